This is an optimization exercise on Yosys and OpenROAD, whose aim is small area, not a production implementation.
Only simulation tests tie the RTL to the original design; equivalence was not proved.
The runs stand in the order in which they began. Some may have run side by side, so a run need not build on the results above it, and the first need not be the original design.
The series may have gaps, and a smaller design here may also do less where the tests do not look.
Power and IR drop assume default switching activity.

==> run.sh <==
#!/bin/bash
# synth_recipe.tcl (not shown) runs the flow's synth.tcl, then flattens the netlist and writes it again
# the make line also repeats each setting of config.mk as NAME=value (left out here)
make -C /OpenROAD-flow-scripts/flow DESIGN_CONFIG=/design/flow/config.mk WORK_HOME=/design/flow/orfs CLKGATE_MAP_FILE= SYNTH_SCRIPT=/design/flow/synth_recipe.tcl finish
==> config.mk <==
export PLATFORM = sky130hd
export DESIGN_NAME = top_RISCV
export DESIGN_NICKNAME = top_RISCV
export VERILOG_FILES = /design/flow/design.v
export SDC_FILE = /design/flow/constraint.sdc
export NUM_CORES = 8
export LEC_CHECK = 0
export ABC_AREA = 1
export CAP_MARGIN = 20
export CORE_MARGIN = 2
export CORE_UTILIZATION = 40
export SLEW_MARGIN = 20
==> constraint.sdc <==
create_clock -name core_clock -period 20.0 [get_ports {clk}]
set_input_delay 4.0000 -clock core_clock [delete_from_list [all_inputs] [get_ports {clk}]]
set_output_delay 4.0000 -clock core_clock [all_outputs]
set_load 0.01 [all_outputs]
==> design.v <==
module adder (
    input wire [31:0] in1,
    input wire [31:0] in2,
    output wire [31:0] out
);
assign out = in1 + in2;
endmodule
module mux2x1 #(parameter n = 32)(
    input wire sel,
    input wire [n-1:0] in0, in1,
    output reg [n-1:0] out
);
always @* begin
    out = (sel) ? in1 : in0;
end
endmodule
module mux3x1 #(parameter n = 32)(
    input wire [1:0] sel,
    input wire [n-1:0] in0, in1, in2,
    output reg [n-1:0] out
);
always @* begin
    case (sel)
        2'b10: out = in2;
        2'b01: out = in1;
        default: out = in0;
    endcase
end
endmodule
module flip_flop #(parameter n = 32) (
    input wire clk,
    input wire rst,
    input wire [n-1:0] d,
    output reg [n-1:0] q
);
always @(posedge clk or posedge rst) begin
    if (rst) begin
        q <= 'b0;
    end
    else begin
        q <= d; 
    end
end
endmodule
module Sign_ext (
    input wire [31:7] in,
    input wire [1:0] opcode,
    output reg [31:0] out
);
always @* begin
    case(opcode)
        2'b00: out = {{20{in[31]}}, in[31:20]};  
        2'b01: out = {{20{in[31]}}, in[31:25], in[11:7]};  
        2'b10: out = {{20{in[31]}}, in[7], in[30:25], in[11:8], 1'b0};  
        2'b11: out = {{12{in[31]}}, in[19:12], in[20], in[30:21], 1'b0};  
        default: out = 32'h00000000;  
    endcase
end
endmodule
module Reg_file (
    input wire clk,
    input wire rst,
    input wire [4:0] Addr1,
    input wire [4:0] Addr2,
    input wire [4:0] Addr3,
    input wire [31:0] wd3,
    input wire we3,
    output reg [31:0] rd1,
    output reg [31:0] rd2
);
reg [31:0] temp [0:31];
integer i;
always @(posedge clk or posedge rst) begin
    if (rst) begin
        for (i = 0; i < 32; i = i + 1) begin
            temp[i] <= 32'h0;
        end
    end
    else begin
        if (we3) begin
            temp[Addr3] <= wd3;
        end
    end
end
always @* begin
    rd1 = (Addr1 == 5'b0) ? 32'h0 : temp[Addr1];
    rd2 = (Addr2 == 5'b0) ? 32'h0 : temp[Addr2];
end
endmodule
module Alu (
    input wire [1:0] ALUctrl,
    input wire [31:0] A, B,
    output reg [31:0] ALUout,
    output wire zero
);
assign zero = (ALUout == 32'b0) ? 1'b1 : 1'b0;
always @(*)
begin
    case(ALUctrl)
        2'b00: ALUout = A + B;
        2'b01: ALUout = A - B;
        2'b10: ALUout = A & B;
        2'b11: ALUout = A | B;
        default: ALUout = 32'b0;
    endcase
end
endmodule
module Alu_decoder (
    input wire [1:0] ALUop,
    input wire [2:0] funct3,
    input wire        funct7_5,
    input wire        op_5,
    output reg [1:0] ALUctrl
);
always @(*)
begin
    case(ALUop)
        2'b00:  
            ALUctrl = 2'b00;
        2'b01:  
            ALUctrl = 2'b01;
        2'b10:  
            case(funct3)
                3'b000: 
                    if ({op_5, funct7_5} == 3'b11)
                        ALUctrl = 2'b01;  
                    else
                        ALUctrl = 2'b00;  
                3'b111: 
                    ALUctrl = 2'b10;  
                3'b110: 
                    ALUctrl = 2'b11;  
                default: 
                    ALUctrl = 2'b00;
            endcase
        default: 
            ALUctrl = 2'b00; 
    endcase
end
endmodule
module main_decoder (
    input wire [6:0] op,
    output reg jump,
    output reg jalr,
    output reg branch,
    output reg [1:0] immsrc,
    output reg ALUsrc,
    output reg [1:0] ALUop,
    output reg [1:0] resultsrc,
    output reg regwr,
    output reg memwr
);
reg [2:0] instr_type;
always @* begin
    instr_type[2] = (op[6] == 1'b1 && op[5:3] == 3'b000) ? 1 : 0;  
    instr_type[1] = (op == 7'b1100011) ? 1 : 0;  
    instr_type[0] = (op == 7'b1101111) ? 1 : 0;  
end
always@(*)
begin
  case(op)
    7'b0000011 :  
    begin
      regwr     = 1'b1  ;
      immsrc    = 2'b00 ;
      ALUsrc    = 1'b1  ;
      memwr     = 1'b0  ;
      resultsrc = 2'b01 ;
      branch    = 1'b0  ; 
      ALUop     = 2'b00 ;
      jump      = 1'b0  ;
      jalr      = 1'b0  ;
    end
    7'b0100011 :  
    begin
      regwr     = 1'b0  ;
      immsrc    = 2'b01 ;
      ALUsrc    = 1'b1  ;
      memwr     = 1'b1  ;
      resultsrc = 2'b00 ;
      branch    = 1'b0  ; 
      ALUop     = 2'b00 ;
      jump      = 1'b0  ;
      jalr      = 1'b0  ;
    end
    7'b0110011 :  
    begin
      regwr     = 1'b1  ;
      immsrc    = 2'b00 ;
      ALUsrc    = 1'b0  ;
      memwr     = 1'b0  ;
      resultsrc = 2'b00 ;
      branch    = 1'b0  ; 
      ALUop     = 2'b10 ;
      jump      = 1'b0  ;
      jalr      = 1'b0  ;
    end
    7'b1100011 :  
    begin
      regwr     = 1'b0  ;
      immsrc    = 2'b10 ;
      ALUsrc    = 1'b0  ;
      memwr     = 1'b0  ;
      resultsrc = 2'b00 ;
      branch    = 1'b1  ; 
      ALUop     = 2'b01 ;
      jump      = 1'b0  ;
      jalr      = 1'b0  ;
    end
    7'b0010011 :  
    begin
      regwr     = 1'b1  ;
      immsrc    = 2'b00 ;
      ALUsrc    = 1'b1  ;
      memwr     = 1'b0  ;
      resultsrc = 2'b00 ;
      branch    = 1'b0  ; 
      ALUop     = 2'b10 ;
      jump      = 1'b0  ;
      jalr      = 1'b0  ;
    end
    7'b1101111 :  
    begin
      regwr     = 1'b1  ;
      immsrc    = 2'b11 ;
      ALUsrc    = 1'b0  ;
      memwr     = 1'b0  ;
      resultsrc = 2'b10 ;
      branch    = 1'b0  ; 
      ALUop     = 2'b00 ;
      jump      = 1'b1  ;
      jalr      = 1'b0  ;
    end
    7'b1100111 :  
    begin
      regwr     = 1'b1  ;
      immsrc    = 2'b00 ;
      ALUsrc    = 1'b1  ;
      memwr     = 1'b0  ;
      resultsrc = 2'b10 ;
      branch    = 1'b0  ; 
      ALUop     = 2'b00 ;
      jump      = 1'b0  ;
      jalr      = 1'b1  ;
    end
    default : 
    begin
      regwr     = 1'b0  ;
      immsrc    = 2'b00 ;
      ALUsrc    = 1'b0  ;
      memwr     = 1'b0  ;
      resultsrc = 2'b00 ;
      branch    = 1'b0  ; 
      ALUop     = 2'b00 ;
      jump      = 1'b0  ;
      jalr      = 1'b0  ;
    end
  endcase
end
endmodule
module control_unit(
    input wire [6:0] op,
    input wire [2:0] funct3,
    input wire funct7_5,
    input wire zero,
    output wire [1:0] PCsrc,
    output wire [1:0] immsrc,
    output wire ALUsrc,
    output wire [1:0] ALUctrl,
    output wire [1:0] resultsrc,
    output wire regwr,
    output wire memwr
);
wire [1:0] ALUop;
wire jump;
wire jalr;
wire branch;
wire zero_new;
assign zero_new = (funct3[0] && op == 7'b1100011) ? !zero : zero;
assign PCsrc = {jalr, ((zero_new & branch) | jump)};
main_decoder u_md (
    .op(op),
    .jump(jump),
    .jalr(jalr),
    .branch(branch),
    .immsrc(immsrc),
    .ALUsrc(ALUsrc),
    .ALUop(ALUop), 
    .resultsrc(resultsrc),
    .regwr(regwr),
    .memwr(memwr)
);
Alu_decoder u_ad (
    .ALUop(ALUop),
    .funct3(funct3),
    .funct7_5(funct7_5),
    .op_5(op[5]),
    .ALUctrl(ALUctrl)
);
endmodule
module datapath (
    input wire clk,
    input wire rst,
    input wire [31:0] instr,
    input wire [31:0] read_data,
    input wire [1:0] PCsrc,
    input wire [1:0] immsrc,
    input wire ALUsrc,
    input wire [1:0] ALUctrl,
    input wire [1:0] resultsrc,
    input wire regwr,
    output wire [31:0] PC,
    output wire zero,
    output wire [31:0] ALUout,
    output wire [31:0] write_data
);
wire [31:0] PCnext, PCplus4, PCtarget;
wire [31:0] result;
wire [31:0] SrcA, SrcB;
wire [31:0] immext;
flip_flop #(32) u_ff(
    .clk(clk),
    .rst(rst),
    .d(PCnext), 
    .q(PC)
);
mux3x1 #(32) u_pcmux (
    .sel(PCsrc),
    .in0(PCplus4),
    .in1(PCtarget),
    .in2({ALUout[31:1], 1'b0}),
    .out(PCnext)
);
Reg_file u_regf (
    .clk(clk),
    .rst(rst),
    .Addr1(instr[19:15]),
    .Addr2(instr[24:20]),
    .Addr3(instr[11:7]),
    .wd3(result), 
    .we3(regwr),
    .rd1(SrcA), 
    .rd2(write_data)
);
Sign_ext u_signext(
    .in(instr[31:7]),
    .opcode(immsrc),
    .out(immext)
);
mux2x1 #(32) u_alumux (
    .sel(ALUsrc),
    .in0(write_data),
    .in1(immext),
    .out(SrcB)
);
adder u_adderplus4 (
    .in1(PC), 
    .in2(32'd4),
    .out(PCplus4)
);
adder u_addertarget (
    .in1(PC), 
    .in2(immext),
    .out(PCtarget)
);
Alu u_ALU (
    .ALUctrl(ALUctrl),
    .A(SrcA),
    .B(SrcB),
    .ALUout(ALUout),
    .zero(zero)
);
mux3x1 #(32) u_resultmux (
    .sel(resultsrc),
    .in0(ALUout),
    .in1(read_data),
    .in2(PCplus4),
    .out(result)
);
endmodule
module top_RISCV #(
    parameter n = 10,
    parameter m = 32
)(
    input wire clk,
    input wire rst,
    output wire [n-1:0] addr,
    output wire [m-1:0] write_data,
    output wire memwr,
    input wire [31:0] read_data,
    output wire [31:0] PC,
    input wire [31:0] instr
);
wire [1:0] PCsrc;
wire [1:0] immsrc;
wire ALUsrc;
wire [1:0] ALUctrl;
wire [1:0] resultsrc;
wire regwr;
wire zero;
wire [31:0] ALUout;
datapath u_dp (
    .clk(clk),
    .rst(rst),
    .instr(instr),
    .read_data(read_data),
    .PC(PC),
    .PCsrc(PCsrc),
    .immsrc(immsrc),
    .ALUsrc(ALUsrc),
    .ALUctrl(ALUctrl),
    .resultsrc(resultsrc),
    .regwr(regwr),
    .zero(zero),
    .ALUout(ALUout),
    .write_data(write_data)
);
control_unit u_cu (
    .op(instr[6:0]),
    .funct3(instr[14:12]),
    .funct7_5(instr[30]),
    .zero(zero),
    .PCsrc(PCsrc),
    .immsrc(immsrc),
    .ALUsrc(ALUsrc),
    .ALUctrl(ALUctrl),
    .resultsrc(resultsrc),
    .regwr(regwr),
    .memwr(memwr)
);
assign addr = ALUout[9:0];
endmodule
==> results of run 1 <==
==> sequential cells by signal, summed over array words and instances, names as in the netlist <==
signal            flops
u_dp.u_ff.q          32
u_dp.u_regf.temp    992
==> logic make-up (layout without fill, tap and decap cells) <==
family          Yosys count  in the layout
buf+inv                1097           1076
xor+xnor                 58             58
fa+ha+maj                74             74
other cells               0             32
flops                  1024           1024
compound gates         1833           1833
simple gates           4530           4530
==> final timing paths <==
path,from,end,slack (ns)
max,instr[21],addr[9],4.60
min,u_dp.u_regf.temp[20][21],u_dp.u_regf.temp[20][21],0.49
max reg2reg,u_dp.u_regf.temp[28][5],u_dp.u_ff.q[22],10.86
min reg2reg,u_dp.u_regf.temp[20][21],u_dp.u_regf.temp[20][21],0.49
max in group asynchronous,rst,u_dp.u_regf.temp[10][15],12.24
min in group asynchronous,rst,u_dp.u_regf.temp[18][2],3.75
==> routing by layer <==
layer  wire length [µm]  vias up
li1                   -    28208
met1             133000    32047
met2             133000     5987
met3              52900     1509
met4              29800       27
met5                194        -
==> layout make-up <==
class	instances	area (µm²)	area share
sequential	1024	25600	0.377
antenna	32	80.1	0.00118
tap	2016	2520	0.0371
timing repair buffer	331	2950	0.0434
clock inverter	51	698	0.0103
inverter	529	2000	0.0294
clock buffer	165	3400	0.0500
multi-input combinational	6495	30700	0.451
==> placed cells by master, fill, tap and decap left out, types with 35 or more instances in the layout <==
master / n
nand4_1: 256
ha_1: 72
a22o_1: 35
inv_2: 60
xor2_1: 41
a22oi_1: 43
a21oi_1: 244
nand3_1: 464
o21ai_0: 1162
nor2_1: 669
inv_1: 456
nor3_1: 55
buf_4: 182
o21ai_1: 102
dfrtp_1: 1024
clkbuf_16: 118
nand2_1: 2950
clkdlybuf4s50_1: 138
==> power by group <==
part | switching (mW) | internal, mW | leakage [nW] | total, mW
clock network | 0.995 | 1.35 | 2.00 | 2.35
registers | 0.133 | 2.18 | 14.0 | 2.31
logic | 0.887 | 0.302 | 16.0 | 1.19
total | 2.02 | 3.83 | 32.0 | 5.85
==> worst max-delay path, delay by kind of cell <==
| family | cells | cell delay (ns) |
|---|---|---|
| AND/OR/NAND/NOR | 13 | 2.88 |
| XOR/XNOR | 1 | 0.14 |
| buffers and inverters | 5 | 2.10 |
| AO/OA/AOI/OAI | 6 | 1.58 |
| adder cells (fa/ha/maj) | 2 | 0.62 |
==> summary.md, run 1 <==
| Metric | Value |
|---|---|
| Status | `complete, no violations` |
| Finished Layout Cells | `10643` |
| Clock transition at the registers of the reported paths | `around 0.060 ns` |
| GRT Total Usage | `0.445` |
| GR Overflow Total | `0` |
| Synth Area per Inst | `6.99 µm²` |
| Synth area leaders | `dfrtp_1 (43%), nand2_1 (18%), o21ai_0 (9.9%)` |
| Sink Count | `1024` |
| Die area | `154000 µm²` |
| Final Cell Area | `67900 µm²` |
| Most used DFF post-synth | `dfrtp_1` |
| Max stage delay cell, worst path | `nand3_1` |
| Fillcell total | `15420` |
| NumNets Final | `8638` |
| Worst hold margin | `0.486 ns` |
| RSZ-0062 raised after global routing | `false` |
| Synth Area in Compound Gates | `0.167` |
| Clk_skew | `0.0476 ns` |
| Vias in the first global route | `61084` |
| Clock Tree Buf Depth | `3` |
| Seq/Total Area, Yosys | `0.425` |
| Total nets after synthesis | `between 8000 and 9000` |
| Dominant cell by count in the synthesized netlist | `nand2_1` |
| Worst-margin pin slew | `1.27 ns` |
| Detailed Place HPWL | `~220 mm` |
| Die height | `392 µm` |
| Post-route ant nets | `0` |
| Vias per inst | `about 6.4` |
| Slew Viols, Final | `0` |
| Hold Path Class | `reg2reg` |
| Xor and xnor area share after synthesis | `0.00843` |
| Final setup violating endpoints | `0` |
| Final Wtd Congestion | `1.07` |
| Simple-gate share of the synthesized area | `0.311` |
| Core area | `150000 µm²` |
| FP Rows | `about 140` |
| Minimum clock period | `between 15 and 20 ns` |
| Pwr/cell area | `86.1 nW/µm²` |
| Routed wire length | `349 mm` |
| Post-synth EDFFs | `0` |
| Startpoint Class | `input pin` |
| Initial Util | `0.402` |
| CTS tree | `done` |
| Adder-cell area share of the yosys netlist | `0.0156` |
| Fmax | `approximately 0.065 GHz` |
| Cell area after synthesis | `60300 µm²` |
| Mux cell area share after synthesis | `0` |
| IO Pins | `141` |
| R2r worst-path depth | `44` |
| Capturing element type of the critical path | `primary output` |
| Cell variety after synth | `57` |
| DRC viols | `0` |
| Met2 GRT Util | `0.587` |
| H-Tree Level Count | `3` |
| Cell count after placement | `slightly above 10000` |
| First-pass GRT wire length | `480 mm` |
| WL/cell | `about 33 µm` |
| Yosys reg bits | `1024` |
| Max Cap Viol | `0` |
| PortBufs | `140` |
| CP arrival | `11.40 ns` |
| GRT met1 Usage | `0.592` |
| Mapped Cells | `8616` |
| CTS Root Cell | `clkbuf_16` |
| CTS Buf Count | `approximately 120` |
| Clk latency of the worst-skew pair | `0.80 ns` |
| Synth warn | `9` |
| Area Growth Syn to Fin | `12.7%` |
| Most frequent CP cell | `nand2_1` |
| Util after Layout | `0.454` |
| CP Max Fanout | `30` |
| FFs w/ async S/R, synth | `1.00` |
| Pwr Total | `about 5.8 mW` |
| Vias | `between 60000 and 70000` |
| Worst Setup Path Type | `in2out` |
| CTS resizes | `0` |
| Largest net degree at the start of global routing | `175` |
| Worst VDD drop | `0.0807 mV` |
| Max-slew headroom | `0.151` |
| Initial antenna violation count | `34` |
| Post-CTS Hold Fix Bufs | `0` |
| Crit-path max cell delay | `0.81 ns` |
| Tcrit/Tclk final | `0.770` |
| Die width | `about 390 µm` |
| Initial drt markers | `approximately 12000` |
| Post-CTS setup buffers | `0` |
| Hold depth | `2` |
| Fraction of layout cells with a size suffix above 1 | `0.0688` |
| Most common library cells after synthesis | `nand2_1 (2951), o21ai_0 (1188), dfrtp_1 (1024)` |
| Critical path required time | `16.00 ns` |
| Leak | `roughly 32 nW` |
| DP Worst Slack | `between 5 and 6 ns` |
| Dpl cell area | `63700 µm²` |
| Synth top area share | `0.425` |
| Final worst slack | `approximately 4.6 ns` |
| Hold Fails Final Rpt | `0` |
| First drt pass iteration count | `13` |
| Combinational family with the most area after synthesis | `simple AND/OR/NAND/NOR gates` |
| Total negative slack | `0 ns` |
| Cell type with the largest total area after synthesis | `dfrtp_1` |
| Met3 usage | `0.171` |
| Global route hottest layer | `met1` |
==> run 2, diff against run 1 <==
==> design.v (replaced) <==
module top_RISCV #(
    parameter n = 10,
    parameter m = 32
)(
    input wire clk,
    input wire rst,
    output wire [n-1:0] addr,
    output wire [m-1:0] write_data,
    output wire memwr,
    input wire [31:0] read_data,
    output wire [31:0] PC,
    input wire [31:0] instr
);
reg  [2:0]  ph;          
reg         clr;         
reg  [31:1] pc_q;        
reg  [27:0] sr;          
reg  [11:0] lk;          
reg  [9:0]  addr_q;      
reg  [4:0]  rd_w;        
reg         we_w, ld_w, jl_w;
reg         cy, lc, neq;
assign PC = {pc_q, 1'b0};
assign addr = addr_q;
wire [6:0] op = instr[6:0];
wire is_b    = op[6] & ~op[2];
wire is_jalr = op[6] & op[2] & ~op[3];
wire is_jal  = op[6] & op[3];
wire is_r    = ~op[6] & op[5] & op[4];
wire is_i    = ~op[6] & ~op[5] & op[4];
wire is_ld   = ~op[6] & ~op[5] & ~op[4];
wire is_st   = ~op[6] & op[5] & ~op[4];
wire is_jl   = is_jal | is_jalr;
wire wr_rd   = is_r | is_i | is_ld | is_jl;
reg [31:0] imm;
always @* begin
    if (is_st)      imm = {{20{instr[31]}}, instr[31:25], instr[11:7]};
    else if (is_b)  imm = {{20{instr[31]}}, instr[7], instr[30:25], instr[11:8], 1'b0};
    else if (is_jal) imm = {{12{instr[31]}}, instr[19:12], instr[20], instr[30:21], 1'b0};
    else            imm = {{20{instr[31]}}, instr[31:20]};
end
wire [31:0] pc_full = {pc_q, 1'b0};
wire [3:0] immn = imm[ph*4 +: 4];
wire [3:0] pcn  = pc_full[ph*4 +: 4];
wire [2:0] rph  = ph + 3'd5;
wire [3:0] rdn  = read_data[rph*4 +: 4];
wire [3:0] tap [0:31];
assign tap[0] = 4'b0;
wire [3:0] wd;
genvar r;
generate
    for (r = 1; r < 32; r = r + 1) begin : g_reg
        reg [31:0] q;
        wire we = clr | (we_w & (rd_w == r));
        always @(posedge clk)
            q <= {q[3:0], q[31:24], we ? wd : q[23:20], q[19:4]};
        assign tap[r] = q[3:0];
    end
endgenerate
wire [3:0] rs1n = tap[instr[19:15]];
wire [3:0] rs2n = tap[instr[24:20]];
wire sub   = is_r & instr[30];
wire logic_op = ~op[6] & op[4] & instr[14];
wire [3:0] A = (is_b | is_jal) ? pcn : rs1n;
wire [3:0] B = is_r ? rs2n : immn;
wire cin = (ph == 3'd0) ? sub : cy;
wire [4:0] sum = A + (B ^ {4{sub}}) + cin;
wire [3:0] res = logic_op ? (instr[12] ? (A & B) : (A | B)) : sum[3:0];
wire [4:0] lsum = pcn + ((ph == 3'd0) ? 4'd4 : {3'b0, lc});
wire ne_now = |(rs1n ^ rs2n);
wire taken = is_b & ~((neq | ne_now) ^ instr[12]);
wire jump = is_jl | taken;
assign wd = clr ? 4'b0 : ld_w ? rdn : jl_w ? lk[11:8] : sr[19:16];
assign write_data = {rs2n, sr};
assign memwr = is_st & (ph == 3'd7) & ~clr;
always @(posedge clk) begin
    cy  <= sum[4];
    lc  <= lsum[4];
    neq <= (ph != 3'd0 & neq) | ne_now;
    sr  <= {is_st ? rs2n : res, sr[27:4]};
    lk  <= {lk[7:0], is_jl ? lsum[3:0] : res};
    if (ph == 3'd2) begin
        addr_q <= {res[1:0], lk[3:0], lk[7:4]};
        rd_w <= instr[11:7];
        we_w <= wr_rd & ~clr;
        ld_w <= is_ld;
        jl_w <= is_jl;
    end
end
always @(posedge clk or posedge rst) begin
    if (rst) begin
        ph <= 3'd0;
        clr <= 1'b1;
        pc_q <= 31'b0;
    end else begin
        ph <= ph + 3'd1;
        if (ph == 3'd7) begin
            clr <= 1'b0;
            if (!clr)
                pc_q <= jump ? {res, sr[27:1]} : {pc_q[31:2] + 30'd1, pc_q[1]};
        end
    end
end
endmodule
==> summary.md, run 2 <==
| Metric | Value |
|---|---|
| Worst hold margin | `0.303 ns (was 0.486 ns)` |
| Hold depth | `0 (was 2)` |
| Reg2reg end | `pc_q[29] (was u_dp.u_ff.q[22])` |
| Detailed Place HPWL | `53.9 mm (was 224 mm)` |
| Yosys reg bits | `1088 (was 1024)` |
| Final Wtd Congestion | `0.918 (was 1.07)` |
| Total nets after synthesis | `2835 (was 8756)` |
| Launching point of the worst reg2reg path | `ph[0] (was u_dp.u_regf.temp[28][5])` |
| IO Pins | `141 (unchanged)` |
| CTS resizes | `0 (unchanged)` |
| Clock Tree Buf Depth | `3 (unchanged)` |
| Combinational family with the most area after synthesis | `simple AND/OR/NAND/NOR gates (unchanged)` |
| Number of flip-flops in the largest register | `992 (unchanged)` |
| Hold EP | `g_reg[11].q[22] (was u_dp.u_regf.temp[20][21])` |
| Synth Area per Inst | `10.8 µm² (was 6.99 µm²)` |
| Pwr/cell area | `133 nW/µm² (was 86.1 nW/µm²)` |
| Worst VDD drop | `0.0891 mV (was 0.0807 mV)` |
| Critical path required time | `16.00 ns (about the same)` |
| Worst Setup Path Type | `in2out (unchanged)` |
| Worst setup path startpoint | `instr[21] (unchanged)` |
| Minimum clock period | `11.25 ns (was 15.40 ns)` |
| CTS Buf Count | `100 (was 117)` |
| NumNets Final | `3021 (was 8638)` |
| Capturing element type of the critical path | `primary output (unchanged)` |
| Max-slew headroom | `0.260 (was 0.151)` |
| Hold_sp | `g_reg[11].q[26] (was u_dp.u_regf.temp[20][21])` |
| FP Rows | `99 (was 142)` |
| Hold Fails Final Rpt | `0 (unchanged)` |
| Clk_skew | `0.0334 ns (was 0.0476 ns)` |
| Die height | `276 µm (was 392 µm)` |
| Mapped Cells | `2756 (was 8616)` |
| Die area | `76300 µm² (was 154000 µm²)` |
| Synth top area share | `0.699 (was 0.425)` |
| Largest regs | `g.q x992, pc_q x31, sr x28 (was u_dp.u_regf.temp x992, u_dp.u_ff.q x32)` |
| Leak | `15.2 nW (was 32.0 nW)` |
| Worst-margin pin slew | `1.11 ns (was 1.27 ns)` |
| Diode count | `0 (was 32)` |
| Slew Viols, Final | `0 (unchanged)` |
| Die width | `276 µm (was 392 µm)` |
| Vias in the first global route | `19096 (was 61084)` |
| WL/cell | `19.4 µm (was 32.8 µm)` |
| Core area | `73200 µm² (was 150000 µm²)` |
| CTS tree | `done (unchanged)` |
| Fmax | `0.0889 GHz (was 0.0650 GHz)` |
| R2r worst-path depth | `15 (was 44)` |
| Synth area leaders | `dfxtp_1 (70%), nand2_1 (7.9%), o21ai_0 (3.1%) (was dfrtp_1 (43%), nand2_1 (18%), o21ai_0 (9.9%))` |
| Cell variety after synth | `45 (was 57)` |
| Fraction of layout cells with a size suffix above 1 | `0.0690 (was 0.0688)` |
| Status | `complete, no violations (unchanged)` |
| R2r setup slk | `15.45 ns (was 10.86 ns)` |
| Most frequent cells in the layout | `dfxtp_1 (1035), nand2_1 (624), nor2_1 (215) (was nand2_1 (2950), o21ai_0 (1162), dfrtp_1 (1024))` |
| Max Cap Viol | `0 (unchanged)` |
| PortBufs | `137 (was 140)` |
| H-Tree Level Count | `3 (unchanged)` |
| Final setup violating endpoints | `0 (unchanged)` |
| Cell area after synthesis | `29600 µm² (was 60300 µm²)` |
| Hold Path Class | `reg2reg (unchanged)` |
| Vias per inst | `4.79 (was 6.37)` |
| Initial antenna violation count | `4 (was 34)` |
| Seq/Total Area, Yosys | `0.747 (was 0.425)` |
| Area Growth Syn to Fin | `20.3% (was 12.7%)` |
| Mux cell area share after synthesis | `0.00135 (was 0)` |
| Sink Count | `1088 (was 1024)` |
| Post-CTS setup buffers | `0 (unchanged)` |
| FFs w/ async S/R, synth | `0.0322 (was 1.00)` |
| RSZ-0062 raised after global routing | `false (unchanged)` |
| DRC viols | `0 (unchanged)` |
| Most common library cells after synthesis | `dfxtp_1 (1035), nand2_1 (624), nor2_1 (216) (was nand2_1 (2951), o21ai_0 (1188), dfrtp_1 (1024))` |
| Clock transition at the registers of the reported paths | `0.06 ns (about the same)` |
| Post-CTS Hold Fix Bufs | `0 (unchanged)` |
| CP arrival | `7.25 ns (was 11.40 ns)` |
| Simple-gate share of the synthesized area | `0.160 (was 0.311)` |
| Initial Util | `0.405 (was 0.402)` |
| Pwr Total | `4.73 mW (was 5.85 mW)` |
| Initial drt markers | `1684 (was 12235)` |
| Clk latency of the worst-skew pair | `0.67 ns (was 0.80 ns)` |
| Startpoint Class | `input pin (unchanged)` |
| Largest net degree at the start of global routing | `62 (was 175)` |
| Dominant cell by count in the synthesized netlist | `dfxtp_1 (was nand2_1)` |
| Most common cell after layout, fill and taps aside | `dfxtp_1 (was nand2_1)` |
| Post-route ant nets | `0 (unchanged)` |
| First-pass GRT wire length | `116 mm (was 480 mm)` |
| Synth Area in Compound Gates | `0.0454 (was 0.167)` |
| Largest Register | `g.q (was u_dp.u_regf.temp)` |
| CTS Root Cell | `clkbuf_16 (unchanged)` |
| Cell type with the largest total area after synthesis | `dfxtp_1 (was dfrtp_1)` |
| Adder-cell area share of the yosys netlist | `0.00599 (was 0.0156)` |
| Synth warn | `1 (was 9)` |
| Post-synth EDFFs | `18 (was 0)` |
| Most used DFF post-synth | `dfxtp_1 (was dfrtp_1)` |
| Total negative slack | `0 ns (unchanged)` |
| First drt pass iteration count | `5 (was 13)` |
| CP Max Fanout | `9 (was 30)` |
| Routed wire length | `77.2 mm (was 349 mm)` |
| GRT Total Usage | `0.201 (was 0.445)` |
| GR Overflow Total | `0 (unchanged)` |
| Vias | `19110 (was 67778)` |
| Tcrit/Tclk final | `0.563 (was 0.770)` |
| Xor and xnor area share after synthesis | `0.00945 (was 0.00843)` |
run 2: kinds of logic after synthesis:
group	after synthesis
XOR/XNOR	32
flip-flops	1088
adder cells (fa/ha/maj)	13
buffers and inverters	237
multiplexers	4
AO/OA/AOI/OAI	249
other	1
AND/OR/NAND/NOR	1132
run 2: worst max-delay path, cell delays in order:
cell and delay [ns]:
clkdlybuf4s50_1 0.83, nand2_2 0.33, nor2_1 0.59, nand2_1 0.15, inv_1 0.12, nand2_1 0.06
nand2_1 0.06, nor2_1 0.04, nand2_1 0.08, nor2_1 0.10, nand3_1 0.25, clkdlybuf4s50_1 0.61
run 2: report_power, final:
part | internal [mW] | switching [mW]
logic | 0.158 | 0.188
clock network | 1.20 | 0.808
registers | 2.27 | 0.104
total | 3.63 | 1.10
run 2: metal layers:
metal,GRT usage,wire length [µm],part of all wire,vias to the layer above
li1,-,-,-,9235
met1,0.266,34900,0.45,8968
met2,0.327,35200,0.46,732
met3,0.0391,4510,0.058,169
met4,0.0758,2580,0.033,6
met5,0,41,0.00053,-
run 2: area by class of cell:
cell class | count | area [µm²]
fillers | 6545 | 37500
flip-flops and latches | 1088 | 22100
multi-input cells | 1431 | 6580
clock buffers | 135 | 2880
repair buffers | 154 | 1490
well taps | 959 | 1200
clock inverters | 52 | 743
inverters | 167 | 627
run 2: worst max-delay path by stage:
stage / endpoint / slack [ns]
floorplan: write_data[30] / 10.94
global placement: write_data[30] / 8.70
detailed placement: write_data[30] / 8.70
CTS: write_data[30] / 8.69
global route: write_data[29] / 8.72
finish: write_data[29] / 8.75
run 2: through the flow:
stage | utilization | setup WS (ns) | instance area [µm²] | instances
final | 0.487 | 8.75 | 35700 | 3986
after global routing | 0.487 | 8.72 | 35700 | 3986
after CTS | 0.487 | 8.69 | 35700 | 3985
after detailed placement | 0.438 | 8.70 | 32000 | 3798
after global placement | 0.438 | 8.70 | 32000 | 3798
after floorplan | - | 10.94 | 29600 | 2756
==> run 3, diff against run 2 <==
--- a/design.v
+++ b/design.v
@@ -18,7 +18,7 @@
 reg  [11:0] lk;          
 reg  [9:0]  addr_q;      
 reg  [4:0]  rd_w;        
-reg         we_w, ld_w, jl_w;
+reg         we_w, ld_w;
 reg         cy, lc, neq;
 assign PC = {pc_q, 1'b0};
 assign addr = addr_q;
@@ -70,7 +70,7 @@
 wire ne_now = |(rs1n ^ rs2n);
 wire taken = is_b & ~((neq | ne_now) ^ instr[12]);
 wire jump = is_jl | taken;
-assign wd = clr ? 4'b0 : ld_w ? rdn : jl_w ? lk[11:8] : sr[19:16];
+assign wd = clr ? 4'b0 : ld_w ? rdn : lk[11:8];
 assign write_data = {rs2n, sr};
 assign memwr = is_st & (ph == 3'd7) & ~clr;
 always @(posedge clk) begin
@@ -84,7 +84,6 @@
         rd_w <= instr[11:7];
         we_w <= wr_rd & ~clr;
         ld_w <= is_ld;
-        jl_w <= is_jl;
     end
 end
 always @(posedge clk or posedge rst) begin
--- a/config.mk
+++ b/config.mk
@@ -9,4 +9,7 @@
 export CAP_MARGIN = 20
 export CORE_MARGIN = 2
 export CORE_UTILIZATION = 40
+export CTS_BUF_LIST = sky130_fd_sc_hd__clkbuf_8
+export CTS_CLUSTER_DIAMETER = 80
+export CTS_CLUSTER_SIZE = 16
 export SLEW_MARGIN = 20
==> summary.md, run 3 <==
| Metric | Value |
|---|---|
| Critical path required time | `16.00 ns (about the same)` |
| CTS tree | `done (unchanged)` |
| Seq/Total Area, Yosys | `0.750 (was 0.747)` |
| Worst-path cell chain | `clkdlybuf4s50_1, buf_4, inv_1, nand2_1, nor2_1, nand2_1, nand2_1, nor2_1, nand2_1, nor2_1, nand2_1, clkdlybuf4s50_1 (was clkdlybuf4s50_1, nand2_2, nor2_1, nand2_1, inv_1, nand2_1, nand2_1, nor2_1, nand2_1, nor2_1, nand3_1, clkdlybuf4s50_1)` |
| First-pass GRT wire length | `111 mm (was 116 mm)` |
| Largest net degree at the start of global routing | `61 (was 62)` |
| Synth area leaders | `dfxtp_1 (70%), nand2_1 (7.9%), o21ai_0 (3.2%) (was dfxtp_1 (70%), nand2_1 (7.9%), o21ai_0 (3.1%))` |
| Final worst slack | `8.63 ns (was 8.75 ns)` |
| Number of flip-flops in the largest register | `992 (unchanged)` |
| Fraction of layout cells with a size suffix above 1 | `0.0487 (was 0.0690)` |
| Die width | `275 µm (was 276 µm)` |
| Post-route ant nets | `0 (unchanged)` |
| DP Worst Slack | `8.58 ns (was 8.70 ns)` |
| Minimum clock period | `11.37 ns (was 11.25 ns)` |
| GR Overflow Total | `0 (unchanged)` |
| Synth Area per Inst | `11.0 µm² (was 10.8 µm²)` |
| Post-CTS Hold Fix Bufs | `0 (unchanged)` |
| Max-slew headroom | `0.327 (was 0.260)` |
| Fmax | `0.0880 GHz (was 0.0889 GHz)` |
| IO Pins | `141 (unchanged)` |
| CP Max Fanout | `22 (was 9)` |
| Crit-path max cell delay | `0.54 ns (was 0.83 ns)` |
| Most frequent cells in the layout | `dfxtp_1 (1035), nand2_1 (618), nor2_1 (199) (was dfxtp_1 (1035), nand2_1 (624), nor2_1 (215))` |
| Die height | `275 µm (was 276 µm)` |
| Clock transition at the registers of the reported paths | `0.09 ns (was 0.06 ns)` |
| WL/cell | `19.7 µm (was 19.4 µm)` |
| Max Cap Viol | `0 (unchanged)` |
| CTS Root Cell | `clkbuf_8 (was clkbuf_16)` |
| DRC viols | `0 (unchanged)` |
| Max stage delay cell, worst path | `clkdlybuf4s50_1 (unchanged)` |
| Dominant cell by count in the synthesized netlist | `dfxtp_1 (unchanged)` |
| Vias | `18479 (was 19110)` |
| Cell type with the largest total area after synthesis | `dfxtp_1 (unchanged)` |
| Tcrit/Tclk final | `0.568 (was 0.563)` |
| Cell variety after synth | `48 (was 45)` |
| Synth top area share | `0.703 (was 0.699)` |
| Total nets after synthesis | `2769 (was 2835)` |
| Initial Util | `0.404 (was 0.405)` |
| Routed wire length | `75.5 mm (was 77.2 mm)` |
| Cell area after synthesis | `29500 µm² (was 29600 µm²)` |
| Finished Layout Cells | `3835 (was 3986)` |
| Post-CTS setup buffers | `0 (unchanged)` |
| CTS Buf Count | `79 (was 100)` |
| Largest Register | `g.q (unchanged)` |
| Hold Path Class | `reg2reg (unchanged)` |
| CP arrival | `7.37 ns (was 7.25 ns)` |
| Pwr Total | `3.75 mW (was 4.73 mW)` |
| Capturing element type of the critical path | `primary output (unchanged)` |
| Slew Viols, Final | `0 (unchanged)` |
| Dpl cell area | `31900 µm² (was 32000 µm²)` |
| Clk latency of the worst-skew pair | `0.72 ns (was 0.67 ns)` |
| PortBufs | `137 (unchanged)` |
| Worst-margin pin slew | `1.01 ns (was 1.11 ns)` |
| CTS resizes | `0 (unchanged)` |
| Worst VDD drop | `0.0947 mV (was 0.0891 mV)` |
| Mapped Cells | `2690 (was 2756)` |
| Post-synth EDFFs | `17 (was 18)` |
| Pwr/cell area | `113 nW/µm² (was 133 nW/µm²)` |
| R2r worst-path depth | `13 (was 15)` |
| Most common library cells after synthesis | `dfxtp_1 (1035), nand2_1 (618), nor2_1 (202) (was dfxtp_1 (1035), nand2_1 (624), nor2_1 (216))` |
| Yosys reg bits | `1087 (was 1088)` |
| FFs w/ async S/R, synth | `0.0322 (about the same)` |
| Status | `complete, no violations (unchanged)` |
| GRT Total Usage | `0.198 (was 0.201)` |
| CP top delay family | `buffers and inverters (was simple AND/OR/NAND/NOR gates)` |
| Area Growth Syn to Fin | `12.4% (was 20.3%)` |
| Most frequent CP cell | `nand2_1 (unchanged)` |
| Initial antenna violation count | `8 (was 4)` |
| Most common cell after layout, fill and taps aside | `dfxtp_1 (unchanged)` |
| Cell count after placement | `3734 (was 3798)` |
| Worst hold margin | `0.300 ns (was 0.303 ns)` |
| Worst Setup Path Type | `in2out (unchanged)` |
| Detailed Place HPWL | `53.2 mm (was 53.9 mm)` |
| Hold Fails Final Rpt | `0 (unchanged)` |
| Die area | `75800 µm² (was 76300 µm²)` |
| Startpoint Class | `input pin (unchanged)` |
| Synth warn | `1 (unchanged)` |
| Final Wtd Congestion | `0.959 (was 0.918)` |
| NumNets Final | `2935 (was 3021)` |
| Vias per inst | `4.82 (was 4.79)` |
| Initial drt markers | `1638 (was 1684)` |
| Util after Layout | `0.454 (was 0.487)` |
| Cell count along the critical path | `12 (unchanged)` |
| Most used DFF post-synth | `dfxtp_1 (unchanged)` |
| Final Cell Area | `33100 µm² (was 35700 µm²)` |
| Hold depth | `0 (unchanged)` |
| Clk_skew | `0.0456 ns (was 0.0334 ns)` |
| H-Tree Level Count | `3 (unchanged)` |
| Final setup violating endpoints | `0 (unchanged)` |
| Buf/Inv on CP | `4 (was 3)` |
| Vias in the first global route | `17785 (was 19096)` |
| Leak | `14.0 nW (was 15.2 nW)` |
| First drt pass iteration count | `6 (was 5)` |
| Total negative slack | `0 ns (unchanged)` |
| Sink Count | `1087 (was 1088)` |
| Core area | `73000 µm² (was 73200 µm²)` |
| FP Rows | `99 (unchanged)` |
| Largest regs | `g.q x992, pc_q x31, sr x28 (unchanged)` |
| RSZ-0062 raised after global routing | `false (unchanged)` |
| Clock Tree Buf Depth | `3 (unchanged)` |
run 3: cell count changes in the layout (fill, tap and decap cells not counted), sizes merged, moves of 7 or more:
cell and delta:
clkbuf -56, inv -32, nand3 -21, clkinv -19
nor3 -15, bufinv -13, o21ai +10, clkinvlp -8
nor2 -7
run 3: logic make-up (layout without fill, tap and decap cells):
kind of cell             Yosys count  in the layout  synth area share
AND/OR/NAND/NOR                 1097           1097             0.159
flip-flops                      1087           1087             0.750
AO/OA/AOI/OAI                    256            256            0.0469
buffers and inverters            199            381            0.0268
XOR/XNOR                          33             33           0.00981
adder cells (fa/ha/maj)           13             13           0.00603
multiplexers                       4              4           0.00136
other                              1              5          0.000127
run 3: layout make-up:
| class | count | area, µm² |
|---|---|---|
| inverter | 129 | 484 |
| timing repair buffer | 155 | 1500 |
| clock inverter | 18 | 150 |
| fill | 6715 | 39800 |
| clock buffer | 79 | 1090 |
| multi-input combinational | 1404 | 6570 |
| tap | 959 | 1200 |
| antenna | 4 | 10.0 |
| sequential | 1087 | 22100 |
run 3: routing by layer:
metal  GRT usage  part of all wire
met1       0.283              0.47
met3      0.0321             0.058
met5           0                 0
met4      0.0586             0.025
met2       0.309              0.45
run 3: worst paths after layout:
check,start,end,slack (ns)
max in group asynchronous,rst,clr,15.93
max,instr[24],write_data[31],8.63
min in group asynchronous,rst,pc_q[11],3.69
max reg2reg,ph[1],lk[1],15.33
min,g_reg[7].q[10],g_reg[7].q[6],0.30
min reg2reg,g_reg[7].q[10],g_reg[7].q[6],0.30
run 3: worst reg2reg max path: cells and delay by family, from the launching register on:
kind / cells / cell delay [ns]
buffers and inverters: 2 / 0.56
AND/OR/NAND/NOR: 2 / 0.57
adder cells (fa/ha/maj): 2 / 0.86
AO/OA/AOI/OAI: 7 / 1.83
flip-flops: 1 / 0.75
run 3: power by group:
| group | internal, mW | switching (mW) | total, mW |
|---|---|---|---|
| clock | 0.381 | 0.641 | 1.02 |
| combinational | 0.162 | 0.196 | 0.358 |
| sequential | 2.27 | 0.0981 | 2.37 |
==> run 4, diff against run 3 <==
--- a/design.v
+++ b/design.v
@@ -44,21 +44,43 @@
 wire [3:0] pcn  = pc_full[ph*4 +: 4];
 wire [2:0] rph  = ph + 3'd5;
 wire [3:0] rdn  = read_data[rph*4 +: 4];
-wire [3:0] tap [0:31];
-assign tap[0] = 4'b0;
+wire [127:0] taps;    
+assign taps[3:0] = 4'b0;
 wire [3:0] wd;
 genvar r;
 generate
     for (r = 1; r < 32; r = r + 1) begin : g_reg
         reg [31:0] q;
-        wire we = clr | (we_w & (rd_w == r));
+        wire we  = we_w & (rd_w == r);
+        wire web = ~(we | clr);
         always @(posedge clk)
-            q <= {q[3:0], q[31:24], we ? wd : q[23:20], q[19:4]};
-        assign tap[r] = q[3:0];
+            q <= {q[3:0], q[31:24], ({4{we}} & wd) | ({4{web}} & q[23:20]), q[19:4]};
+        assign taps[4*r +: 4] = q[3:0];
     end
 endgenerate
-wire [3:0] rs1n = tap[instr[19:15]];
-wire [3:0] rs2n = tap[instr[24:20]];
+function [3:0] rd_port(input [4:0] a, input [127:0] t);
+    reg [7:0] s;
+    reg [3:0] g0, g1, g2, g3;
+    integer i;
+    begin
+        s = 8'b1 << a[2:0];
+        g0 = 4'b0; g1 = 4'b0; g2 = 4'b0; g3 = 4'b0;
+        for (i = 0; i < 8; i = i + 1) begin
+            g0 = g0 | ({4{s[i]}} & t[4*i +: 4]);
+            g1 = g1 | ({4{s[i]}} & t[32 + 4*i +: 4]);
+            g2 = g2 | ({4{s[i]}} & t[64 + 4*i +: 4]);
+            g3 = g3 | ({4{s[i]}} & t[96 + 4*i +: 4]);
+        end
+        case (a[4:3])
+            2'd0: rd_port = g0;
+            2'd1: rd_port = g1;
+            2'd2: rd_port = g2;
+            default: rd_port = g3;
+        endcase
+    end
+endfunction
+wire [3:0] rs1n = rd_port(instr[19:15], taps);
+wire [3:0] rs2n = rd_port(instr[24:20], taps);
 wire sub   = is_r & instr[30];
 wire logic_op = ~op[6] & op[4] & instr[14];
 wire [3:0] A = (is_b | is_jal) ? pcn : rs1n;
@@ -70,7 +92,7 @@
 wire ne_now = |(rs1n ^ rs2n);
 wire taken = is_b & ~((neq | ne_now) ^ instr[12]);
 wire jump = is_jl | taken;
-assign wd = clr ? 4'b0 : ld_w ? rdn : lk[11:8];
+assign wd = ld_w ? rdn : lk[11:8];
 assign write_data = {rs2n, sr};
 assign memwr = is_st & (ph == 3'd7) & ~clr;
 always @(posedge clk) begin
@@ -82,7 +104,6 @@
     if (ph == 3'd2) begin
         addr_q <= {res[1:0], lk[3:0], lk[7:4]};
         rd_w <= instr[11:7];
-        we_w <= wr_rd & ~clr;
         ld_w <= is_ld;
     end
 end
@@ -91,8 +112,11 @@
         ph <= 3'd0;
         clr <= 1'b1;
         pc_q <= 31'b0;
+        we_w <= 1'b0;
     end else begin
         ph <= ph + 3'd1;
+        if (ph == 3'd2)
+            we_w <= wr_rd & ~clr;
         if (ph == 3'd7) begin
             clr <= 1'b0;
             if (!clr)
==> flow/run.sh (new file) <==
#!/bin/bash
# Layout flow: ORFS's own steps, with three changes that only affect how the
# layout is built: a different ABC mapping script in synthesis (registers are
# mapped before ABC, exactly as in the standard synthesis), the smallest buffer
# for the port buffers, and clock tree settings (leaf clustering, no dummy loads).
# Each tool's output goes to a log file in the work folder (orfs/logs/... for
# the ORFS steps).
set -euo pipefail
W=$(pwd)
F=$W/flow
{
  printf 'proc abc {args} {\n  set i [lsearch $args -script]\n  if {$i >= 0} { lset args [expr {$i + 1}] %s }\n  yosys abc {*}$args\n}\n' "$F/abc.script"
  cat "$W/synth_recipe.tcl"
} > "$W/own_synth.tcl"
. "$F/settings.sh"
make -C "$FLOW_HOME" DESIGN_CONFIG="$W/config.mk" WORK_HOME="$W/orfs" CLKGATE_MAP_FILE= \
  SYNTH_SCRIPT="$W/own_synth.tcl" \
  "BUFFER_PORTS_ARGS=$BUFFER_PORTS_ARGS" \
  "CTS_ARGS=$CTS_ARGS" \
  finish > "$W/make.log" 2>&1
R=$W/orfs/results/$FLOW_PLATFORM/top_RISCV/base
: # left out here: write the final layout as DEF
==> flow/abc.script (new file) <==
strash
&get -n
&dch -f
&nf -R 1000
&put
topo
==> flow/settings.sh (new file) <==
BUFFER_PORTS_ARGS="-buffer_cell sky130_fd_sc_hd__buf_1"
CTS_ARGS="-sink_clustering_enable -repair_clock_nets -dont_use_dummy_load -buf_list sky130_fd_sc_hd__clkbuf_8 -sink_clustering_size 16 -sink_clustering_max_diameter 80"
==> standard.sh (new file) <==
#!/bin/bash
# synth_recipe.tcl (not shown) runs the flow's synth.tcl, then flattens the netlist and writes it again
# the make line also repeats each setting of config.mk as NAME=value (left out here)
make -C /OpenROAD-flow-scripts/flow DESIGN_CONFIG=/design/flow/config.mk WORK_HOME=/design/flow/orfs CLKGATE_MAP_FILE= SYNTH_SCRIPT=/design/flow/synth_recipe.tcl "${@:-finish}"
--- a/config.mk
+++ b/config.mk
@@ -9,7 +9,4 @@
 export CAP_MARGIN = 20
 export CORE_MARGIN = 2
 export CORE_UTILIZATION = 40
-export CTS_BUF_LIST = sky130_fd_sc_hd__clkbuf_8
-export CTS_CLUSTER_DIAMETER = 80
-export CTS_CLUSTER_SIZE = 16
 export SLEW_MARGIN = 20
removed: run.sh
==> summary.md, run 4 <==
| Metric | Value |
|---|---|
| Post-route ant nets | `0 (unchanged)` |
| Buf/Inv on CP | `2 (was 4)` |
| Most common library cells after synthesis | `dfxtp_1 (1035), a22o_1 (135), nor2_1 (110) (was dfxtp_1 (1035), nand2_1 (618), nor2_1 (202))` |
| Synth area leaders | `dfxtp_1 (75%), a22o_1 (4.3%), dfrtp_1 (3.2%) (was dfxtp_1 (70%), nand2_1 (7.9%), o21ai_0 (3.2%))` |
| First-pass GRT wire length | `91.6 mm (was 111 mm)` |
| Leak | `11.8 nW (was 14.0 nW)` |
| CP top delay family | `compound AO/OA/AOI/OAI gates (was buffers and inverters)` |
| Crit-path max cell delay | `0.79 ns (was 0.54 ns)` |
| GRT Total Usage | `0.173 (was 0.198)` |
| Largest regs | `g.q x992, pc_q x31, sr x28 (unchanged)` |
| Post-synth EDFFs | `16 (was 17)` |
| Total nets after synthesis | `1948 (was 2769)` |
| Sw Share | `0.245 (was 0.250)` |
| Initial Util | `0.402 (was 0.404)` |
| Minimum clock period | `10.99 ns (was 11.37 ns)` |
| Sink Count | `1087 (unchanged)` |
| Slew Viols, Final | `0 (unchanged)` |
| Cell area after synthesis | `27500 µm² (was 29500 µm²)` |
| FFs w/ async S/R, synth | `0.0331 (was 0.0322)` |
| CTS resizes | `0 (unchanged)` |
| Max Cap Viol | `0 (unchanged)` |
| Largest net degree at the start of global routing | `44 (was 61)` |
| Fmax | `0.0910 GHz (was 0.0880 GHz)` |
| Util after Layout | `0.445 (was 0.454)` |
| Final setup violating endpoints | `0 (unchanged)` |
| Critical path required time | `16.00 ns (about the same)` |
| Startpoint Class | `input pin (unchanged)` |
| Synth top area share | `0.753 (was 0.703)` |
| Dominant cell by count in the synthesized netlist | `dfxtp_1 (unchanged)` |
| Pwr Total | `3.65 mW (was 3.75 mW)` |
| Most frequent CP cell | `buf_1 (was nand2_1)` |
| RSZ-0062 raised after global routing | `false (unchanged)` |
| Clock power share | `0.263 (was 0.273)` |
| CP arrival | `6.99 ns (was 7.37 ns)` |
| Core area | `68300 µm² (was 73000 µm²)` |
| Worst-path cell chain | `buf_1, and3b_1, a22o_1, a221oi_1, a31oi_1, a211oi_1, a21oi_1, buf_1 (was clkdlybuf4s50_1, buf_4, inv_1, nand2_1, nor2_1, nand2_1, nand2_1, nor2_1, nand2_1, nor2_1, nand2_1, clkdlybuf4s50_1)` |
| NumNets Final | `2183 (was 2935)` |
| Die width | `266 µm (was 275 µm)` |
| Largest Register | `g.q (unchanged)` |
| Hold Path Class | `reg2reg (unchanged)` |
| FP Rows | `96 (was 99)` |
| Number of flip-flops in the largest register | `992 (unchanged)` |
| Clk_skew | `0.0859 ns (was 0.0456 ns)` |
| Clock transition at the registers of the reported paths | `0.09 ns (about the same)` |
| Mapped Cells | `1869 (was 2690)` |
| Clock Tree Buf Depth | `3 (unchanged)` |
| Synth warn | `1 (unchanged)` |
| Max-slew headroom | `0.348 (was 0.327)` |
| Pint | `2.76 mW (was 2.81 mW)` |
| Max stage delay cell, worst path | `and3b_1 (was clkdlybuf4s50_1)` |
| First drt pass iteration count | `7 (was 6)` |
| Die height | `266 µm (was 275 µm)` |
| Finished Layout Cells | `2987 (was 3835)` |
| Post-CTS Hold Fix Bufs | `0 (unchanged)` |
| Most common cell after layout, fill and taps aside | `dfxtp_1 (unchanged)` |
| Yosys reg bits | `1087 (unchanged)` |
| R2r setup slk | `15.82 ns (was 15.33 ns)` |
| Worst Setup Path Type | `in2out (unchanged)` |
| Initial antenna violation count | `4 (was 8)` |
| Cell variety after synth | `46 (was 48)` |
| Clk latency of the worst-skew pair | `0.69 ns (was 0.72 ns)` |
| Worst VDD drop | `0.0822 mV (was 0.0947 mV)` |
| WL/cell | `20.7 µm (was 19.7 µm)` |
| Synth Area per Inst | `14.7 µm² (was 11.0 µm²)` |
| Most used DFF post-synth | `dfxtp_1 (unchanged)` |
| CTS Buf Count | `78 (was 79)` |
| Detailed Place HPWL | `41.3 mm (was 53.2 mm)` |
| CTS tree | `done (unchanged)` |
| Routed wire length | `61.8 mm (was 75.5 mm)` |
| Status | `complete, no violations (unchanged)` |
| Flop pwr share | `0.656 (was 0.632)` |
| Worst-margin pin slew | `0.974 ns (was 1.01 ns)` |
| Vias per inst | `5.07 (was 4.82)` |
| Worst hold margin | `0.294 ns (was 0.300 ns)` |
| Initial drt markers | `1513 (was 1638)` |
| Post-CTS setup buffers | `0 (unchanged)` |
| Total negative slack | `0 ns (unchanged)` |
| Hold Fails Final Rpt | `0 (unchanged)` |
| GR Overflow Total | `0 (unchanged)` |
| Capturing element type of the critical path | `primary output (unchanged)` |
| Cell type with the largest total area after synthesis | `dfxtp_1 (unchanged)` |
| Comb power frac | `0.080 (was 0.096)` |
| Psw | `896 µW (was 936 µW)` |
| Area Growth Syn to Fin | `10.6% (was 12.4%)` |
| Seq/Total Area, Yosys | `0.804 (was 0.750)` |
| IO Pins | `141 (unchanged)` |
| Vias | `15143 (was 18479)` |
| Cell count after placement | `2906 (was 3734)` |
| CP Max Fanout | `16 (was 22)` |
| Tcrit/Tclk final | `0.550 (was 0.568)` |
| H-Tree Level Count | `3 (unchanged)` |
| Fillcell total | `6104 (was 6715)` |
| Fraction of layout cells with a size suffix above 1 | `0.0585 (was 0.0487)` |
| PortBufs | `137 (unchanged)` |
| CTS Root Cell | `clkbuf_8 (unchanged)` |
| Most frequent cells in the layout | `dfxtp_1 (1035), buf_1 (137), a22o_1 (135) (was dfxtp_1 (1035), nand2_1 (618), nor2_1 (199))` |
| DRC viols | `0 (unchanged)` |
| Die area | `70900 µm² (was 75800 µm²)` |
| Vias in the first global route | `14531 (was 17785)` |
| Final Wtd Congestion | `0.909 (was 0.959)` |
| Pwr/cell area | `120 nW/µm² (was 113 nW/µm²)` |
[run 4: cell types whose count changed after synthesis, moves of 15 or more]
cell      previous run  this run
a22o_1               0       135
a221oi_1             0        15
nand4_1             81        11
clkbuf_1            46         0
o21ai_0            191        44
nand2_1            618        86
a21oi_1             28        46
inv_1              120         0
nor2_1             202       110
mux2i_1              4        27
a222oi_1             0        39
nand3_1            152        37
a22oi_1              0        38
[run 4: final cells by class]
| cell class | instances | area, µm² | area share |
|---|---|---|---|
| Tap cell | 882 | 1100 | 0.0363 |
| Sequential cell | 1087 | 22100 | 0.727 |
| Inverter | 14 | 52.6 | 0.00173 |
| Multi-Input combinational cell | 767 | 5420 | 0.178 |
| Clock buffer | 78 | 1070 | 0.0353 |
| Timing Repair Buffer | 156 | 657 | 0.0216 |
| Antenna cell | 3 | 7.51 | 0.000247 |
[run 4: power groups by stage]
stage | registers (mW) | logic, mW | clock network (mW)
after CTS | 2.40 | 0.293 | 0.995
after global placement | 2.44 | 0.285 | 0
after global routing | 2.41 | 0.320 | 1.08
after floorplan | 2.44 | 0.147 | 0
after detailed placement | 2.45 | 0.292 | 0
final | 2.40 | 0.292 | 0.962
[run 4: per-stage QoR]
step / cell area, µm² / setup WS (ns)
floorplan: 27500 / 10.17
global placement: 29300 / 9.11
detailed placement: 29300 / 9.08
CTS: 30400 / 9.08
global route: 30400 / 9.00
finish: 30400 / 9.01
[run 4: logic make-up after synthesis]
group	count (synthesis)	share of synthesized area
xor gates and xnor gates	41	0.0131
other	1	0.000136
and+or+nand+nor	306	0.0504
adders and majority gates	14	0.00682
DFF	1087	0.804
AOI/OAI and AO/OA	356	0.0991
buffers and inverters	15	0.00218
muxes	49	0.0246
[run 4: worst paths after layout]
path | depth (start not counted) | from | to
max | 8 | instr[20] | write_data[31]
min | 0 | g_reg[7].q[18] | g_reg[7].q[14]
max reg2reg | 13 | ph[0] | lk[2]
min reg2reg | 0 | g_reg[7].q[18] | g_reg[7].q[14]
max in group asynchronous | 3 | rst | clr
min in group asynchronous | 3 | rst | pc_q[23]
[run 4: layer usage]
| layer | up-vias | routed length, µm | global-route usage |
|---|---|---|---|
| met5 | - | 27 | 0 |
| met3 | 174 | 3430 | 0.0330 |
| met1 | 7426 | 28600 | 0.239 |
| li1 | 7022 | - | - |
| met4 | 4 | 2090 | 0.0664 |
| met2 | 517 | 27700 | 0.269 |
==> run 5, diff against run 4 <==
--- a/design.v
+++ b/design.v
@@ -32,15 +32,21 @@
 wire is_st   = ~op[6] & op[5] & ~op[4];
 wire is_jl   = is_jal | is_jalr;
 wire wr_rd   = is_r | is_i | is_ld | is_jl;
-reg [31:0] imm;
+reg [3:0] immn;
+wire sgn = instr[31];
 always @* begin
-    if (is_st)      imm = {{20{instr[31]}}, instr[31:25], instr[11:7]};
-    else if (is_b)  imm = {{20{instr[31]}}, instr[7], instr[30:25], instr[11:8], 1'b0};
-    else if (is_jal) imm = {{12{instr[31]}}, instr[19:12], instr[20], instr[30:21], 1'b0};
-    else            imm = {{20{instr[31]}}, instr[31:20]};
+    case (ph)
+        3'd0: immn = is_st ? instr[10:7] : is_b ? {instr[10:8], 1'b0} :
+                     is_jal ? {instr[23:21], 1'b0} : instr[23:20];
+        3'd1: immn = (is_st | is_b) ? {instr[27:25], instr[11]} : instr[27:24];
+        3'd2: immn = is_b ? {instr[7], instr[30:28]} :
+                     is_jal ? {instr[20], instr[30:28]} : instr[31:28];
+        3'd3: immn = is_jal ? instr[15:12] : {4{sgn}};
+        3'd4: immn = is_jal ? instr[19:16] : {4{sgn}};
+        default: immn = {4{sgn}};
+    endcase
 end
 wire [31:0] pc_full = {pc_q, 1'b0};
-wire [3:0] immn = imm[ph*4 +: 4];
 wire [3:0] pcn  = pc_full[ph*4 +: 4];
 wire [2:0] rph  = ph + 3'd5;
 wire [3:0] rdn  = read_data[rph*4 +: 4];
==> flow/abc.script (replaced) <==
strash
&get -n
&deepsyn -T 60
&dch -f
&nf -R 1000
&put
topo
==> summary.md, run 5 <==
| Metric | Value |
|---|---|
| Status | `complete, no violations (unchanged)` |
| Most used DFF post-synth | `dfxtp_1 (unchanged)` |
| Startpoint Class | `input pin (unchanged)` |
| H-Tree Level Count | `3 (unchanged)` |
| Total negative slack | `0 ns (unchanged)` |
| GR Overflow Total | `0 (unchanged)` |
| Largest net degree at the start of global routing | `60 (was 44)` |
| Cell area after synthesis | `27000 µm² (was 27500 µm²)` |
| Hold EP | `g_reg[12].q[13] (was g_reg[7].q[14])` |
| Largest regs | `g.q x992, pc_q x31, sr x28 (unchanged)` |
| Minimum clock period | `10.74 ns (was 10.99 ns)` |
| Pwr/cell area | `122 nW/µm² (was 120 nW/µm²)` |
| Worst-margin pin slew | `0.901 ns (was 0.974 ns)` |
| Final worst slack | `9.26 ns (was 9.01 ns)` |
| Fraction of layout cells with a size suffix above 1 | `0.0525 (was 0.0585)` |
| Most common cell after layout, fill and taps aside | `dfxtp_1 (unchanged)` |
| Reg2reg end | `pc_q[31] (was lk[2])` |
| CTS Buf Count | `78 (unchanged)` |
| Synth area leaders | `dfxtp_1 (77%), a22o_1 (4.3%), dfrtp_1 (3.2%) (was dfxtp_1 (75%), a22o_1 (4.3%), dfrtp_1 (3.2%))` |
| CTS tree | `done (unchanged)` |
| Worst Setup Path Type | `in2out (unchanged)` |
| Post-CTS Hold Fix Bufs | `0 (unchanged)` |
| Area Growth Syn to Fin | `10.5% (was 10.6%)` |
| Die area | `69600 µm² (was 70900 µm²)` |
| First drt pass iteration count | `14 (was 7)` |
| Most common library cells after synthesis | `dfxtp_1 (1035), a22o_1 (133), nor2_1 (112) (was dfxtp_1 (1035), a22o_1 (135), nor2_1 (110))` |
| NumNets Final | `2140 (was 2183)` |
| Final Wtd Congestion | `0.936 (was 0.909)` |
| Worst hold margin | `0.276 ns (was 0.294 ns)` |
| Simple-gate share of the synthesized area | `0.0505 (was 0.0504)` |
| Hold depth | `0 (unchanged)` |
| Adder-cell area share of the yosys netlist | `0.00825 (was 0.00682)` |
| Xor and xnor area share after synthesis | `0.00584 (was 0.0131)` |
| R2r setup slk | `15.18 ns (was 15.82 ns)` |
| Synth top area share | `0.767 (was 0.753)` |
| Leak | `11.5 nW (was 11.8 nW)` |
| Synth warn | `1 (unchanged)` |
| Yosys reg bits | `1087 (unchanged)` |
| Combinational family with the most area after synthesis | `compound AO/OA/AOI/OAI gates (unchanged)` |
| Hold_sp | `g_reg[12].q[17] (was g_reg[7].q[18])` |
| Sink Count | `1087 (unchanged)` |
| Number of flip-flops in the largest register | `992 (unchanged)` |
| DP Worst Slack | `9.08 ns (about the same)` |
| Synth Area per Inst | `14.8 µm² (was 14.7 µm²)` |
| Clock Tree Buf Depth | `3 (unchanged)` |
| Post-synth EDFFs | `16 (unchanged)` |
| Mux cell area share after synthesis | `0.00278 (was 0.0246)` |
| Fmax | `0.0931 GHz (was 0.0910 GHz)` |
| Detailed Place HPWL | `41.3 mm (about the same)` |
| CP Max Fanout | `9 (was 16)` |
| Critical path required time | `16.00 ns (about the same)` |
| Seq/Total Area, Yosys | `0.819 (was 0.804)` |
| Largest Register | `g.q (unchanged)` |
| CTS Root Cell | `clkbuf_8 (unchanged)` |
| Dominant cell by count in the synthesized netlist | `dfxtp_1 (unchanged)` |
| Total nets after synthesis | `1907 (was 1948)` |
| Final setup violating endpoints | `0 (unchanged)` |
| Tcrit/Tclk final | `0.537 (was 0.550)` |
| Hold Fails Final Rpt | `0 (unchanged)` |
| Vias per inst | `5.14 (was 5.07)` |
| GRT Total Usage | `0.177 (was 0.173)` |
| CP arrival | `6.74 ns (was 6.99 ns)` |
| WL/cell | `21.2 µm (was 20.7 µm)` |
| Max Cap Viol | `0 (unchanged)` |
| Clock transition at the registers of the reported paths | `0.09 ns (about the same)` |
| Initial antenna violation count | `5 (was 4)` |
| Most frequent cells in the layout | `dfxtp_1 (1035), buf_1 (137), a22o_1 (133) (was dfxtp_1 (1035), buf_1 (137), a22o_1 (135))` |
| Max-slew headroom | `0.399 (was 0.348)` |
| Initial drt markers | `1728 (was 1513)` |
| PortBufs | `137 (unchanged)` |
| IO Pins | `141 (unchanged)` |
| Launching point of the worst reg2reg path | `ph[0] (unchanged)` |
| First-pass GRT wire length | `91.7 mm (was 91.6 mm)` |
| Vias in the first global route | `14677 (was 14531)` |
| R2r worst-path depth | `20 (was 13)` |
| Clk latency of the worst-skew pair | `0.70 ns (was 0.69 ns)` |
| Cell variety after synth | `47 (was 46)` |
| Post-CTS setup buffers | `0 (unchanged)` |
| Post-route ant nets | `0 (unchanged)` |
| CTS resizes | `0 (unchanged)` |
| Cell type with the largest total area after synthesis | `dfxtp_1 (unchanged)` |
| Worst VDD drop | `0.0755 mV (was 0.0822 mV)` |
| Routed wire length | `62.2 mm (was 61.8 mm)` |
| Fillcell total | `6054 (was 6104)` |
| FFs w/ async S/R, synth | `0.0331 (unchanged)` |
| Die height | `264 µm (was 266 µm)` |
| Hold Path Class | `reg2reg (unchanged)` |
| DRC viols | `0 (unchanged)` |
| FP Rows | `95 (was 96)` |
| RSZ-0062 raised after global routing | `false (unchanged)` |
| Initial Util | `0.403 (was 0.402)` |
| Synth Area in Compound Gates | `0.111 (was 0.0991)` |
| Mapped Cells | `1826 (was 1869)` |
| Die width | `264 µm (was 266 µm)` |
| Slew Viols, Final | `0 (unchanged)` |
| Clk_skew | `0.0766 ns (was 0.0859 ns)` |
| Capturing element type of the critical path | `primary output (unchanged)` |
| Core area | `67000 µm² (was 68300 µm²)` |
| Vias | `15076 (was 15143)` |
## run 5: cell count changes after synthesis, sizes merged, moves of 10 or more
cell    change
a21oi      +16
a221oi     +16
a22oi      -19
and3       +29
mux2i      -24
mux4       -14
nand2      -39
nor3       -10
o22ai      +23
or2        +12
xor2       -16
## run 5: worst max-delay path, stage by stage
cell and delay [ns]:
buf_1 0.42, nor3b_2 0.72, buf_4 0.31, a22oi_1 0.11, nand4_1 0.16, a221oi_1 0.07
a21oi_1 0.24, and3_1 0.42, buf_1 0.28
## run 5: through the flow
stage           util  std cells  cell area (µm²)  power (mW)
2_1_floorplan      -       1826            27000        2.56
3_3_place_gp   0.429       2852            28800        2.71
3_5_place_dp   0.429       2852            28800        2.72
4_1_cts        0.445       2930            29800        3.67
5_1_grt        0.445       2931            29800        3.78
6_report       0.445       2931            29800        3.63
## run 5: worst max path at each step
| stage | slack (ns) | to | startpoint | depth (start not counted) |
|---|---|---|---|---|
| global route | 9.19 | write_data[29] | instr[21] | 9 |
| floorplan | 10.24 | write_data[30] | instr[20] | 5 |
| global placement | 9.09 | write_data[29] | instr[20] | 8 |
| CTS | 9.07 | write_data[29] | instr[20] | 8 |
| finish | 9.26 | write_data[30] | instr[21] | 9 |
| detailed placement | 9.08 | write_data[29] | instr[20] | 8 |
## run 5: cells by family after synthesis
family          Yosys count
flops                  1087
compound gates          389
simple gates            285
buf+inv                  22
xor+xnor                 18
fa+ha+maj                17
mux                       7
other cells               1
## run 5: where the power goes
| part | internal [mW] | switching (mW) |
|---|---|---|
| Clock | 0.351 | 0.612 |
| Combinational | 0.0961 | 0.165 |
| Sequential | 2.30 | 0.110 |
| Total | 2.75 | 0.887 |
## run 5: final cells by class
cell class                 count  area (µm²)  share of cell area
inverter                      21        78.8             0.00264
multi-input combinational    717        4850               0.163
tap                          873        1090              0.0366
clock buffer                  78        1070              0.0360
timing repair buffer         154         642              0.0215
antenna                        1        2.50           0.0000839
sequential                  1087       22100               0.741
## run 5: routing by layer
metal,global-route usage,share of wire,up-vias,wire length (µm)
met2,0.272,0.43,711,26600
met1,0.245,0.46,7281,28700
met3,0.0417,0.077,180,4800
met5,0,0.00055,-,34
li1,-,-,6898,-
met4,0.0604,0.032,6,2010
==> run 6, diff against run 5 <==
==> flow/settings.sh (replaced) <==
BUFFER_PORTS_ARGS="-buffer_cell sky130_fd_sc_hd__buf_1"
CTS_ARGS="-sink_clustering_enable -repair_clock_nets -dont_use_dummy_load -buf_list sky130_fd_sc_hd__clkbuf_8 -sink_clustering_size 20 -sink_clustering_max_diameter 60"
--- a/config.mk
+++ b/config.mk
@@ -8,5 +8,5 @@
 export ABC_AREA = 1
 export CAP_MARGIN = 20
 export CORE_MARGIN = 2
-export CORE_UTILIZATION = 40
+export CORE_UTILIZATION = 60
 export SLEW_MARGIN = 20
==> summary.md, run 6 <==
| Metric | Value |
|---|---|
| Flop pwr share | `0.676 (was 0.663)` |
| IO Pins | `141 (unchanged)` |
| Seq/Total Area, Yosys | `0.819 (unchanged)` |
| Pwr Total | `3.54 mW (was 3.63 mW)` |
| Status | `complete, no violations (unchanged)` |
| Xor and xnor area share after synthesis | `0.00584 (unchanged)` |
| Vias per inst | `5.54 (was 5.14)` |
| Initial antenna violation count | `3 (was 5)` |
| Buf/Inv on CP | `2 (was 3)` |
| GR Overflow Total | `0 (unchanged)` |
| Sink Count | `1087 (unchanged)` |
| Fraction of layout cells with a size suffix above 1 | `0.0493 (was 0.0525)` |
| R2r setup slk | `15.39 ns (was 15.18 ns)` |
| Clock power share | `0.251 (was 0.265)` |
| Max stage delay cell, worst path | `and3b_1 (was nor3b_2)` |
| Yosys reg bits | `1087 (unchanged)` |
| First-pass GRT wire length | `86.1 mm (was 91.7 mm)` |
| Largest net degree at the start of global routing | `60 (unchanged)` |
| Synth warn | `1 (unchanged)` |
| Leak | `11.5 nW (about the same)` |
| Pint | `2.70 mW (was 2.75 mW)` |
| Clock transition at the registers of the reported paths | `0.11 ns (was 0.09 ns)` |
| Hold Fails Final Rpt | `0 (unchanged)` |
| Initial Util | `0.609 (was 0.403)` |
| Synth top area share | `0.767 (unchanged)` |
| First drt pass iteration count | `8 (was 14)` |
| Core area | `44300 µm² (was 67000 µm²)` |
| Largest Register | `g.q (unchanged)` |
| Die height | `216 µm (was 264 µm)` |
| Detailed Place HPWL | `37.4 mm (was 41.3 mm)` |
| Sw Share | `0.238 (was 0.244)` |
| Synth Area in Compound Gates | `0.111 (unchanged)` |
| Vias in the first global route | `14110 (was 14677)` |
| Post-route ant nets | `0 (unchanged)` |
| Clk latency of the worst-skew pair | `0.67 ns (was 0.70 ns)` |
| Total negative slack | `0 ns (unchanged)` |
| CP Max Fanout | `16 (was 9)` |
| CTS Buf Count | `66 (was 78)` |
| CP arrival | `6.82 ns (was 6.74 ns)` |
| Die width | `216 µm (was 264 µm)` |
| Startpoint Class | `input pin (unchanged)` |
| Cell variety after synth | `47 (unchanged)` |
| Mapped Cells | `1826 (unchanged)` |
| Fmax | `0.0924 GHz (was 0.0931 GHz)` |
| Post-CTS Hold Fix Bufs | `0 (unchanged)` |
| GRT Total Usage | `0.249 (was 0.177)` |
| CTS Root Cell | `clkbuf_8 (unchanged)` |
| Initial drt markers | `1308 (was 1728)` |
| Fillcell total | `3298 (was 6054)` |
| Max Cap Viol | `0 (unchanged)` |
| Most frequent cells in the layout | `dfxtp_1 (1035), buf_1 (137), a22o_1 (133) (unchanged)` |
| Simple-gate share of the synthesized area | `0.0505 (unchanged)` |
| Synth area leaders | `dfxtp_1 (77%), a22o_1 (4.3%), dfrtp_1 (3.2%) (unchanged)` |
| Worst VDD drop | `0.0941 mV (was 0.0755 mV)` |
| Crit-path max cell delay | `0.89 ns (was 0.72 ns)` |
| DRC viols | `0 (unchanged)` |
| NumNets Final | `2132 (was 2140)` |
| CP top delay family | `simple AND/OR/NAND/NOR gates (unchanged)` |
| Minimum clock period | `10.82 ns (was 10.74 ns)` |
| Number of flip-flops in the largest register | `992 (unchanged)` |
| Most frequent CP cell | `buf_1 (unchanged)` |
| Cell type with the largest total area after synthesis | `dfxtp_1 (unchanged)` |
| RSZ-0062 raised after global routing | `false (unchanged)` |
| Final Wtd Congestion | `0.896 (was 0.936)` |
| FP Rows | `77 (was 95)` |
| Worst Setup Path Type | `in2out (unchanged)` |
| Clk_skew | `0.0667 ns (was 0.0766 ns)` |
| CTS resizes | `0 (unchanged)` |
| Dominant cell by count in the synthesized netlist | `dfxtp_1 (unchanged)` |
| Worst-margin pin slew | `1.15 ns (was 0.901 ns)` |
| Routed wire length | `58.0 mm (was 62.2 mm)` |
| CTS tree | `done (unchanged)` |
| Hold Path Class | `reg2reg (unchanged)` |
| Die area | `46700 µm² (was 69600 µm²)` |
| H-Tree Level Count | `3 (unchanged)` |
| Psw | `844 µW (was 887 µW)` |
| Post-synth EDFFs | `16 (unchanged)` |
| Adder-cell area share of the yosys netlist | `0.00825 (unchanged)` |
| Area Growth Syn to Fin | `8.74% (was 10.5%)` |
| Combinational family with the most area after synthesis | `compound AO/OA/AOI/OAI gates (unchanged)` |
| Cell area after synthesis | `27000 µm² (unchanged)` |
| Total nets after synthesis | `1907 (unchanged)` |
| Slew Viols, Final | `0 (unchanged)` |
| Dpl cell area | `28400 µm² (was 28800 µm²)` |
| Tcrit/Tclk final | `0.541 (was 0.537)` |
| Post-CTS setup buffers | `0 (unchanged)` |
| Pwr/cell area | `121 nW/µm² (was 122 nW/µm²)` |
| Most common cell after layout, fill and taps aside | `dfxtp_1 (unchanged)` |
| Final setup violating endpoints | `0 (unchanged)` |
| Max-slew headroom | `0.233 (was 0.399)` |
| Critical path required time | `16.00 ns (about the same)` |
| Most common library cells after synthesis | `dfxtp_1 (1035), a22o_1 (133), nor2_1 (112) (unchanged)` |
| Comb power frac | `0.073 (was 0.072)` |
| WL/cell | `22.0 µm (was 21.2 µm)` |
| Vias | `14645 (was 15076)` |
| PortBufs | `137 (unchanged)` |
| Mux cell area share after synthesis | `0.00278 (unchanged)` |
| Synth Area per Inst | `14.8 µm² (unchanged)` |
| Largest regs | `g.q x992, pc_q x31, sr x28 (unchanged)` |
| Worst-path cell chain | `buf_1, and3b_1, a22oi_1, nand4_1, a221oi_1, a31oi_1, and3_1, buf_1 (was buf_1, nor3b_2, buf_4, a22oi_1, nand4_1, a221oi_1, a21oi_1, and3_1, buf_1)` |
| Final Cell Area | `29400 µm² (was 29800 µm²)` |
| Capturing element type of the critical path | `primary output (unchanged)` |
| Clock Tree Buf Depth | `3 (unchanged)` |
| FFs w/ async S/R, synth | `0.0331 (unchanged)` |
| Most used DFF post-synth | `dfxtp_1 (unchanged)` |
==> run 6: cell counts after synthesis <==
No cell type changed its count.
==> run 6: logic make-up (layout without fill, tap and decap cells) <==
family / after synthesis / after routing
compound gates: 389 / 389
xor+xnor: 18 / 18
fa+ha+maj: 17 / 17
buf+inv: 22 / 245
flops: 1087 / 1087
mux: 7 / 7
other cells: 1 / 2
simple gates: 285 / 285
==> run 6: layer usage <==
| metal | part of all wire | GRT usage |
|---|---|---|
| met1 | 0.48 | 0.365 |
| met2 | 0.42 | 0.371 |
| met3 | 0.067 | 0.0493 |
| met4 | 0.029 | 0.0890 |
| met5 | 0.00019 | 0 |
==> run 6: path summary, 6_finish.rpt <==
kind	startpoint	end	depth (start not counted)
setup / recovery	instr[22]	write_data[31]	8
hold / removal	g_reg[13].q[17]	g_reg[13].q[13]	0
setup reg to reg	ph[0]	pc_q[31]	20
hold reg to reg	g_reg[13].q[17]	g_reg[13].q[13]	0
max in group asynchronous	rst	clr	3
min in group asynchronous	rst	we_w	3
==> run 6: power by group through the flow <==
stage / Sequential [mW] / Clock (mW) / Combinational [mW]
2_1_floorplan: 2.44 / 0 / 0.121
3_3_place_gp: 2.44 / 0 / 0.255
3_5_place_dp: 2.44 / 0 / 0.257
4_1_cts: 2.39 / 0.913 / 0.259
5_1_grt: 2.41 / 0.987 / 0.282
6_report: 2.39 / 0.889 / 0.257
==> run 6: layout make-up <==
type,instances,area (µm²),area share
timing repair buffer,158,672,0.0229
tap,592,741,0.0252
sequential,1087,22100,0.753
clock buffer,66,908,0.0309
antenna,1,2.50,0.0000852
inverter,21,78.8,0.00269
multi-input combinational,717,4850,0.165
==> run 6: through the flow <==
stage,cells,util,hold WS [ns],worst slack [ns]
after global placement,2575,0.642,0.310,9.36
after floorplan,1826,-,0.310,10.24
after detailed placement,2575,0.642,0.312,9.33
after CTS,2641,0.662,0.304,9.32
after global routing,2641,0.662,0.300,9.16
final,2642,0.662,0.304,9.18

port drivers added, routing unchanged:
No port has a modelled driver above. Below, the same layouts with a new extraction and two added sets of constraints.
Step 1: set_driving_cell puts a clkbuf_16 on clk and a buf_2 on each other input, an assumption about the parent block.
Step 2, shift: input delay + t, output delay - t, t = (earliest + latest rising clock arrival at the registers) / 2. This alone moves slack from input paths to output paths.
Slacks: ideal / step 1 / step 2; pairs: ideal / step 1.
| run | t, ns | slack for setup (ns) | latest minus earliest clock arrival (ns) | worst register clock-pin slew, ns | pins driven straight from the clock port |
|---|---|---|---|---|---|
| run 1 | 0.859 | 4.605 / 4.544 / 4.544 | 0.048 / 0.047 | 0.07 / 0.07 | 1 |
| run 2 | 0.714 | 8.748 / 8.725 / 8.725 | 0.034 / 0.033 | 0.07 / 0.07 | 1 |
| run 3 | 0.754 | 8.635 / 8.611 / 8.611 | 0.046 / 0.045 | 0.11 / 0.11 | 1 |
| run 4 | 0.703 | 9.008 / 8.982 / 8.982 | 0.087 / 0.087 | 0.11 / 0.11 | 1 |
| run 5 | 0.714 | 9.256 / 9.125 / 9.125 | 0.077 / 0.077 | 0.10 / 0.10 | 1 |
| run 6 | 0.690 | 9.181 / 9.151 / 9.151 | 0.067 / 0.068 | 0.12 / 0.12 | 1 |
After both steps every run listed still meets setup and hold. For run 5, which loses most, drivers alone change the setup slack by -0.131 ns; drivers and shift together by -0.131 ns.
